Source: an optimization exercise on an open RTL-to-GDS flow (aim: a short achievable clock period and few clock cycles). Production flows keep margins and buffers that such runs may drop.
Where RTL was checked, it was by simulation tests only, not by an equivalence proof against the original.
Order is by start time. A run may have started before the one above it ended, and the first run may already hold edits.
Not every run is shown, and edits may drop behaviour that the tests do not exercise.
The RTL of runs 1 and 2 was laid out without a check of its function.
Power is estimated from default activity; no workload was simulated.

===== design.v =====
`timescale 1ns / 1ps
module ALU #(parameter N=32)(busA, busB, opCode, result, zero, overflow);
	input signed [N-1:0] busA;
   input	signed [N-1:0] busB;
   input [3:0] opCode;
	output reg [N-1:0] result;
	output reg zero;
	output reg overflow;
	always@(*)
		begin
			case(opCode)				
				0: {overflow,result} = busB <<  busA[4:0];	 
				1: {overflow,result} = busB >>  busA[4:0];	 
				2: {overflow,result} = busB >>> busA[4:0];	 
				3: {overflow,result} = busA + busB;				 
				4: {overflow,result} = busA - busB;				 
				5: {overflow,result} = busA & busB;				 
				6: {overflow,result} = busA | busB;				 
				7: {overflow,result} = busA ^ busB;				 
				8: {overflow,result} = ~(busA | busB);			 
				9: {overflow,result} = (busA < busB);			 
				default: {overflow,result} = 0;
			endcase
			zero = (result==0)? 1'b1 : 1'b0;
		end
endmodule
`timescale 1ns / 1ps
module Main_Control(InstrOP, InstrFunc, RegDst, Branch, BranchType, Jump, MemToReg, MemWrite, ALUSrc,
							ALUShiftImm, RegWrite, LoadImm, ZeroEx, EOP, memReadWidth, aluControlCU);
	input [5:0] InstrOP;
	input [5:0] InstrFunc;
	output reg RegDst;
	output reg Branch;
	output reg BranchType;
	output reg Jump;
	output reg MemToReg;
	output reg [3:0] MemWrite;
	output reg ALUSrc;
	output reg ALUShiftImm;
	output reg RegWrite;
	output reg LoadImm;
	output reg ZeroEx;
	output reg EOP;
	output reg [1:0] memReadWidth;  
	output reg [3:0] aluControlCU;
	always @*
	begin
	case (InstrOP)
		'b100000:
		begin		 
			EOP				<= 0; 
			RegDst 			<= 0; 
			Branch 			<= 0;
			BranchType 		<= 0;
			Jump        	<= 0;
			MemToReg		<= 1;
			MemWrite		<= 0;
			ALUSrc			<= 1;
			ALUShiftImm		<= 0;
			RegWrite	 	<= 1;
			LoadImm			<= 0;
			ZeroEx			<= 0;
			aluControlCU	<= 3;
			memReadWidth	<= 2;
		end		
		'b100001:
		begin		 
			EOP				<= 0; 
			RegDst			<= 0;
			Branch			<= 0;
			BranchType		<= 0;
			Jump        	<= 0;
			MemToReg		<= 1;
			MemWrite		<= 0;
			ALUSrc			<= 1;
			ALUShiftImm		<= 0;
			RegWrite		<= 1;
			LoadImm			<= 0;
			ZeroEx			<= 0;
			aluControlCU	<= 3;
			memReadWidth	<= 1;
		end
		'b100011:
		begin		 
			EOP				<= 0; 
			RegDst			<= 0;
			Branch			<= 0;
			BranchType		<= 0;
			Jump        	<= 0;
			MemToReg		<= 1;
			MemWrite		<= 0;
			ALUSrc			<= 1;
			ALUShiftImm		<= 0;
			RegWrite		<= 1;
			LoadImm			<= 0;
			ZeroEx			<= 0;
			aluControlCU	<= 3;
			memReadWidth	<= 0;
		end
		'b100111:
		begin		 
			EOP				<= 0;
			RegDst			<= 0;
			Branch			<= 0;
			BranchType		<= 0;
			Jump        	<= 0;
			MemToReg		<= 1;
			MemWrite		<= 0;
			ALUSrc			<= 1;
			ALUShiftImm		<= 0;
			RegWrite		<= 1;
			LoadImm  		<= 0;
			ZeroEx			<= 0;
			aluControlCU	<= 3;
			memReadWidth	<= 0;
		end
		'b100100:
		begin	 
			EOP				<= 0;
			RegDst			<= 0;
			Branch			<= 0;
			BranchType		<= 0;
			Jump        	<= 0;
			MemToReg		<= 1;
			MemWrite		<= 0;
			ALUSrc			<= 1;
			ALUShiftImm		<= 0;
			RegWrite		<= 1;
			LoadImm			<= 0;
			ZeroEx			<= 0;
			aluControlCU	<= 3;
			memReadWidth	<= 2;
		end
		'b100101:
		begin	 
			EOP				<= 0;
			RegDst			<= 0;
			Branch			<= 0;
			BranchType		<= 0;
			Jump        	<= 0;
			MemToReg		<= 1;
			MemWrite		<= 0;
			ALUSrc			<= 1;
			ALUShiftImm		<= 0;
			RegWrite		<= 1;
			LoadImm			<= 0;
			ZeroEx			<= 0;
			aluControlCU	<= 3;
			memReadWidth	<= 1;
		end
		'b101000:
		begin	 
			EOP				<= 0;
			RegDst			<= 0;
			Branch			<= 0;
			BranchType		<= 0;
			Jump        	<= 0;
			MemToReg		<= 0;
			MemWrite		<= 4'd1;
			ALUSrc			<= 1;
			ALUShiftImm		<= 0;
			RegWrite		<= 0;
			LoadImm			<= 0;
			ZeroEx			<= 0;
			aluControlCU	<= 3;
			memReadWidth	<= 0;
		end
		'b101001:
		begin	 
			EOP				<= 0;
			RegDst			<= 0;
			Branch			<= 0;
			BranchType		<= 0;
			Jump        	<= 0;
			MemToReg		<= 0;
			MemWrite		<= 4'b0011;
			ALUSrc			<= 1;
			ALUShiftImm		<= 0;
			RegWrite		<= 0;
			LoadImm			<= 0;
			ZeroEx			<= 0;
			aluControlCU	<= 3;
			memReadWidth	<= 0;
		end
		'b101011:
		begin	 
			EOP				<= 0;
			RegDst			<= 0;
			Branch			<= 0;
			BranchType		<= 0;
			Jump        	<= 0;
			MemToReg		<= 0;
			MemWrite		<= 4'b1111;
			ALUSrc			<= 1;
			ALUShiftImm		<= 0;
			RegWrite		<= 0;
			LoadImm			<= 0;
			ZeroEx			<= 0;
			aluControlCU	<= 3;
			memReadWidth	<= 0;
		end
		'b001000:
		begin	 
			EOP				<= 0;
			RegDst			<= 0;
			Branch			<= 0;
			BranchType		<= 0;
			Jump        	<= 0;
			MemToReg		<= 0;
			MemWrite		<= 0;
			ALUSrc			<= 1;
			ALUShiftImm		<= 0;
			RegWrite		<= 1;
			LoadImm			<= 0;
			ZeroEx			<= 0;
			aluControlCU	<= 3;
			memReadWidth	<= 0;
		end
		'b001100:
		begin	 
			EOP				<= 0;
			RegDst			<= 0;
			Branch			<= 0;
			BranchType		<= 0;
			Jump        	<= 0;
			MemToReg		<= 0;
			MemWrite		<= 0;
			ALUSrc			<= 1;
			ALUShiftImm		<= 0;
			RegWrite		<= 1;
			LoadImm			<= 0;
			ZeroEx			<= 1;
			aluControlCU	<= 5;
			memReadWidth	<= 0;
		end
		'b001101:
		begin	 
			EOP				<= 0;
			RegDst			<= 0;
			Branch			<= 0;
			BranchType		<= 0;
			Jump        	<= 0;
			MemToReg		<= 0;
			MemWrite		<= 0;
			ALUSrc			<= 1;
			ALUShiftImm		<= 0;
			RegWrite		<= 1;
			LoadImm			<= 0;
			ZeroEx			<= 1;
			aluControlCU	<= 6;
			memReadWidth	<= 0;
		end
		'b001110:
		begin	 
			EOP				<= 0;
			RegDst			<= 0;
			Branch			<= 0;
			BranchType		<= 0;
			Jump        	<= 0;
			MemToReg		<= 0;
			MemWrite		<= 0;
			ALUSrc			<= 1;
			ALUShiftImm		<= 0;
			RegWrite		<= 1;
			LoadImm			<= 0;
			ZeroEx			<= 1;
			aluControlCU	<= 7;
			memReadWidth	<= 0;
		end
		'b001010:
		begin	 
			EOP				<= 0;
			RegDst			<= 0;
			Branch			<= 0;
			BranchType		<= 0;
			Jump        	<= 0;
			MemToReg		<= 0;
			MemWrite		<= 0;
			ALUSrc			<= 1;
			ALUShiftImm		<= 0;
			RegWrite		<= 1;
			LoadImm			<= 0;
			ZeroEx			<= 0;
			aluControlCU	<= 9;
			memReadWidth	<= 0;
		end	
	   'b001111:
		begin	 
			EOP				<= 0;
			RegDst			<= 0;
			Branch			<= 0;
			BranchType		<= 0;
			Jump        	<= 0;
			MemToReg		<= 0;
			MemWrite		<= 0;
			ALUSrc			<= 1;
			ALUShiftImm		<= 0;
			RegWrite		<= 1;
			LoadImm			<= 1;
			ZeroEx			<= 0;
			aluControlCU	<= 0;
			memReadWidth	<= 0;
		end	
		'b000100:
		begin  
			EOP				<= 0;
			RegDst			<= 0;
			Branch			<= 1;
			BranchType		<= 0;
			Jump        	<= 0;
			MemToReg		<= 0;
			MemWrite		<= 0;
			ALUSrc			<= 0;
			ALUShiftImm		<= 0;
			RegWrite		<= 0;
			LoadImm			<= 0;
			ZeroEx			<= 0;
			aluControlCU	<= 4;
			memReadWidth	<= 0;
		end
		'b000101:
		begin  
			EOP				<= 0;
			RegDst			<= 0;
			Branch			<= 1;
			BranchType		<= 1;
			Jump        	<= 0;
			MemToReg		<= 0;
			MemWrite		<= 0;
			ALUSrc			<= 0;
			ALUShiftImm		<= 0;
			RegWrite		<= 0;
			LoadImm			<= 0;
			ZeroEx			<= 0;
			aluControlCU	<= 4;
			memReadWidth	<= 0;
		end
		'b000010:
		begin  
			EOP				<= 0;
			RegDst			<= 0;
			Branch			<= 1;  
			BranchType		<= 1;  
			Jump        	<= 1;
			MemToReg		<= 0;
			MemWrite		<= 0;
			ALUSrc			<= 0;
			ALUShiftImm		<= 0;
			RegWrite		<= 0;
			LoadImm			<= 0;
			ZeroEx			<= 0;
			aluControlCU	<= 4;
			memReadWidth	<= 0;
		end
		'b111111:
		begin  
			EOP				<= 1;
			RegDst			<= 0;
			Branch			<= 0;
			BranchType		<= 0;
			Jump        	<= 0;
			MemToReg		<= 0;
			MemWrite		<= 0;
			ALUSrc			<= 1;
			ALUShiftImm		<= 0;
			RegWrite		<= 0;
			LoadImm			<= 0;
			ZeroEx			<= 1;
			aluControlCU	<= 6;
			memReadWidth	<= 0;
		end
		default:
		begin  
			EOP				<= 0;
			RegDst			<= 1;
			Branch			<= 0;
			BranchType		<= 0;
			Jump        	<= 0;
			MemToReg		<= 0;
			MemWrite		<= 0;
			ALUSrc			<= 0;
			ALUShiftImm 	<=((InstrFunc==0) ||(InstrFunc==2)||(InstrFunc==3));
			RegWrite		<= 1;
			LoadImm			<= 0;
			ZeroEx			<= 0;
			memReadWidth	<= 0;
			case(InstrFunc)
				6'b000000: aluControlCU <= 0;  
				6'b000010: aluControlCU <= 1;  
				6'b000011: aluControlCU <= 2;  
				6'b000110: aluControlCU <= 1;  
				6'b000111: aluControlCU <= 2;  
				6'b000100: aluControlCU <= 0;  
				6'b100000: aluControlCU <= 3;  
				6'b100010: aluControlCU <= 4;  
				6'b100100: aluControlCU <= 5;  
				6'b100101: aluControlCU <= 6;  
				6'b100110: aluControlCU <= 7;  
				6'b100111: aluControlCU <= 8;  
				6'b101010: aluControlCU <= 9;  
				default: aluControlCU	<= 'hF;
			endcase
		end		
	endcase
end
endmodule
`timescale 1ns / 1ps
module Main_Hazard(branchID, rsID, rtID, rsEX, rtEX, writeRegEX, writeRegMEM, writeRegWB, memToRegEX, memToRegMEM,
						regWriteEX, regWriteMEM, regWriteWB, stallFE, stallID,
						forwardAID, forwardBID, flushEX, forwardAEX, forwardBEX);
	input branchID;
	input [4:0] rsID;
	input [4:0]	rtID;
	input [4:0]	rsEX;
	input [4:0]	rtEX;
	input [4:0]	writeRegEX;
	input [4:0]	writeRegMEM;
	input [4:0]	writeRegWB;
	input memToRegEX;
	input memToRegMEM;
	input regWriteEX;
	input regWriteMEM;
	input regWriteWB;
	output stallFE;
	output stallID;
	output forwardAID;
	output forwardBID;
	output flushEX;
	output reg [1:0] forwardAEX;
	output reg [1:0] forwardBEX;
	wire lwstall;
	wire branchstall;
	assign lwstall = ((rsID == rtEX) || (rtID == rtEX)) && memToRegEX;
	assign stallFE = lwstall || branchstall;
	assign stallID = lwstall || branchstall;
	assign flushEX = lwstall || branchstall;
	assign forwardAID =  (rsID == writeRegMEM) && regWriteMEM && (writeRegMEM != 0);
   assign forwardBID =  (rtID == writeRegMEM) && regWriteMEM && (writeRegMEM != 0);
	assign branchstall = (branchID && regWriteEX && (writeRegEX == rsID || writeRegEX == rtID)) || (branchID && memToRegMEM && (writeRegMEM == rsID || writeRegMEM == rtID));
	always @* 
	begin
		if ((rsEX == writeRegMEM) && regWriteMEM && (writeRegMEM != 0))
			begin
				forwardAEX <= 'b10;
			end
		else if ((rsEX == writeRegWB) && regWriteWB && (writeRegWB != 0))
			begin
				forwardAEX <= 'b01;
			end
		else 
			begin
				forwardAEX <= 'b00;
			end
		if ((rtEX == writeRegMEM) && regWriteMEM && (writeRegMEM != 0))
			begin
				forwardBEX <= 'b10;
			end
		else if ((rtEX == writeRegWB) && regWriteWB && (writeRegWB != 0))
			begin
				forwardBEX <= 'b01;
			end
		else
			begin
				forwardBEX <= 'b00;
			end
	end
endmodule
`timescale 1ns / 1ps
module Register_File(clk, reset, wr_enable3, read_addr1, read_addr2, write_addr3, write_data3, read_data1, read_data2, 
							read_data_to_debug_0, read_data_to_debug_1, read_data_to_debug_2, read_data_to_debug_3, 
							read_data_to_debug_4, read_data_to_debug_5, read_data_to_debug_6, read_data_to_debug_7,
							read_data_to_debug_8, read_data_to_debug_9, read_data_to_debug_10, read_data_to_debug_11, 
							read_data_to_debug_12, read_data_to_debug_13, read_data_to_debug_14, read_data_to_debug_15,
							read_data_to_debug_16, read_data_to_debug_17, read_data_to_debug_18, read_data_to_debug_19, 
							read_data_to_debug_20, read_data_to_debug_21, read_data_to_debug_22, read_data_to_debug_23,
							read_data_to_debug_24, read_data_to_debug_25, read_data_to_debug_26, read_data_to_debug_27, 
							read_data_to_debug_28, read_data_to_debug_29, read_data_to_debug_30, read_data_to_debug_31);
	input clk;
	input reset;
	input wr_enable3;
	input [4:0] read_addr1;
	input [4:0] read_addr2;
	input [4:0] write_addr3;
	input [31:0] write_data3;
	output [31:0] read_data1;
	output [31:0] read_data2;
	output [31:0] read_data_to_debug_0;
	output [31:0] read_data_to_debug_1;
	output [31:0] read_data_to_debug_2;
	output [31:0] read_data_to_debug_3;
	output [31:0] read_data_to_debug_4;
	output [31:0] read_data_to_debug_5;
	output [31:0] read_data_to_debug_6;
	output [31:0] read_data_to_debug_7;
	output [31:0] read_data_to_debug_8;
	output [31:0] read_data_to_debug_9;
	output [31:0] read_data_to_debug_10;
	output [31:0] read_data_to_debug_11;
	output [31:0] read_data_to_debug_12;
	output [31:0] read_data_to_debug_13;
	output [31:0] read_data_to_debug_14;
	output [31:0] read_data_to_debug_15;
	output [31:0] read_data_to_debug_16;
	output [31:0] read_data_to_debug_17;
	output [31:0] read_data_to_debug_18;
	output [31:0] read_data_to_debug_19;
	output [31:0] read_data_to_debug_20;
	output [31:0] read_data_to_debug_21;
	output [31:0] read_data_to_debug_22;
	output [31:0] read_data_to_debug_23;
	output [31:0] read_data_to_debug_24;
	output [31:0] read_data_to_debug_25;
	output [31:0] read_data_to_debug_26;
	output [31:0] read_data_to_debug_27;
	output [31:0] read_data_to_debug_28;
	output [31:0] read_data_to_debug_29;
	output [31:0] read_data_to_debug_30;
	output [31:0] read_data_to_debug_31;
	reg [31:0] reg_file[31:0];
	integer i;
	always @(posedge clk)
		begin
			if (reset == 1)
				begin
					for (i = 0; i <= 31; i = i + 1)
						reg_file[i] <= 0;
				end
			else if (wr_enable3 == 1)
				begin
					reg_file[write_addr3] <= write_data3;
				end
		end
	assign read_data1 = (read_addr1 == 0) ? 0 : (wr_enable3 && (write_addr3 == read_addr1)) ? write_data3 : reg_file[read_addr1];
	assign read_data2 = (read_addr2 == 0) ? 0 : (wr_enable3 && (write_addr3 == read_addr2)) ? write_data3 : reg_file[read_addr2];
	assign read_data_to_debug_0 = reg_file[0];
	assign read_data_to_debug_1 = reg_file[1];
	assign read_data_to_debug_2 = reg_file[2];
	assign read_data_to_debug_3 = reg_file[3];
	assign read_data_to_debug_4 = reg_file[4];
	assign read_data_to_debug_5 = reg_file[5];
	assign read_data_to_debug_6 = reg_file[6];
	assign read_data_to_debug_7 = reg_file[7];
	assign read_data_to_debug_8 = reg_file[8];
	assign read_data_to_debug_9 = reg_file[9];
	assign read_data_to_debug_10 = reg_file[10];
	assign read_data_to_debug_11 = reg_file[11];
	assign read_data_to_debug_12 = reg_file[12];
	assign read_data_to_debug_13 = reg_file[13];
	assign read_data_to_debug_14 = reg_file[14];
	assign read_data_to_debug_15 = reg_file[15];
	assign read_data_to_debug_16 = reg_file[16];
	assign read_data_to_debug_17 = reg_file[17];
	assign read_data_to_debug_18 = reg_file[18];
	assign read_data_to_debug_19 = reg_file[19];
	assign read_data_to_debug_20 = reg_file[20];
	assign read_data_to_debug_21 = reg_file[21];
	assign read_data_to_debug_22 = reg_file[22];
	assign read_data_to_debug_23 = reg_file[23];
	assign read_data_to_debug_24 = reg_file[24];
	assign read_data_to_debug_25 = reg_file[25];
	assign read_data_to_debug_26 = reg_file[26];
	assign read_data_to_debug_27 = reg_file[27];
	assign read_data_to_debug_28 = reg_file[28];
	assign read_data_to_debug_29 = reg_file[29];
	assign read_data_to_debug_30 = reg_file[30];
	assign read_data_to_debug_31 = reg_file[31];
endmodule
`timescale 1ns / 1ps
module IF_ID(clk, reset, clear, stall_ID, programCounter_in, instruction_in, enableDebug, resetDebug, programCounter_out, instruction_out);
	input clk;
	input reset;
	input clear;
	input stall_ID;
	input	[7:0] programCounter_in;
	input	[31:0] instruction_in;
	input enableDebug;
	input resetDebug;
	output reg [7:0] programCounter_out;
	output reg [31:0] instruction_out;
	always @(posedge clk)
		begin
			if(reset || resetDebug)
				begin
					instruction_out <= 0;
					programCounter_out <= 0;
				end
			else if(~stall_ID && enableDebug)
				begin
					if(clear)
						begin
							instruction_out <= 0;
						end
					else
						begin
							instruction_out <= instruction_in;
						end
					programCounter_out <= programCounter_in;
				end
		end
endmodule
`timescale 1ns / 1ps
module ID_EX(clk, reset, syncClr, aluSrc_in, aluShiftImm_in, regDst_in, loadImm_in, memToReg_in, regWrite_in, eop_in, 
				memReadWidth_in, memWrite_in, aluControl_in, rs_in, rt_in, rd_in, sa_in, signImm_in, readData1_in, readData2_in, 
				enableDebug, resetDebug, aluSrc_out, aluShiftImm_out, memToReg_out, regDst_out, loadImm_out, regWrite_out, 
				eop_out, memReadWidth_out, memWrite_out, aluControl_out, rs_out, rt_out, rd_out, sa_out, signImm_out, 
				readData1_out, readData2_out);
	input clk;
	input reset;
	input syncClr;
	input aluSrc_in;
	input aluShiftImm_in;
	input regDst_in;
	input loadImm_in;
	input memToReg_in;
	input regWrite_in;
	input eop_in;
	input [1:0] memReadWidth_in;
	input [3:0] memWrite_in;
	input [3:0] aluControl_in;
	input [4:0] rs_in;
	input [4:0] rt_in;
	input [4:0] rd_in;
	input [4:0] sa_in;
	input [31:0] signImm_in;
	input [31:0] readData1_in;
	input [31:0] readData2_in;
	input enableDebug;
	input resetDebug;
	output reg aluSrc_out;
	output reg aluShiftImm_out;
	output reg memToReg_out;
	output reg regDst_out;
	output reg loadImm_out;
	output reg regWrite_out;
	output reg eop_out;
	output reg [1:0] memReadWidth_out;
	output reg [3:0] memWrite_out;
	output reg [3:0] aluControl_out;
	output reg [4:0] rs_out;
	output reg [4:0] rt_out;
	output reg [4:0] rd_out;
	output reg [4:0] sa_out;
	output reg [31:0] signImm_out;
	output reg [31:0] readData1_out;
	output reg [31:0] readData2_out;
	always @(posedge clk)
		begin
			if (reset || resetDebug || (syncClr && enableDebug))
				begin
					aluControl_out <= 0;
					signImm_out <= 0;
					readData1_out <= 0;
					readData2_out <= 0;
					aluSrc_out <= 0;
					aluShiftImm_out <= 0;
					memWrite_out <= 0;
					memToReg_out <= 0;
					memReadWidth_out <= 0;
					regWrite_out <= 0;
					rs_out <= 0;
					rt_out <= 0;
					rd_out <= 0;
					sa_out <= 0;
					regDst_out <= 0;
					loadImm_out <= 0;
					eop_out <= 0;
				end
			else if (enableDebug)
				begin
					aluControl_out <= aluControl_in;
					signImm_out <= signImm_in;
					readData1_out <= readData1_in;
					readData2_out <= readData2_in;
					aluSrc_out <= aluSrc_in;
					aluShiftImm_out <= aluShiftImm_in;
					memWrite_out <= memWrite_in;
					memToReg_out <=  memToReg_in;
					memReadWidth_out <= memReadWidth_in;
					regWrite_out <= regWrite_in;
					rs_out <= rs_in;
					rt_out <= rt_in;
					rd_out <= rd_in;
					sa_out <= sa_in;
					regDst_out <= regDst_in;
					loadImm_out <= loadImm_in;
					eop_out <= eop_in;
				end		
			end
endmodule
`timescale 1ns / 1ps
module EX_MEM(clk, reset, writeReg_in, writeData_in, aluOut_in, regWrite_in, memToReg_in,
					memWrite_in, memReadWidth_in, eop_in, writeReg_out, writeData_out, aluOut_out,
					regWrite_out, memToReg_out, memWrite_out, memReadWidth_out, eop_out,
					enableDebug, resetDebug);
		input clk;
		input reset;
		input	[4:0] writeReg_in;
		input	[31:0] writeData_in;
		input	[31:0] aluOut_in;
		input regWrite_in;
		input memToReg_in;
		input [3:0]memWrite_in;
		input [1:0] memReadWidth_in;
		input	eop_in;
		input enableDebug;
		input resetDebug;
		output reg [4:0] writeReg_out;
		output reg [31:0] writeData_out;
		output reg [31:0] aluOut_out;
		output reg regWrite_out;
		output reg memToReg_out;
		output reg [3:0]memWrite_out;
		output reg [1:0] memReadWidth_out;
		output reg eop_out;
always @(posedge clk)
	 begin
		if(reset || resetDebug)
		begin
			writeReg_out<=0;
			writeData_out<=0;
			aluOut_out<=0;
			regWrite_out<=0;
			memToReg_out<=0;
			memWrite_out<=0;
			memReadWidth_out<=0;
			eop_out<=0;
		end
		else if(enableDebug)
		begin
			writeReg_out<=writeReg_in;
			writeData_out<=writeData_in;
			aluOut_out<=aluOut_in;
			regWrite_out<=regWrite_in;
			memToReg_out<=memToReg_in;
			memWrite_out<=memWrite_in;
			memReadWidth_out<=memReadWidth_in;
			eop_out<=eop_in;
		end		
	 end
endmodule
`timescale 1ns / 1ps
module MEM_WB(clk, reset, enableDebug, resetDebug, regWrite_in, memToReg_in, eop_in, writeReg_in, aluOut_in, readData_in,
					regWrite_out, memToReg_out, eop_out, writeReg_out, aluOut_out, readData_out);
	input clk;
	input reset;
	input regWrite_in;
	input memToReg_in;
	input eop_in;
	input [4:0] writeReg_in;
	input [31:0] aluOut_in;
	input [31:0] readData_in;
	input enableDebug;
	input resetDebug;
	output reg regWrite_out;
	output reg memToReg_out;
	output reg eop_out;
	output reg [4:0] writeReg_out;
	output reg [31:0] aluOut_out;
	output reg [31:0] readData_out;
	always @(posedge clk)
	begin
		if(reset || resetDebug)
		begin
			writeReg_out <= 0;
			aluOut_out <= 0;
			readData_out <= 0;
			regWrite_out <= 0;
			memToReg_out <= 0;
			eop_out <= 0;
		end
		else if(enableDebug)
		begin
			writeReg_out <= writeReg_in;
			aluOut_out <= aluOut_in;
			readData_out <= readData_in;
			regWrite_out <= regWrite_in;
			memToReg_out <= memToReg_in;
			eop_out <= eop_in;
		end		
	 end
endmodule
`timescale 1ns / 1ps
module Program_Counter(clk,notEnable,reset,enableDebug,resetDebug,addr_in,addr_out);
	input clk;
	input notEnable;
	input reset;
	input enableDebug;
	input resetDebug;
	input	[7:0] addr_in;
	output reg [7:0] addr_out;
	always @(posedge clk)
		begin
			if(reset || resetDebug)
				begin
					addr_out <= 0;
				end
			else if(~notEnable && enableDebug)
				begin
					addr_out <= addr_in;
				end
		end
endmodule
`timescale 1ns / 1ps
module Sign_Extend(a,zeroEx,y);
	input [15:0] a;
	input zeroEx;
	output reg [31:0] y;
	always @(*) 
		begin
			if(zeroEx)
				begin
					y <= {16'h0000,a};
				end
			else if(a[15])
				begin
					y <= {16'hFFFF,a};
				end
			else 
				begin
					y <= {16'h0000,a};
				end
		end
endmodule
`timescale 1ns / 1ps
module Sumador(a, b, result);
	input [7:0] a;
	input [7:0] b;
	output [7:0] result;
	assign result = a + b;
endmodule
`timescale 1ns / 1ps
module MemoryLoadMask(dataIn, maskLength, dataOut);
	input      [31:0]	dataIn;
	input      [1:0]	maskLength;
	output reg [31:0]	dataOut;
	always @*
		begin
			case (maskLength)
				0: dataOut <= dataIn;
				1: dataOut <= dataIn&32'hFFFF;
				2: dataOut <= dataIn&32'hFF;
				default: dataOut <= dataIn;
			endcase
		end
endmodule
`timescale 1ns / 1ps
module Mux_2in_1out #(parameter DB = 32)(DatoA, DatoB, Sel, Salida);
	input [DB-1:0] DatoA;
	input [DB-1:0] DatoB;
	input Sel;
	output reg [DB-1:0] Salida;
	always @(*)
	begin
		if(Sel == 0)
			Salida <= DatoA;
		else
			Salida <= DatoB;
	end
endmodule
`timescale 1ns / 1ps
module Mux_3in_1out #(parameter DB = 32)(DatoA, DatoB, DatoC, Sel, Salida);
    input [DB-1:0] DatoA;
    input [DB-1:0] DatoB;
    input [DB-1:0] DatoC;
    input [1:0] Sel;	 
    output reg [DB-1:0] Salida;
	always @(*)
	begin
		if(Sel == 0)
			begin
				Salida = DatoA;
			end
		else if(Sel == 1)
			begin
				Salida = DatoB;
			end
		else if(Sel == 2)
			begin
				Salida = DatoC;
			end
		else
			begin
				Salida = DatoC;
			end
	end
endmodule
`timescale 1ns / 1ps
module mips_core(clk, reset, imem_addr, imem_data, dmem_addr, dmem_we, dmem_wdata, dmem_rdata, halted);
	input clk;
	input reset;
	output [7:0] imem_addr;
	input [31:0] imem_data;
	output [7:0] dmem_addr;
	output [3:0] dmem_we;
	output [31:0] dmem_wdata;
	input [31:0] dmem_rdata;
	output halted;
	wire [31:0]instruction;
	wire [31:0]instructionID;
	wire regWrite, regWriteEX, regWriteMEM, regWriteWB;
	wire memToReg, memToRegEX, memToRegMEM, memToRegWB;
	wire [3:0]memWrite;
	wire [3:0]memWriteEX;
	wire [3:0]memWriteMEM;
	wire [3:0]aluControl;
	wire [3:0]aluControlEX;
	wire aluSrc, aluSrcEX;
	wire aluShiftImm, aluShiftImmEX;
	wire regDst, regDstEX;
	wire loadImm, loadImmEX;
	wire branch, branchType, jump;
	wire endOfProgramFlag, endOfProgramFlagEX, endOfProgramFlagMEM, endOfProgramFlagWB;
	wire [1:0] memReadWidth;
	wire [1:0] memReadWidthEX;
	wire [1:0] memReadWidthMEM;
	wire [31:0]sigExtOut;
	wire [31:0]sigExtEX;
	wire zeroExtendFlag;
	wire [31:0]aluOut;
	wire [31:0]aluOutMEM;
	wire [31:0]aluOutWB;
	wire aluZero;
	wire aluOverflow;
	wire [31:0]readData1;
	wire [31:0]readData1EX;
	wire [31:0]readData2;
	wire [31:0]readData2EX;
	wire [31:0]readDataMemory;
	wire [31:0]readDataMemoryMasked;
	wire [31:0]memoryOutWB;
	wire [7:0] PC;
	wire [7:0] pcFE;
	wire [7:0] pcNext;
	wire [7:0] pcNextID;
	wire [4:0]rsEX;
	wire [4:0]rtEX;
	wire [4:0]rdEX;
	wire [4:0]shamtEX;
	wire [4:0]writeRegisterMEM;
	wire [4:0]writeRegisterWB;
	wire [7:0]pcBranchAddr;
	wire [31:0] writeDataEX;
	wire [31:0] writeDataMEM;
	wire stallFE, stallID, forwardAID, forwardBID, flushEX;
	wire [1:0] forwardAEX;
	wire [1:0] forwardBEX;
	wire [4:0]writeRegister;
	wire [31:0]aluOperand1;
	wire [31:0]aluOperand2;
	wire [31:0] resultWB;
	wire pcSrc;
	wire branchTaken;
	wire [31:0]srcAEX;
	wire [31:0]srcBEX;
	wire [31:0]branchSrcA;
	wire [31:0]branchSrcB;
	wire run = ~endOfProgramFlagWB;
	Main_Control unit_control(
		.InstrOP(instructionID[31:26]),
		.InstrFunc(instructionID[5:0]),
		.RegDst(regDst),
		.Branch(branch),
		.BranchType(branchType),
		.Jump(jump),
		.MemToReg(memToReg),
		.MemWrite(memWrite),
		.ALUSrc(aluSrc),
		.ALUShiftImm(aluShiftImm),
		.RegWrite(regWrite),
		.LoadImm(loadImm),
		.ZeroEx(zeroExtendFlag),
		.EOP(endOfProgramFlag),
		.memReadWidth(memReadWidth),
		.aluControlCU(aluControl)
	);
	Register_File reg_bank(
		.clk(clk),
		.wr_enable3(regWriteWB),
		.read_addr1(instructionID[25:21]),
		.read_addr2(instructionID[20:16]),
		.write_addr3(writeRegisterWB),
		.reset(reset),
		.write_data3(resultWB),
		.read_data1(readData1),
		.read_data2(readData2)
	);
	ALU alu(
		.busA(aluOperand1),
		.busB(aluOperand2),
		.opCode(aluControlEX),
		.result(aluOut),
		.zero(aluZero),
		.overflow(aluOverflow)
	);
	Sign_Extend signExt(
		.a(instructionID[15:0]),
		.zeroEx(zeroExtendFlag),
		.y(sigExtOut)
	);
	Sumador branchPCAdd(
		.a(pcNextID),
		.b(sigExtOut[7:0]),
		.result(pcBranchAddr)
	);
	Sumador PCAdd(
		.a(pcFE),
		.b(8'b1),
		.result(pcNext)
	);
	IF_ID if_id(
		.clk(clk),
		.reset(reset),
		.enableDebug(run),
		.resetDebug(1'b0),
		.stall_ID(stallID),
		.clear(pcSrc),
		.instruction_in(instruction),
		.programCounter_in(pcNext),
		.instruction_out(instructionID),
		.programCounter_out(pcNextID)
	);
	ID_EX id_ex(
		.clk(clk),
		.reset(reset),
		.enableDebug(run),
		.resetDebug(1'b0),
		.syncClr(flushEX),
		.rs_in(instructionID[25:21]),
		.rt_in(instructionID[20:16]),
		.rd_in(instructionID[15:11]),
		.sa_in(instructionID[10:6]),
		.aluControl_in(aluControl),
		.signImm_in(sigExtOut),
		.readData1_in(readData1),
		.readData2_in(readData2),
		.aluSrc_in(aluSrc),
		.aluShiftImm_in(aluShiftImm),
		.regDst_in(regDst),
		.loadImm_in(loadImm),
		.memWrite_in(memWrite),
		.memToReg_in(memToReg),
		.memReadWidth_in(memReadWidth),
		.regWrite_in(regWrite),
		.eop_in(endOfProgramFlag),
		.aluControl_out(aluControlEX),
		.signImm_out(sigExtEX),
		.readData1_out(readData1EX),
		.readData2_out(readData2EX),
		.aluSrc_out(aluSrcEX),
		.aluShiftImm_out(aluShiftImmEX),
		.memWrite_out(memWriteEX),
		.memToReg_out(memToRegEX),
		.memReadWidth_out(memReadWidthEX),
		.rs_out(rsEX),
		.rt_out(rtEX),
		.rd_out(rdEX),
		.sa_out(shamtEX),
		.regDst_out(regDstEX),
		.loadImm_out(loadImmEX),
		.regWrite_out(regWriteEX),
		.eop_out(endOfProgramFlagEX)
	);
	EX_MEM ex_mem(
		.clk(clk),
		.reset(reset),
		.enableDebug(run),
		.resetDebug(1'b0),
		.writeReg_in(writeRegister),
		.writeData_in(writeDataEX),
		.aluOut_in(aluOut),
		.regWrite_in(regWriteEX),
		.memToReg_in(memToRegEX),
		.memWrite_in(memWriteEX),
		.memReadWidth_in(memReadWidthEX),
		.eop_in(endOfProgramFlagEX),
		.writeReg_out(writeRegisterMEM),
		.writeData_out(writeDataMEM),
		.aluOut_out(aluOutMEM),
		.regWrite_out(regWriteMEM),
		.memToReg_out(memToRegMEM),
		.memWrite_out(memWriteMEM),
		.memReadWidth_out(memReadWidthMEM),
		.eop_out(endOfProgramFlagMEM)
	);
	MemoryLoadMask mask (
		.dataIn(readDataMemory),
		.maskLength(memReadWidthMEM),
		.dataOut(readDataMemoryMasked)
	);
	MEM_WB mem_wb(
		.clk(clk),
		.reset(reset),
		.enableDebug(run),
		.resetDebug(1'b0),
		.writeReg_in(writeRegisterMEM),
		.aluOut_in(aluOutMEM),
		.readData_in(readDataMemoryMasked),
		.regWrite_in(regWriteMEM),
		.memToReg_in(memToRegMEM),
		.eop_in(endOfProgramFlagMEM),
		.writeReg_out(writeRegisterWB),
		.aluOut_out(aluOutWB),
		.readData_out(memoryOutWB),
		.regWrite_out(regWriteWB),
		.memToReg_out(memToRegWB),
		.eop_out(endOfProgramFlagWB)
	);
	Program_Counter programCounter(
		.clk(clk),
		.reset(reset),
		.enableDebug(run),
		.resetDebug(1'b0),
		.notEnable(stallFE),
		.addr_in(PC),
		.addr_out(pcFE)
	);
	Main_Hazard hazards (
		.branchID(branch),
		.rsID(instructionID[25:21]),
		.rtID(instructionID[20:16]),
		.rsEX(rsEX),
		.rtEX(rtEX),
		.writeRegEX(writeRegister),
		.writeRegMEM(writeRegisterMEM),
		.writeRegWB(writeRegisterWB),
		.memToRegEX(memToRegEX),
		.memToRegMEM(memToRegMEM),
		.regWriteEX(regWriteEX),
		.regWriteMEM(regWriteMEM),
		.regWriteWB(regWriteWB),
		.stallFE(stallFE),
		.stallID(stallID),
		.forwardAID(forwardAID),
		.forwardBID(forwardBID),
		.flushEX(flushEX),
		.forwardAEX(forwardAEX),
		.forwardBEX(forwardBEX)
	);
	Mux_2in_1out #(5) registerWriteMux(
		.DatoA(rtEX),
		.DatoB(rdEX),
		.Sel(regDstEX),
		.Salida(writeRegister)
	);
	Mux_3in_1out regOrImmSelectorMux(
		.DatoA(srcAEX),
		.DatoB({27'd0, shamtEX}),
		.DatoC(32'd16),
		.Sel((loadImmEX) ? 2'd2 : {1'b0, aluShiftImmEX}),
		.Salida(aluOperand1)
	);
	Mux_2in_1out aluSourceSelectorMux(
		.DatoA(srcBEX),
		.DatoB(sigExtEX),
		.Sel(aluSrcEX),
		.Salida(aluOperand2)
	);
	Mux_2in_1out #(1) programCounterMux(
		.DatoA(branch & branchTaken),
		.DatoB(1'b1),
		.Sel(jump),
		.Salida(pcSrc)
	);
	Mux_2in_1out #(1) branchTakenMux(
		.DatoA(branchSrcA == branchSrcB),
		.DatoB(branchSrcA != branchSrcB),
		.Sel(branchType),
		.Salida(branchTaken)
	);
	Mux_2in_1out memToRegMux(
		.DatoA(aluOutWB),
		.DatoB(memoryOutWB),
		.Sel(memToRegWB),
		.Salida(resultWB)
	);
	Mux_3in_1out #(8) programCounterAddressMux(
		.DatoA(pcNext),
		.DatoB(pcBranchAddr),
		.DatoC(pcBranchAddr),
		.Sel((jump) ? 2'd2 : {1'b0, pcSrc}),
		.Salida(PC)
	);
	Mux_3in_1out srcASelectorMux(
		.DatoA(readData1EX),
		.DatoB(resultWB),
		.DatoC(aluOutMEM),
		.Sel(forwardAEX),
		.Salida(srcAEX)
	);
	Mux_3in_1out srcBSelectorMux(
		.DatoA(readData2EX),
		.DatoB(resultWB),
		.DatoC(aluOutMEM),
		.Sel(forwardBEX),
		.Salida(srcBEX)
	);
	Mux_2in_1out branchSrcASelectorMux(
		.DatoA(readData1),
		.DatoB(aluOutMEM),
		.Sel(forwardAID),
		.Salida(branchSrcA)
	);
	Mux_2in_1out branchSrcBSelectorMux(
		.DatoA(readData2),
		.DatoB(aluOutMEM),
		.Sel(forwardBID),
		.Salida(branchSrcB)
	);
	assign writeDataEX = srcBEX;
	assign imem_addr = pcFE;
	assign instruction = imem_data;
	assign dmem_addr = aluOutMEM[7:0];
	assign dmem_we = run ? memWriteMEM : 4'b0000;
	assign dmem_wdata = writeDataMEM;
	assign readDataMemory = dmem_rdata;
	assign halted = endOfProgramFlagWB;
endmodule

===== run.sh =====
#!/bin/bash
# synth_recipe.tcl (not shown) runs the flow's synth.tcl, then flattens the netlist and writes it again
# the make line also repeats each setting of config.mk as NAME=value (left out here)
make -C /OpenROAD-flow-scripts/flow DESIGN_CONFIG=/design/flow/config.mk WORK_HOME=/design/flow/orfs CLKGATE_MAP_FILE= SYNTH_SCRIPT=/design/flow/synth_recipe.tcl finish

===== config.mk =====
export PLATFORM = sky130hd
export DESIGN_NAME = mips_core
export DESIGN_NICKNAME = mips_core
export VERILOG_FILES = /design/flow/design.v
export SDC_FILE = /design/flow/constraint.sdc
export NUM_CORES = 4
export LEC_CHECK = 0
export CAP_MARGIN = 20
export CORE_MARGIN = 2
export CORE_UTILIZATION = 40
export SLEW_MARGIN = 20

===== constraint.sdc =====
create_clock -name core_clock -period 9.0 [get_ports {clk}]
set_input_delay 1.8000 -clock core_clock [delete_from_list [all_inputs] [get_ports {clk}]]
set_output_delay 1.8000 -clock core_clock [all_outputs]
set_load 0.01 [all_outputs]

==> results of run 1 <==
[kinds of logic after synthesis]
kind of cell	count (synthesis)	share of synthesized area
mux	899	0.2038
buf+inv	815	0.04490
simple gates	2462	0.1316
flops	1342	0.4786
fa+ha+maj	118	0.01933
compound gates	1284	0.1102
xor+xnor	103	0.01163
[worst paths after layout]
path / startpoint / end / slack (ns) / cells past startpoint
max: mem_wb.writeReg_out[4]$_SDFFE_PP0N_ / ex_mem.aluOut_out[29]$_SDFFE_PP0N_ / 1.09 / 21
min: if_id.instruction_out[13]$_SDFFE_PP0P_ / id_ex.rd_out[2]$_SDFFE_PP0N_ / 0.45 / 2
max reg2reg: mem_wb.writeReg_out[4]$_SDFFE_PP0N_ / ex_mem.aluOut_out[29]$_SDFFE_PP0N_ / 1.09 / 21
min reg2reg: if_id.instruction_out[13]$_SDFFE_PP0P_ / id_ex.rd_out[2]$_SDFFE_PP0N_ / 0.45 / 2
[cell type report]
cell class / instances / area (um^2) / area share
Multi-Input combinational cell: 4866 / 37670 / 0.4340
Sequential cell: 1342 / 37150 / 0.4280
Clock buffer: 193 / 4004 / 0.04613
Timing Repair Buffer: 373 / 3274 / 0.03773
Tap cell: 2526 / 3161 / 0.03642
Clock inverter: 83 / 1047 / 0.01207
Inverter: 128 / 481.7 / 0.005551
Antenna cell: 3 / 7.507 / 0.00008650
[cells in the mapped netlist, types with 66 or more instances]
cell,count
nor2_1,1574
inv_1,121
nand2_1,502
a21oi_1,271
mux2i_1,321
mux4_2,540
a22oi_1,149
o22ai_1,101
clkbuf_1,506
o211ai_1,68
ha_1,115
edfxtp_1,1024
dfxtp_1,318
o21ai_0,245
nor3_1,66
[metal layers]
layer	track usage	vias to the layer above
met5	0	-
met4	0.1946	10
met3	0.09567	1047
met2	0.4768	4464
met1	0.3938	31394
li1	-	25799
[worst register-to-register path, cell delays in order, from the launching register on]
cell and delay [ns]:
dfxtp_1 0.48, or3_1 0.46, o31ai_1 0.80, nor4_1 0.14, o311ai_0 0.78, o211ai_1 0.36
ha_1 0.41, a21oi_1 0.18, o21bai_1 0.14, a2111oi_0 0.74, nor3_1 0.21, o21ai_0 0.43
o211ai_1 0.19, a41oi_1 0.35, o31ai_1 0.19, a31o_2 0.31, a221o_1 0.39, a211o_1 0.31
a21oi_1 0.18, xnor2_1 0.09, a2111oi_0 0.47, a211oi_1 0.14
[cell usage in the layout, fill, tap and decap left out, drive strengths merged, types with 70 or more instances in the layout]
cell type / n
a21oi: 271
a22oi: 149
buf: 256
clkbuf: 193
clkdlybuf4s50: 117
dfxtp: 318
edfxtp: 1024
ha: 115
inv: 130
mux2i: 321
mux4: 540
nand2: 502
nor2: 1576
o211ai: 70
o21ai: 256
o22ai: 102
[report_power, final]
| part | leakage, nW | total [mW] | internal [mW] | switching, mW |
|---|---|---|---|---|
| Combinational | 14.4 | 6.61 | 2.22 | 4.39 |
| Clock | 2.44 | 6.35 | 3.55 | 2.80 |
| Sequential | 13.2 | 7.60 | 7.04 | 0.553 |
| Total | 30.1 | 20.6 | 12.8 | 7.74 |
[sequential cells by signal, summed over array words and instances, names as in the netlist, 5 cells and up, named ones only]
signal / cells
id_ex.readData1_out: 32
if_id.instruction_out: 32
ex_mem.writeReg_out: 5
id_ex.rt_out: 5
id_ex.signImm_out: 9
mem_wb.readData_out: 32
programCounter.addr_out: 8
id_ex.readData2_out: 32
reg_bank.reg_file: 1024
ex_mem.writeData_out: 32
id_ex.rs_out: 5
ex_mem.aluOut_out: 32
mem_wb.aluOut_out: 32
if_id.programCounter_out: 8
mem_wb.writeReg_out: 5
==> impl_metrics.env, run 1 <==
export IMPL_synth_edf_count=1024
export IMPL_setup_worst_path_end_class="register"
export IMPL_synth_flop_cell="edfxtp_1"
export IMPL_grt_start_max_net_pins=104
export IMPL_io_pins=119
export IMPL_path_class="register to register"
export IMPL_path_buf_inv=0
export IMPL_layout_cells_non_filler=9514
export IMPL_fp_dieH_um=444.3
export IMPL_track_usage=0.3146
export IMPL_dr_pass1_iters=7
export IMPL_cts_htree_levels=4
export IMPL_routabilityCongestion=1.000
export IMPL_min_period_over_period=0.8791
export IMPL_dr_total_vias=62714
export IMPL_syn_inst=7023
export IMPL_cts_buffers=149
export IMPL_powerDensity_nw_per_um2=236.9
export IMPL_yosysSeqAreaShare=0.4786
export IMPL_coreArea_um2=192600
export IMPL_cp_slowest_cell="o31ai_1"
export IMPL_drtIter0Drc=9614
export IMPL_wl_met2_um=139300
export IMPL_ant_nets=0
export IMPL_grt_pass1_vias=60191
export IMPL_cts_tree="done"
export IMPL_worstMarginPinSlew_ns=1.295
export IMPL_crit_chain="or3_1 > o31ai_1 > nor4_1 > o311ai_0 > o211ai_1 > ha_1 > a21oi_1 > o21bai_1 > a2111oi_0 > nor3_1 > o21ai_0 > o211ai_1 > a41oi_1 > o31ai_1 > a31o_2 > a221o_1 > a211o_1 > a21oi_1 > xnor2_1 > a2111oi_0 > a211oi_1"
export IMPL_cts_resized=0
export IMPL_gr_total_overflow=0
export IMPL_worst_hold_path_type="register to register"
export IMPL_fill_cells=17627
export IMPL_place_hpwl_um=206100
export IMPL_ys_top_cells_by_area="edfxtp_1, mux4_2, dfxtp_1, nor2_1, mux2i_1"
export IMPL_rsz0062_at_grt="no"
export IMPL_synth_seq_cells=1342
export IMPL_hold_viol=0
export IMPL_fmax_ghz=0.1264
export IMPL_wl_um=317000
export IMPL_cts_setup_buffers=0
export IMPL_rows=161
export IMPL_post_drt_wl_per_cell_um=33.32
export IMPL_status="complete, no violations"
export IMPL_dp_cells=9234
export IMPL_final_util=0.4507
export IMPL_synth_top_area_cell="edfxtp_1"
export IMPL_tns_ns=0
export IMPL_wirelength_met1_um=113600
export IMPL_fin_total_pwr_mw=20.56
export IMPL_setup_viol=0
export IMPL_crit_family="compound AO/OA/AOI/OAI gates"
export IMPL_die_width_um=444.3
export IMPL_wl_met3_um=39900
export IMPL_clk_pin_slew_worst_paths_ns=0.06
export IMPL_slew_limit_headroom=0.1294
export IMPL_start_util=0.4027
export IMPL_fin_area_um2=86790
export IMPL_grt_pass1_wl_um=446700
export IMPL_ir_worst_vdd_uv=202.0
export IMPL_critPathMaxFanout=14
export IMPL_synth_top_area_share=0.3965
export IMPL_drcViolationCount=0
export IMPL_place_area_um2=81700
export IMPL_startpoint_type="register"
export IMPL_clockBufferDepth=3
export IMPL_max_cap_violations=0
export IMPL_finalNetCount=7044
export IMPL_slew_violations=0
export IMPL_syn_avg_cell_area_um2=11.04
export IMPL_portBuffers=118
export IMPL_area_growth_pct=11.90
export IMPL_timing_final_crit_period_ns=7.912
export IMPL_clk_latency_ns=0.86
export IMPL_cts_sinks=1342
export IMPL_top_layer_used="met5"
export IMPL_timing_final_ws_setup_ns=1.088
export IMPL_cts_root_buffer="clkbuf_16"
export IMPL_antenna_found_initial=6
export IMPL_finClkSkew_ns=0.08194
export IMPL_synthArstFlopShare=0
export IMPL_yosys_warnings=16
export IMPL_syn_area_um2=77560
export IMPL_p_leak_nw=30.07
export IMPL_drive_above_1_share=0.1770
export IMPL_max_stage_delay_ns=0.80
export IMPL_yosysUniqueCellTypes=93
export IMPL_cp_data_arrival_time_ns=8.55
export IMPL_die_area_um2=197400
export IMPL_ctsHoldBuffers=0
export IMPL_viasPerCell=6.592
export IMPL_hold_worst_slack_ns=0.4548
export IMPL_required_ns=9.64
export IMPL_dpl_worst_slack_ns=1.466
==> inputs of run 2 (changes only) <==
==> design.v (replaced) <==
`timescale 1ns / 1ps
module mips_core(clk, reset, imem_addr, imem_data, dmem_addr, dmem_we, dmem_wdata, dmem_rdata, halted);
	input clk;
	input reset;
	output [7:0] imem_addr;
	input [31:0] imem_data;
	output [7:0] dmem_addr;
	output [3:0] dmem_we;
	output [31:0] dmem_wdata;
	input [31:0] dmem_rdata;
	output halted;
	localparam K_ADD = 4, K_SUB = 3, K_LOG = 2, K_SH = 1, K_SLT = 0;
	localparam F_WB = 1, F_REG = 0;
	reg        reset_q;
	reg  [7:0] fa_seq, fa_tgt;
	reg        fa_sel;
	reg        d_valid;
	reg [31:0] d_ir;
	reg  [7:0] d_pc1, d_tgt;
	reg        d_pred;
	reg  [4:0] e_rd;
	reg  [3:0] e_we;
	reg        e_load, e_br, e_eop;
	reg        e_bne, e_pred;
	reg  [7:0] e_alt;
	reg [31:0] e_a, e_b, e_t;
	reg  [6:0] e_fa, e_fb, e_ft;
	reg  [4:0] e_kind;
	reg        e_and, e_or, e_xor, e_nor, e_sll, e_sra;
	reg  [1:0] e_width;
	reg        mis_q;     
	reg        dead;      
	reg        h;         
	reg  [4:0] m_rd;
	reg  [3:0] m_we;
	reg        m_load;
	reg  [4:0] m_kind;
	reg [31:0] m_add, m_sub, m_log, m_sh;
	reg        m_slt;
	reg [31:0] m_wd;
	reg  [1:0] m_width;
	reg  [4:0] w_rd;
	reg [31:0] w_res;
	assign halted = h;
	wire [7:0] pcF = fa_sel ? fa_tgt : fa_seq;
	assign imem_addr = pcF;
	wire [31:0] fI = imem_data;
	wire [7:0] pc1F = pcF + 8'd1;
	wire [7:0] tgtF;
	wire predF;
	mc_fetch u_fetch(.pc1(pc1F), .ir(fI), .tgt(tgtF), .pred(predF));
	wire [5:0] op = d_ir[31:26];
	wire [4:0] rs = d_ir[25:21];
	wire [4:0] rt = d_ir[20:16];
	wire [4:0] rdf = d_ir[15:11];
	wire [4:0] sa = d_ir[10:6];
	wire [5:0] fn = d_ir[5:0];
	wire [15:0] imm = d_ir[15:0];
	wire isLoad  = (op[5:3] == 3'b100) & (op[1:0] != 2'b10);
	wire isStore = (op[5:2] == 4'b1010) & (op[1:0] != 2'b10);
	wire isADDI  = (op == 6'b001000);
	wire isSLTI  = (op == 6'b001010);
	wire isANDI  = (op == 6'b001100);
	wire isORI   = (op == 6'b001101);
	wire isXORI  = (op == 6'b001110);
	wire isLUI   = (op == 6'b001111);
	wire isBr    = (op[5:1] == 5'b00010);
	wire isJ     = (op == 6'b000010);
	wire isEOP   = (op == 6'b111111);
	wire isI     = isADDI | isSLTI | isANDI | isORI | isXORI | isLUI;
	wire isR     = ~(isLoad | isStore | isI | isBr | isJ | isEOP);
	wire fSLL  = (fn == 6'b000000);
	wire fSRL  = (fn == 6'b000010);
	wire fSRA  = (fn == 6'b000011);
	wire fSLLV = (fn == 6'b000100);
	wire fSRLV = (fn == 6'b000110);
	wire fSRAV = (fn == 6'b000111);
	wire fADD  = (fn == 6'b100000);
	wire fSUB  = (fn == 6'b100010);
	wire fAND  = (fn == 6'b100100);
	wire fOR   = (fn == 6'b100101);
	wire fXOR  = (fn == 6'b100110);
	wire fNOR  = (fn == 6'b100111);
	wire fSLT  = (fn == 6'b101010);
	wire shImm = isR & (fSLL | fSRL | fSRA);
	wire kAnd = (isR & fAND) | isANDI;
	wire kOr  = (isR & fOR) | isORI | isLUI;
	wire kXor = (isR & fXOR) | isXORI;
	wire kNor = isR & fNOR;
	wire kSll = isR & (fSLL | fSLLV);
	wire kSr  = isR & (fSRL | fSRLV | fSRA | fSRAV);
	wire [4:0] kind;
	assign kind[K_ADD] = (isR & fADD) | isADDI | isLoad | isStore;
	assign kind[K_SUB] = isR & fSUB;
	assign kind[K_LOG] = kAnd | kOr | kXor | kNor;
	assign kind[K_SH]  = kSll | kSr;
	assign kind[K_SLT] = (isR & fSLT) | isSLTI;
	wire useA = ((isR & ~shImm) | isLoad | isStore | (isI & ~isLUI) | isBr);
	wire useB = isR | isBr;
	wire useT = isStore;
	wire [4:0] dest = isR ? rdf : ((isLoad | isI) ? rt : 5'd0);
	wire [32*32-1:0] rf_flat;
	wire [31:0] rfA, rfB;
	mc_rfread u_rfread(.rf(rf_flat), .ra(rs), .rb(rt), .w_rd(w_rd), .w_res(w_res), .da(rfA), .db(rfB));
	wire [31:0] seImm = {{16{imm[15]}}, imm};
	wire [31:0] zeImm = {16'd0, imm};
	wire [31:0] immX = isLUI ? {imm, 16'd0} : ((isANDI | isORI | isXORI) ? zeImm : seImm);
	wire [31:0] aVal = shImm ? {27'd0, sa} : (isLUI ? 32'd0 : rfA);
	wire [31:0] bVal = useB ? rfB : immX;
	wire eLd = e_load & (e_rd != 5'd0);
	wire stall = d_valid & eLd & ((useA & (rs == e_rd)) | ((useB | useT) & (rt == e_rd)));
	wire eW = (e_rd != 5'd0);
	wire mW = (m_rd != 5'd0);
	wire fam = useA & eW & (rs == e_rd);
	wire faw = useA & mW & (rs == m_rd) & ~fam;
	wire fbm = useB & eW & (rt == e_rd);
	wire fbw = useB & mW & (rt == m_rd) & ~fbm;
	wire ftm = useT & eW & (rt == e_rd);
	wire ftw = useT & mW & (rt == m_rd) & ~ftm;
	wire [6:0] selA = {{5{fam}} & e_kind, faw, ~(fam | faw)};
	wire [6:0] selB = {{5{fbm}} & e_kind, fbw, ~(fbm | fbw)};
	wire [6:0] selT = {{5{ftm}} & e_kind, ftw, ~(ftm | ftw)};
	wire [31:0] xAdd, xSub, xLog, xSh, T;
	wire xSlt, eq;
	mc_ex u_ex(.fa(e_fa), .fb(e_fb), .ft(e_ft),
		.m_add(m_add), .m_sub(m_sub), .m_log(m_log), .m_sh(m_sh), .m_slt(m_slt),
		.w_res(w_res), .e_a(e_a), .e_b(e_b), .e_t(e_t),
		.op_and(e_and), .op_or(e_or), .op_xor(e_xor), .op_nor(e_nor),
		.op_sll(e_sll), .op_sra(e_sra),
		.add(xAdd), .sub(xSub), .slt(xSlt), .log(xLog), .sh(xSh), .t(T), .eq(eq));
	wire eValid = ~mis_q;
	wire mis = e_br & eValid & ((e_bne ^ eq) ^ e_pred);
	wire eopEX = e_eop & eValid;
	assign dmem_addr = m_add[7:0];
	assign dmem_we = m_we;
	assign dmem_wdata = m_wd;
	wire [31:0] mRes = ({32{m_kind[K_ADD]}} & m_add) | ({32{m_kind[K_SUB]}} & m_sub) |
	                   ({32{m_kind[K_LOG]}} & m_log) | ({32{m_kind[K_SH]}} & m_sh) |
	                   {31'd0, m_kind[K_SLT] & m_slt};
	wire [31:0] ldMask = {{16{m_width[1]}}, {8{m_width[0]}}, 8'hff};
	wire [31:0] resM = m_load ? (dmem_rdata & ldMask) : mRes;
	always @(posedge clk) reset_q <= reset;
	always @(posedge clk) begin
		if (reset) begin
			fa_seq <= 8'd0;
			fa_sel <= 1'b0;
			d_valid <= 1'b0;
			mis_q <= 1'b0;
			dead <= 1'b0;
			h <= 1'b0;
			e_rd <= 5'd0; e_we <= 4'd0; e_load <= 1'b0; e_br <= 1'b0; e_eop <= 1'b0;
			m_rd <= 5'd0; m_we <= 4'd0; m_load <= 1'b0;
			w_rd <= 5'd0;
		end else begin
			if (mis) begin
				fa_seq <= e_alt;
				fa_sel <= 1'b0;
				d_valid <= 1'b0;
			end else if (stall) begin
				fa_seq <= pcF;
				fa_sel <= 1'b0;
			end else begin
				fa_seq <= pc1F;
				fa_sel <= predF;
				d_valid <= 1'b1;
			end
			mis_q <= mis;
			dead <= dead | eopEX;
			if (stall | ~d_valid | dead | eopEX) begin
				e_rd <= 5'd0; e_we <= 4'd0; e_load <= 1'b0; e_br <= 1'b0; e_eop <= 1'b0;
			end else begin
				e_rd <= dest;
				e_we <= isStore ? {op[1] & op[0], op[1] & op[0], op[0], 1'b1} : 4'd0;
				e_load <= isLoad;
				e_br <= isBr & (rs != rt);
				e_eop <= isEOP;
			end
			m_rd <= eValid ? e_rd : 5'd0;
			m_we <= eValid ? e_we : 4'd0;
			m_load <= e_load & eValid;
			h <= h | eopEX;
			w_rd <= m_rd;
		end
	end
	always @(posedge clk) fa_tgt <= tgtF;
	always @(posedge clk) begin
		if (~stall) begin
			d_ir <= fI;
			d_pc1 <= pc1F;
			d_tgt <= tgtF;
			d_pred <= predF;
		end
		e_bne <= op[0];
		e_pred <= d_pred;
		e_alt <= d_pred ? d_pc1 : d_tgt;
		e_a <= aVal; e_b <= bVal; e_t <= rfB;
		e_fa <= selA; e_fb <= selB; e_ft <= selT;
		e_kind <= kind;
		e_and <= kAnd; e_or <= kOr; e_xor <= kXor; e_nor <= kNor;
		e_sll <= kSll; e_sra <= fSRA | fSRAV;
		e_width <= op[1:0];
		m_kind <= e_kind;
		m_add <= xAdd; m_sub <= xSub; m_log <= xLog; m_sh <= xSh; m_slt <= xSlt;
		m_wd <= T;
		m_width <= e_width;
		w_res <= resM;
	end
	assign rf_flat[31:0] = 32'd0;
	genvar gi;
	generate
		for (gi = 1; gi < 32; gi = gi + 1) begin : g_rf
			reg [31:0] q;
			always @(posedge clk) begin
				if (reset_q)
					q <= 32'd0;
				else if (w_rd == gi)
					q <= w_res;
			end
			assign rf_flat[gi*32 +: 32] = q;
		end
	endgenerate
endmodule
module mc_fetch(pc1, ir, tgt, pred);
	input [7:0] pc1;
	input [31:0] ir;
	output [7:0] tgt;
	output pred;
	wire [5:0] op = ir[31:26];
	assign tgt = pc1 + ir[7:0];
	assign pred = (op == 6'b000010) |
	              ((op[5:1] == 5'b00010) & (op[0] ^ (ir[25:21] == ir[20:16])));
endmodule
module mc_rfread(rf, ra, rb, w_rd, w_res, da, db);
	input [32*32-1:0] rf;
	input [4:0] ra, rb, w_rd;
	input [31:0] w_res;
	output [31:0] da, db;
	assign da = (ra == 5'd0) ? 32'd0 : (ra == w_rd) ? w_res : rf[ra*32 +: 32];
	assign db = (rb == 5'd0) ? 32'd0 : (rb == w_rd) ? w_res : rf[rb*32 +: 32];
endmodule
module mc_ex(fa, fb, ft, m_add, m_sub, m_log, m_sh, m_slt, w_res, e_a, e_b, e_t,
	op_and, op_or, op_xor, op_nor, op_sll, op_sra, add, sub, slt, log, sh, t, eq);
	input [6:0] fa, fb, ft;
	input [31:0] m_add, m_sub, m_log, m_sh, w_res, e_a, e_b, e_t;
	input m_slt;
	input op_and, op_or, op_xor, op_nor, op_sll, op_sra;
	output [31:0] add, sub, log, sh, t;
	output slt, eq;
	wire [31:0] A = ({32{fa[6]}} & m_add) | ({32{fa[5]}} & m_sub) | ({32{fa[4]}} & m_log) |
	                ({32{fa[3]}} & m_sh) | {31'd0, fa[2] & m_slt} | ({32{fa[1]}} & w_res) |
	                ({32{fa[0]}} & e_a);
	wire [31:0] B = ({32{fb[6]}} & m_add) | ({32{fb[5]}} & m_sub) | ({32{fb[4]}} & m_log) |
	                ({32{fb[3]}} & m_sh) | {31'd0, fb[2] & m_slt} | ({32{fb[1]}} & w_res) |
	                ({32{fb[0]}} & e_b);
	assign t      = ({32{ft[6]}} & m_add) | ({32{ft[5]}} & m_sub) | ({32{ft[4]}} & m_log) |
	                ({32{ft[3]}} & m_sh) | {31'd0, ft[2] & m_slt} | ({32{ft[1]}} & w_res) |
	                ({32{ft[0]}} & e_t);
	mc_add32 u_add(.a(A), .b(B), .cin(1'b0), .s(add));
	mc_add32 u_sub(.a(A), .b(~B), .cin(1'b1), .s(sub));
	assign slt = (A[31] ^ B[31]) ? A[31] : sub[31];
	assign log = ({32{op_and}} & (A & B)) | ({32{op_or}} & (A | B)) |
	             ({32{op_xor}} & (A ^ B)) | ({32{op_nor}} & ~(A | B));
	wire [4:0] s = A[4:0];
	wire [33:0] srx = $signed({op_sra & B[31], B[31], B}) >>> s;
	assign sh = op_sll ? (B << s) : srx[31:0];
	assign eq = (A == B);
endmodule
module mc_add32(a, b, cin, s);
	input [31:0] a, b;
	input cin;
	output [31:0] s;
	wire [31:0] p0 = a ^ b;
	wire [31:0] g0 = (a & b) | {31'd0, p0[0] & cin};
	wire [31:0] g1, p1, g2, p2, g3, p3, g4, p4, g5, p5;
	genvar i;
	generate
		for (i = 0; i < 32; i = i + 1) begin : g_ks
			if (i >= 1) begin : l1
				assign g1[i] = g0[i] | (p0[i] & g0[i-1]);
				assign p1[i] = p0[i] & p0[i-1];
			end else begin : l1n
				assign g1[i] = g0[i];
				assign p1[i] = p0[i];
			end
			if (i >= 2) begin : l2
				assign g2[i] = g1[i] | (p1[i] & g1[i-2]);
				assign p2[i] = p1[i] & p1[i-2];
			end else begin : l2n
				assign g2[i] = g1[i];
				assign p2[i] = p1[i];
			end
			if (i >= 4) begin : l3
				assign g3[i] = g2[i] | (p2[i] & g2[i-4]);
				assign p3[i] = p2[i] & p2[i-4];
			end else begin : l3n
				assign g3[i] = g2[i];
				assign p3[i] = p2[i];
			end
			if (i >= 8) begin : l4
				assign g4[i] = g3[i] | (p3[i] & g3[i-8]);
				assign p4[i] = p3[i] & p3[i-8];
			end else begin : l4n
				assign g4[i] = g3[i];
				assign p4[i] = p3[i];
			end
			if (i >= 16) begin : l5
				assign g5[i] = g4[i] | (p4[i] & g4[i-16]);
				assign p5[i] = p4[i] & p4[i-16];
			end else begin : l5n
				assign g5[i] = g4[i];
				assign p5[i] = p4[i];
			end
		end
	endgenerate
	wire [31:0] c = {g5[30:0], cin};
	assign s = p0 ^ c;
endmodule
--- a/config.mk
+++ b/config.mk
@@ -8,4 +8,8 @@
 export CAP_MARGIN = 20
 export CORE_MARGIN = 2
 export CORE_UTILIZATION = 40
+export SETUP_SLACK_MARGIN = 5
 export SLEW_MARGIN = 20
+export SYNTH_HIERARCHICAL = 1
+export SYNTH_MINIMUM_KEEP_SIZE = 0
+export TNS_END_PERCENT = 100
==> impl_metrics.env, run 2 <==
export IMPL_track_usage=0.3290
export IMPL_start_util=0.4016
export IMPL_p_leak_nw=29.76
export IMPL_syn_area_um2=76220
export IMPL_ys_top_cells_by_area="dfxtp_1, mux4_2, nand2_1, a21oi_1, a22oi_1"
export IMPL_reg2reg_depth=10
export IMPL_syn_inst=8650
export IMPL_crit_family="buffers and inverters"
export IMPL_synth_seq_cells=1427
export IMPL_yosys_warnings=7
export IMPL_yosysSeqAreaShare=0.3812
export IMPL_cts_tree="done"
export IMPL_max_cap_violations=0
export IMPL_cts_root_buffer="clkbuf_16"
export IMPL_setup_worst_path_end_class="register"
export IMPL_cts_buffers=161
export IMPL_setup_viol=0
export IMPL_grt_pass1_vias=66677
export IMPL_clockBufferDepth=3
export IMPL_io_pins=119
export IMPL_gr_total_overflow=0
export IMPL_crit_chain="buf_4 > buf_4 > buf_4 > nor2b_4 > buf_6 > a22oi_1 > a21oi_1 > a22o_1 > nand2_1 > o21ai_0"
export IMPL_cpMostUsedCell="buf_4"
export IMPL_drive_above_1_share=0.1375
export IMPL_final_common_cell="nand2_1"
export IMPL_synthArstFlopShare=0
export IMPL_area_growth_pct=12.06
export IMPL_place_hpwl_um=201900
export IMPL_path_class="register to register"
export IMPL_cp_depth=10
export IMPL_cp_data_arrival_time_ns=4.81
export IMPL_synth_xor_area_frac=0.01184
export IMPL_routabilityCongestion=1.019
export IMPL_clk_latency_ns=0.83
export IMPL_required_ns=9.72
export IMPL_rows=160
export IMPL_layout_cells_non_filler=11031
export IMPL_hold_viol=0
export IMPL_slew_violations=0
export IMPL_tns_ns=0
export IMPL_synth_top_area_cell="dfxtp_1"
export IMPL_slew_limit_headroom=0.1749
export IMPL_grt_pass1_wl_um=470600
export IMPL_wl_um=331100
export IMPL_coreArea_um2=189800
export IMPL_syn_avg_cell_area_um2=8.811
export IMPL_ir_worst_vdd_uv=163.4
export IMPL_place_area_um2=79210
export IMPL_synth_top_family_by_area="multiplexers"
export IMPL_portBuffers=118
export IMPL_post_drt_wl_per_cell_um=30.01
export IMPL_top_register="g_rf.q"
export IMPL_synth_common_cells="nand2_1, dfxtp_1, a21oi_1"
export IMPL_synth_most_common_cell="nand2_1"
export IMPL_antenna_found_initial=13
export IMPL_finClkSkew_ns=0.04336
export IMPL_cts_sinks=1427
export IMPL_ctsHoldBuffers=0
export IMPL_die_width_um=440.5
export IMPL_dr_pass1_iters=10
export IMPL_synth_top_area_share=0.3619
export IMPL_grt_start_max_net_pins=223
export IMPL_finalNetCount=8589
export IMPL_timing_final_ws_setup_ns=4.906
export IMPL_synth_mux_area_frac=0.1873
export IMPL_dr_total_vias=71053
export IMPL_yosysUniqueCellTypes=105
export IMPL_min_path_cells=0
export IMPL_cp_slowest_cell="nor2b_4"
export IMPL_synth_adder_area_share=0.02331
export IMPL_drtIter0Drc=10978
export IMPL_synth_compound_gate_area_share=0.1833
export IMPL_synth_edf_count=49
export IMPL_mostFrequentLayoutCells="nand2_1, dfxtp_1, a21oi_1, mux4_2, a22oi_1"
export IMPL_drcViolationCount=0
export IMPL_ant_nets=0
export IMPL_dp_cells=10718
export IMPL_synth_flop_cell="dfxtp_1"
export IMPL_fp_dieH_um=440.5
export IMPL_dpl_worst_slack_ns=4.456
export IMPL_fmax_ghz=0.2442
export IMPL_worstMarginPinSlew_ns=1.233
export IMPL_viasPerCell=6.441
export IMPL_final_util=0.4501
export IMPL_rsz0062_at_grt="yes"
export IMPL_path_buf_inv=4
export IMPL_powerDensity_nw_per_um2=195.9
export IMPL_clk_pin_slew_worst_paths_ns=0.07
export IMPL_largest_register_ffs=992
export IMPL_max_stage_delay_ns=0.58
export IMPL_min_period_over_period=0.4549
export IMPL_hold_worst_slack_ns=0.3297
export IMPL_fin_total_pwr_mw=16.73
export IMPL_die_area_um2=194100
export IMPL_fin_area_um2=85410
export IMPL_timing_final_crit_period_ns=4.094
export IMPL_yosys_area_share_simple=0.1624
export IMPL_startpoint_type="register"
export IMPL_status="complete, no violations"
export IMPL_worst_hold_path_type="register to register"
export IMPL_critPathMaxFanout=17
export IMPL_cts_htree_levels=4
==> run 2: changes by cell type in the layout (fill, tap and decap cells not counted), sizes merged, moves of 66 or more <==
cell | previous run | this run
nand2 | 502 | 2284
buf | 256 | 188
edfxtp | 1024 | 49
nor2 | 1576 | 202
mux4 | 540 | 452
o21ai | 256 | 124
nand3 | 52 | 143
dfxtp | 318 | 1378
a22oi | 149 | 431
o22ai | 102 | 33
conb | 0 | 66
a21oi | 271 | 1188
==> run 2: path summary, 6_finish.rpt <==
check                     start                 end  slack [ns]
max          d_ir[24]$_DFFE_PN_      e_a[0]$_DFF_P_        4.91
min          e_width[1]$_DFF_P_  m_width[1]$_DFF_P_        0.33
max reg2reg  d_ir[24]$_DFFE_PN_      e_a[0]$_DFF_P_        4.91
min reg2reg  e_width[1]$_DFF_P_  m_width[1]$_DFF_P_        0.33
==> run 2: modules after synthesis (local to each module, per instance) <==
module,area [um^2],flops+latches,cells inside,times used
mc_fetch,439.2,0,61,1
mc_ex,8238,0,1201,1
mips_core,47040,1427,5488,1
mc_rfread,16550,0,1324,1
mc_add32,1977,0,288,2
==> run 2: timing repair <==
item / CTS / global route
buffers inserted: 6 / 2
pin swaps: 4 / 6
cloned: 0 / 1
endpoints found under the setup margin: 46 / 89
resized for setup: 45 / 50
==> run 2: cell type report <==
cell class / instances / area (um^2)
antenna: 6 / 15.01
timing repair buffer: 309 / 2913
clock inverter: 74 / 1036
tap: 2511 / 3142
fill: 18173 / 104400
clock buffer: 219 / 4549
inverter: 107 / 414.1
multi-input combinational: 6378 / 44270
sequential: 1427 / 29080
==> run 2: report_power, final <==
part | switching, mW | total, mW | internal, mW
Combinational | 1.74 | 2.56 | 0.821
Clock | 2.98 | 7.04 | 4.07
Sequential | 0.480 | 7.13 | 6.65
==> run 2: logic make-up after synthesis <==
| family | Yosys count |
|---|---|
| xor+xnor | 103 |
| buf+inv | 909 |
| mux | 850 |
| flops | 1427 |
| other cells | 3 |
| simple gates | 2980 |
| compound gates | 2239 |
| fa+ha+maj | 139 |
==> run 2: metal layers <==
| layer | track usage | share of wire | wire [um] | vias up |
|---|---|---|---|---|
| met2 | 0.4938 | 0.43 | 142900 | 4869 |
| met5 | 0 | 0.00041 | 137 | - |
| li1 | - | - | - | 30494 |
| met3 | 0.08821 | 0.12 | 41270 | 1099 |
| met4 | 0.1852 | 0.066 | 21740 | 8 |
| met1 | 0.4274 | 0.38 | 125000 | 34583 |
==> inputs of run 3 (changes only) <==
--- a/design.v
+++ b/design.v
@@ -12,8 +12,7 @@
 	localparam K_ADD = 4, K_SUB = 3, K_LOG = 2, K_SH = 1, K_SLT = 0;
 	localparam F_WB = 1, F_REG = 0;
 	reg        reset_q;
-	reg  [7:0] fa_seq, fa_tgt;
-	reg        fa_sel;
+	reg  [7:0] pc;
 	reg        d_valid;
 	reg [31:0] d_ir;
 	reg  [7:0] d_pc1, d_tgt;
@@ -21,7 +20,7 @@
 	reg  [4:0] e_rd;
 	reg  [3:0] e_we;
 	reg        e_load, e_br, e_eop;
-	reg        e_bne, e_pred;
+	reg        e_misEq, e_misNe;   
 	reg  [7:0] e_alt;
 	reg [31:0] e_a, e_b, e_t;
 	reg  [6:0] e_fa, e_fb, e_ft;
@@ -42,8 +41,8 @@
 	reg  [4:0] w_rd;
 	reg [31:0] w_res;
 	assign halted = h;
-	wire [7:0] pcF = fa_sel ? fa_tgt : fa_seq;
-	assign imem_addr = pcF;
+	wire [7:0] pcF = pc;
+	assign imem_addr = pc;
 	wire [31:0] fI = imem_data;
 	wire [7:0] pc1F = pcF + 8'd1;
 	wire [7:0] tgtF;
@@ -108,7 +107,8 @@
 	wire [31:0] aVal = shImm ? {27'd0, sa} : (isLUI ? 32'd0 : rfA);
 	wire [31:0] bVal = useB ? rfB : immX;
 	wire eLd = e_load & (e_rd != 5'd0);
-	wire stall = d_valid & eLd & ((useA & (rs == e_rd)) | ((useB | useT) & (rt == e_rd)));
+	wire idValid = d_valid & ~mis_q;
+	wire stall = idValid & eLd & ((useA & (rs == e_rd)) | ((useB | useT) & (rt == e_rd)));
 	wire eW = (e_rd != 5'd0);
 	wire mW = (m_rd != 5'd0);
 	wire fam = useA & eW & (rs == e_rd);
@@ -129,7 +129,7 @@
 		.op_sll(e_sll), .op_sra(e_sra),
 		.add(xAdd), .sub(xSub), .slt(xSlt), .log(xLog), .sh(xSh), .t(T), .eq(eq));
 	wire eValid = ~mis_q;
-	wire mis = e_br & eValid & ((e_bne ^ eq) ^ e_pred);
+	wire mis = e_br & eValid & (eq ? e_misEq : e_misNe);
 	wire eopEX = e_eop & eValid;
 	assign dmem_addr = m_add[7:0];
 	assign dmem_we = m_we;
@@ -142,8 +142,7 @@
 	always @(posedge clk) reset_q <= reset;
 	always @(posedge clk) begin
 		if (reset) begin
-			fa_seq <= 8'd0;
-			fa_sel <= 1'b0;
+			pc <= 8'd0;
 			d_valid <= 1'b0;
 			mis_q <= 1'b0;
 			dead <= 1'b0;
@@ -152,21 +151,15 @@
 			m_rd <= 5'd0; m_we <= 4'd0; m_load <= 1'b0;
 			w_rd <= 5'd0;
 		end else begin
-			if (mis) begin
-				fa_seq <= e_alt;
-				fa_sel <= 1'b0;
-				d_valid <= 1'b0;
-			end else if (stall) begin
-				fa_seq <= pcF;
-				fa_sel <= 1'b0;
-			end else begin
-				fa_seq <= pc1F;
-				fa_sel <= predF;
+			if (mis)
+				pc <= e_alt;
+			else if (~stall)
+				pc <= predF ? tgtF : pc1F;
+			if (~stall)
 				d_valid <= 1'b1;
-			end
 			mis_q <= mis;
 			dead <= dead | eopEX;
-			if (stall | ~d_valid | dead | eopEX) begin
+			if (stall | ~idValid | dead | eopEX) begin
 				e_rd <= 5'd0; e_we <= 4'd0; e_load <= 1'b0; e_br <= 1'b0; e_eop <= 1'b0;
 			end else begin
 				e_rd <= dest;
@@ -182,7 +175,6 @@
 			w_rd <= m_rd;
 		end
 	end
-	always @(posedge clk) fa_tgt <= tgtF;
 	always @(posedge clk) begin
 		if (~stall) begin
 			d_ir <= fI;
@@ -190,8 +182,8 @@
 			d_tgt <= tgtF;
 			d_pred <= predF;
 		end
-		e_bne <= op[0];
-		e_pred <= d_pred;
+		e_misEq <= op[0] ^ ~d_pred;
+		e_misNe <= op[0] ^ d_pred;
 		e_alt <= d_pred ? d_pc1 : d_tgt;
 		e_a <= aVal; e_b <= bVal; e_t <= rfB;
 		e_fa <= selA; e_fb <= selB; e_ft <= selT;
@@ -246,72 +238,49 @@
 	input op_and, op_or, op_xor, op_nor, op_sll, op_sra;
 	output [31:0] add, sub, log, sh, t;
 	output slt, eq;
-	wire [31:0] A = ({32{fa[6]}} & m_add) | ({32{fa[5]}} & m_sub) | ({32{fa[4]}} & m_log) |
-	                ({32{fa[3]}} & m_sh) | {31'd0, fa[2] & m_slt} | ({32{fa[1]}} & w_res) |
-	                ({32{fa[0]}} & e_a);
-	wire [31:0] B = ({32{fb[6]}} & m_add) | ({32{fb[5]}} & m_sub) | ({32{fb[4]}} & m_log) |
-	                ({32{fb[3]}} & m_sh) | {31'd0, fb[2] & m_slt} | ({32{fb[1]}} & w_res) |
-	                ({32{fb[0]}} & e_b);
-	assign t      = ({32{ft[6]}} & m_add) | ({32{ft[5]}} & m_sub) | ({32{ft[4]}} & m_log) |
-	                ({32{ft[3]}} & m_sh) | {31'd0, ft[2] & m_slt} | ({32{ft[1]}} & w_res) |
-	                ({32{ft[0]}} & e_t);
+	wire [31:0] A, B, A2, B2;
+	mc_fwd u_fa(.sel(fa), .m_add(m_add), .m_sub(m_sub), .m_log(m_log), .m_sh(m_sh), .m_slt(m_slt), .w_res(w_res), .r(e_a), .y(A));
+	mc_fwd u_fb(.sel(fb), .m_add(m_add), .m_sub(m_sub), .m_log(m_log), .m_sh(m_sh), .m_slt(m_slt), .w_res(w_res), .r(e_b), .y(B));
+	mc_fwd u_fa2(.sel(fa), .m_add(m_add), .m_sub(m_sub), .m_log(m_log), .m_sh(m_sh), .m_slt(m_slt), .w_res(w_res), .r(e_a), .y(A2));
+	mc_fwd u_fb2(.sel(fb), .m_add(m_add), .m_sub(m_sub), .m_log(m_log), .m_sh(m_sh), .m_slt(m_slt), .w_res(w_res), .r(e_b), .y(B2));
+	mc_fwd u_ft(.sel(ft), .m_add(m_add), .m_sub(m_sub), .m_log(m_log), .m_sh(m_sh), .m_slt(m_slt), .w_res(w_res), .r(e_t), .y(t));
 	mc_add32 u_add(.a(A), .b(B), .cin(1'b0), .s(add));
 	mc_add32 u_sub(.a(A), .b(~B), .cin(1'b1), .s(sub));
-	assign slt = (A[31] ^ B[31]) ? A[31] : sub[31];
-	assign log = ({32{op_and}} & (A & B)) | ({32{op_or}} & (A | B)) |
-	             ({32{op_xor}} & (A ^ B)) | ({32{op_nor}} & ~(A | B));
-	wire [4:0] s = A[4:0];
-	wire [33:0] srx = $signed({op_sra & B[31], B[31], B}) >>> s;
-	assign sh = op_sll ? (B << s) : srx[31:0];
+	assign slt = (A2[31] ^ B2[31]) ? A2[31] : sub[31];
+	assign log = ({32{op_and}} & (A2 & B2)) | ({32{op_or}} & (A2 | B2)) |
+	             ({32{op_xor}} & (A2 ^ B2)) | ({32{op_nor}} & ~(A2 | B2));
+	wire [4:0] s = A2[4:0];
+	wire [63:0] srx = {{31{op_sra & B2[31]}}, B2[31], B2} >> s;
+	assign sh = op_sll ? (B2 << s) : srx[31:0];
 	assign eq = (A == B);
 endmodule
+module mc_fwd(sel, m_add, m_sub, m_log, m_sh, m_slt, w_res, r, y);
+	input [6:0] sel;
+	input [31:0] m_add, m_sub, m_log, m_sh, w_res, r;
+	input m_slt;
+	output [31:0] y;
+	assign y = ({32{sel[6]}} & m_add) | ({32{sel[5]}} & m_sub) | ({32{sel[4]}} & m_log) |
+	           ({32{sel[3]}} & m_sh) | {31'd0, sel[2] & m_slt} | ({32{sel[1]}} & w_res) |
+	           ({32{sel[0]}} & r);
+endmodule
 module mc_add32(a, b, cin, s);
 	input [31:0] a, b;
 	input cin;
 	output [31:0] s;
-	wire [31:0] p0 = a ^ b;
-	wire [31:0] g0 = (a & b) | {31'd0, p0[0] & cin};
-	wire [31:0] g1, p1, g2, p2, g3, p3, g4, p4, g5, p5;
-	genvar i;
-	generate
-		for (i = 0; i < 32; i = i + 1) begin : g_ks
-			if (i >= 1) begin : l1
-				assign g1[i] = g0[i] | (p0[i] & g0[i-1]);
-				assign p1[i] = p0[i] & p0[i-1];
-			end else begin : l1n
-				assign g1[i] = g0[i];
-				assign p1[i] = p0[i];
-			end
-			if (i >= 2) begin : l2
-				assign g2[i] = g1[i] | (p1[i] & g1[i-2]);
-				assign p2[i] = p1[i] & p1[i-2];
-			end else begin : l2n
-				assign g2[i] = g1[i];
-				assign p2[i] = p1[i];
-			end
-			if (i >= 4) begin : l3
-				assign g3[i] = g2[i] | (p2[i] & g2[i-4]);
-				assign p3[i] = p2[i] & p2[i-4];
-			end else begin : l3n
-				assign g3[i] = g2[i];
-				assign p3[i] = p2[i];
-			end
-			if (i >= 8) begin : l4
-				assign g4[i] = g3[i] | (p3[i] & g3[i-8]);
-				assign p4[i] = p3[i] & p3[i-8];
-			end else begin : l4n
-				assign g4[i] = g3[i];
-				assign p4[i] = p3[i];
-			end
-			if (i >= 16) begin : l5
-				assign g5[i] = g4[i] | (p4[i] & g4[i-16]);
-				assign p5[i] = p4[i] & p4[i-16];
-			end else begin : l5n
-				assign g5[i] = g4[i];
-				assign p5[i] = p4[i];
-			end
-		end
-	endgenerate
-	wire [31:0] c = {g5[30:0], cin};
-	assign s = p0 ^ c;
+	wire [31:0] p = a ^ b;
+	wire [31:0] g = a & b;
+	wire [31:0] t = a | b;
+	wire [31:0] h0 = {g[31:1], g[0] | cin};
+	wire [31:0] x0 = {t[30:0], 1'b0};
+	wire [31:0] h1 = h0 | (x0 & {h0[30:0], 1'b0});
+	wire [31:0] x1 = x0 & {x0[30:0], 1'b0};
+	wire [31:0] h2 = h1 | (x1 & {h1[29:0], 2'b0});
+	wire [31:0] x2 = x1 & {x1[29:0], 2'b0};
+	wire [31:0] h3 = h2 | (x2 & {h2[27:0], 4'b0});
+	wire [31:0] x3 = x2 & {x2[27:0], 4'b0};
+	wire [31:0] h4 = h3 | (x3 & {h3[23:0], 8'b0});
+	wire [31:0] x4 = x3 & {x3[23:0], 8'b0};
+	wire [31:0] h5 = h4 | (x4 & {h4[15:0], 16'b0});
+	wire [31:0] c = {t[30:0] & h5[30:0], cin};
+	assign s = p ^ c;
 endmodule
==> impl_metrics.env, run 3 <==
export IMPL_syn_area_um2=81830
export IMPL_p_clk_frac=0.411
export IMPL_ant_nets=0
export IMPL_rsz0062_at_grt="yes"
export IMPL_slew_limit_headroom=0.1172
export IMPL_yosysSeqAreaShare=0.3531
export IMPL_cpMostUsedCell="buf_4"
export IMPL_cts_tree="done"
export IMPL_largest_register_ffs=992
export IMPL_yosys_warnings=7
export IMPL_timing_final_ws_setup_ns=4.851
export IMPL_ir_worst_vdd_uv=147.9
export IMPL_cts_htree_levels=4
export IMPL_fmax_ghz=0.2410
export IMPL_clk_latency_ns=0.86
export IMPL_synth_top_area_share=0.3352
export IMPL_antenna_found_initial=26
export IMPL_tns_ns=0
export IMPL_coreArea_um2=204000
export IMPL_setup_worst_path_end_class="register"
export IMPL_place_area_um2=84700
export IMPL_min_period_over_period=0.4610
export IMPL_worstMarginPinSlew_ns=1.324
export IMPL_yosysUniqueCellTypes=106
export IMPL_gr_total_overflow=0
export IMPL_finalNetCount=9215
export IMPL_viasPerCell=6.453
export IMPL_drcViolationCount=0
export IMPL_synth_flop_cell="dfxtp_1"
export IMPL_area_growth_pct=10.79
export IMPL_powerDensity_nw_per_um2=184.9
export IMPL_synth_common_cells="nand2_1, dfxtp_1, a21oi_1"
export IMPL_synthArstFlopShare=0
export IMPL_portBuffers=118
export IMPL_internal_power_mw=11.39
export IMPL_p_leak_nw=31.51
export IMPL_final_util=0.4445
export IMPL_ctsHoldBuffers=0
export IMPL_synth_seq_cells=1419
export IMPL_cts_sinks=1419
export IMPL_switching_share=0.3205
export IMPL_io_pins=119
export IMPL_fill_cells=19524
export IMPL_fin_area_um2=90660
export IMPL_start_util=0.4012
export IMPL_path_class="register to register"
export IMPL_clk_pin_slew_worst_paths_ns=0.06
export IMPL_place_hpwl_um=218900
export IMPL_drtIter0Drc=10667
export IMPL_cts_root_buffer="clkbuf_16"
export IMPL_dpl_worst_slack_ns=3.880
export IMPL_final_common_cell="nand2_1"
export IMPL_grt_pass1_wl_um=507600
export IMPL_fin_total_pwr_mw=16.76
export IMPL_timing_final_crit_period_ns=4.149
export IMPL_drive_above_1_share=0.1557
export IMPL_grt_pass1_vias=71882
export IMPL_dr_total_vias=75569
export IMPL_synth_top_area_cell="dfxtp_1"
export IMPL_synth_most_common_cell="nand2_1"
export IMPL_hold_viol=0
export IMPL_die_area_um2=208200
export IMPL_dr_pass1_iters=7
export IMPL_fp_dieH_um=456.3
export IMPL_worst_hold_path_type="register to register"
export IMPL_cp_slowest_cell="a221oi_1"
export IMPL_synth_edf_count=49
export IMPL_slew_violations=0
export IMPL_grt_start_max_net_pins=220
export IMPL_startpoint_type="register"
export IMPL_wl_um=357200
export IMPL_top_register="g_rf.q"
export IMPL_path_buf_inv=2
export IMPL_syn_avg_cell_area_um2=8.933
export IMPL_rows=166
export IMPL_crit_chain="buf_4 > nand3b_1 > buf_4 > o221ai_1 > a221oi_1 > a21oi_1 > a22o_1 > and2_1"
export IMPL_max_stage_delay_ns=0.96
export IMPL_critPathMaxFanout=31
export IMPL_routabilityCongestion=0.9964
export IMPL_cp_data_arrival_time_ns=4.86
export IMPL_p_comb_frac=0.160
export IMPL_layout_cells_non_filler=11710
export IMPL_hold_worst_slack_ns=0.2975
export IMPL_power_switching_mw=5.372
export IMPL_setup_viol=0
export IMPL_pwr_share_seq=0.429
export IMPL_ys_top_cells_by_area="dfxtp_1, mux4_2, nand2_1, a21oi_1, a22oi_1"
export IMPL_post_drt_wl_per_cell_um=30.50
export IMPL_finClkSkew_ns=0.07151
export IMPL_status="complete, no violations"
export IMPL_die_width_um=456.3
export IMPL_max_cap_violations=0
export IMPL_mostFrequentLayoutCells="nand2_1, dfxtp_1, a21oi_1, mux4_2, a22oi_1"
export IMPL_syn_inst=9161
export IMPL_track_usage=0.3284
export IMPL_dp_cells=11396
export IMPL_required_ns=9.71
export IMPL_clockBufferDepth=3
export IMPL_crit_family="compound AO/OA/AOI/OAI gates"
export IMPL_cts_buffers=162
-- run 3: power groups by stage --
stage          registers (mW)  logic (mW)  clock network [mW]
5_1_grt                  7.20        2.77                7.18
4_1_cts                  7.15        2.57                6.94
3_5_place_dp             7.28        2.54                   0
3_3_place_gp             7.29        2.53                   0
6_report                 7.19        2.68                6.90
2_1_floorplan            7.03        1.64                   0
-- run 3: metal layers --
layer / GRT usage / share of wire / up-vias
li1: - / - / 32276
met1: 0.4020 / 0.36 / 36651
met2: 0.5029 / 0.44 / 5125
met3: 0.08550 / 0.12 / 1497
met4: 0.2320 / 0.084 / 20
met5: 0 / 0.00048 / -
-- run 3: cell type report --
type,count,area [um^2],area share
flip-flops and latches,1419,28980,0.3196
multi-input cells,6718,48750,0.5378
inverters,257,967.2,0.01067
well taps,2688,3363,0.03710
clock inverters,66,858.3,0.009468
clock buffers,227,4648,0.05127
repair buffers,326,3068,0.03384
diodes,9,22.52,0.0002484
-- run 3: kinds of logic (layout without fill, tap and decap cells) --
kind of cell    Yosys count  in the layout  share of synthesized area
simple gates           3041           3043                     0.1531
compound gates         2365           2366                     0.1957
flops                  1419           1419                     0.3531
buf+inv                1092            876                    0.06049
mux                     835            835                     0.1814
fa+ha+maj               265            265                    0.04098
xor+xnor                141            141                    0.01509
other cells               3             77                  0.0001376
-- run 3: final timing paths --
| check | start | end | slack, ns | cells after the start |
|---|---|---|---|---|
| hold / removal | e_width[0]$_DFF_P_ | m_width[0]$_DFF_P_ | 0.30 | 0 |
| hold reg to reg | e_width[0]$_DFF_P_ | m_width[0]$_DFF_P_ | 0.30 | 0 |
| setup / recovery | d_ir[24]$_DFFE_PN_ | e_a[26]$_SDFF_PP0_ | 4.85 | 8 |
| setup reg to reg | d_ir[24]$_DFFE_PN_ | e_a[26]$_SDFF_PP0_ | 4.85 | 8 |
-- run 3: Yosys stat by module, one instance, submodules excluded --
module	flip-flops and latches	times used	cell area, um^2
mc_add32	0	2	2688
mc_fwd	0	5	1220
mc_ex	0	1	6556
mc_fetch	0	1	439.2
mips_core	1419	1	46810
mc_rfread	0	1	16550
-- run 3: what timing repair did --
action	in CTS	in global routing
cloned	3	1
setup endpoints to repair	95	99
resized for setup	36	39
pin swaps	6	0
setup buffers	7	0
Testbench counts for the RTL of run 3, summed over its fixed seeds: cycles 73,312.
==> inputs of run 4 (changes only) <==
==> flow/run.sh (new file) <==
#!/bin/bash
set -euo pipefail
bash standard.sh SETUP_SLACK_MARGIN=6.3 finish > make_finish.log 2>&1
==> standard.sh (new file) <==
#!/bin/bash
# synth_recipe.tcl (not shown) runs the flow's synth.tcl, then flattens the netlist and writes it again
# the make line also repeats each setting of config.mk as NAME=value (left out here)
make -C /OpenROAD-flow-scripts/flow DESIGN_CONFIG=/design/flow/config.mk WORK_HOME=/design/flow/orfs CLKGATE_MAP_FILE= SYNTH_SCRIPT=/design/flow/synth_recipe.tcl "${@:-finish}"
removed: run.sh
==> impl_metrics.env, run 4 <==
export IMPL_setup_viol=0
export IMPL_synth_top_area_cell="dfxtp_1"
export IMPL_post_drt_wl_per_cell_um=32.30
export IMPL_critPathMaxFanout=12
export IMPL_ys_top_cells_by_area="dfxtp_1, mux4_2, nand2_1, a21oi_1, a22oi_1"
export IMPL_required_ns=9.72
export IMPL_routabilityCongestion=0.9904
export IMPL_synth_edf_count=49
export IMPL_rsz0062_at_grt="yes"
export IMPL_area_growth_pct=23.46
export IMPL_startpoint_type="register"
export IMPL_finClkSkew_ns=0.06585
export IMPL_synth_flop_cell="dfxtp_1"
export IMPL_min_path_cells=0
export IMPL_rr_startpoint="e_fa[3]$_DFF_P_"
export IMPL_dr_total_vias=80398
export IMPL_cts_sinks=1419
export IMPL_grt_pass1_wl_um=545300
export IMPL_yosysUniqueCellTypes=106
export IMPL_cts_root_buffer="clkbuf_16"
export IMPL_dp_cells=11398
export IMPL_timing_final_ws_setup_ns=5.475
export IMPL_clk_latency_ns=0.85
export IMPL_mostFrequentLayoutCells="nand2_1, dfxtp_1, a21oi_1, mux4_2, buf_4"
export IMPL_p_leak_nw=36.31
export IMPL_cp_data_arrival_time_ns=4.24
export IMPL_status="complete, no violations"
export IMPL_path_class="register to register"
export IMPL_ff2ff_setup_slack_ns=5.47
export IMPL_top_register="g_rf.q"
export IMPL_grt_pass1_vias=75167
export IMPL_synth_common_cells="nand2_1, dfxtp_1, a21oi_1"
export IMPL_reg2reg_depth=13
export IMPL_fp_dieH_um=456.3
export IMPL_synth_top_area_share=0.3352
export IMPL_tns_ns=0
export IMPL_yosysSeqAreaShare=0.3531
export IMPL_largest_register_ffs=992
export IMPL_synth_most_common_cell="nand2_1"
export IMPL_dr_pass1_iters=12
export IMPL_ant_nets=0
export IMPL_cts_buffers=161
export IMPL_synth_seq_cells=1419
export IMPL_cts_tree="done"
export IMPL_clk_pin_slew_worst_paths_ns=0.06
export IMPL_drcViolationCount=0
export IMPL_syn_inst=9161
export IMPL_die_area_um2=208200
export IMPL_syn_area_um2=81830
export IMPL_grt_start_max_net_pins=238
export IMPL_finalNetCount=9694
export IMPL_max_cap_violations=0
export IMPL_track_usage=0.3568
export IMPL_r2r_end="pc[5]$_SDFFE_PP0P_"
export IMPL_place_hpwl_um=219800
export IMPL_wl_um=393900
export IMPL_viasPerCell=6.594
export IMPL_drive_above_1_share=0.2628
export IMPL_fill_cells=18547
export IMPL_yosys_warnings=7
export IMPL_portBuffers=118
export IMPL_antenna_found_initial=19
export IMPL_slew_violations=0
export IMPL_cts_htree_levels=4
export IMPL_gr_total_overflow=0
export IMPL_timing_final_crit_period_ns=3.525
export IMPL_powerDensity_nw_per_um2=174.6
export IMPL_drtIter0Drc=11743
export IMPL_clockBufferDepth=3
export IMPL_syn_avg_cell_area_um2=8.933
export IMPL_worstHoldStart="e_width[1]$_DFF_P_"
export IMPL_rows=166
export IMPL_slew_limit_headroom=0.2506
export IMPL_synthArstFlopShare=0
export IMPL_coreArea_um2=204000
export IMPL_hold_viol=0
export IMPL_layout_cells_non_filler=12193
export IMPL_die_width_um=456.3
export IMPL_fmax_ghz=0.2837
export IMPL_ir_worst_vdd_uv=194.6
export IMPL_setup_worst_path_end_class="register"
export IMPL_final_common_cell="nand2_1"
export IMPL_worst_hold_path_type="register to register"
export IMPL_io_pins=119
export IMPL_worstMarginPinSlew_ns=1.124
export IMPL_worstHoldEndpoint="m_width[1]$_DFF_P_"
export IMPL_start_util=0.4012
export IMPL_dpl_worst_slack_ns=3.858
export IMPL_fin_total_pwr_mw=17.64
export IMPL_min_period_over_period=0.3917
==> run 4: worst max path at each step <==
| stage | start | endpoint | slack, ns | cells past startpoint |
|---|---|---|---|---|
| after floorplan | imem_data[29] | pc[5]$_SDFFE_PP0P_ | 5.74 | 10 |
| after global routing | e_fa[3]$_DFF_P_ | pc[5]$_SDFFE_PP0P_ | 5.45 | 13 |
| after detailed placement | e_fa[3]$_DFF_P_ | pc[5]$_SDFFE_PP0P_ | 3.86 | 13 |
| final | e_fa[3]$_DFF_P_ | pc[5]$_SDFFE_PP0P_ | 5.47 | 13 |
| after global placement | e_fa[3]$_DFF_P_ | pc[5]$_SDFFE_PP0P_ | 3.77 | 13 |
| after CTS | e_fb[3]$_DFF_P_ | pc[5]$_SDFFE_PP0P_ | 5.67 | 12 |
==> run 4: where the power goes <==
group / internal, mW / switching, mW / total (mW)
registers: 6.60 / 0.628 / 7.23
clock network: 3.98 / 2.96 / 6.95
logic: 1.33 / 2.14 / 3.47
==> run 4: worst max-delay path: stages, from the launching register on <==
cell      delay (ns)
dfxtp_4         0.41
buf_12          0.17
buf_16          0.17
a22oi_2         0.21
nand3_2         0.15
xor2_2          0.19
nor4_4          0.33
nand4_1         0.19
nor2_4          0.42
mux2_4          0.35
nand3b_1        0.15
nand2_1         0.11
a21oi_4         0.21
mux2_4          0.32
==> run 4: final cells by class <==
type | instances | area, um^2 | area share
tap | 2688 | 3363 | 0.03329
sequential | 1419 | 29110 | 0.2881
inverter | 257 | 1001 | 0.009908
multi-input combinational | 6718 | 52310 | 0.5177
clock buffer | 229 | 4627 | 0.04580
timing repair inverter | 3 | 22.52 | 0.0002229
clock inverter | 61 | 855.8 | 0.008471
antenna | 15 | 37.54 | 0.0003715
timing repair buffer | 803 | 9709 | 0.09611
==> run 4: stage by stage <==
| step | hold WS, ns | instance area [um^2] | utilization |
|---|---|---|---|
| 2_1_floorplan | 0.3096 | 82450 | - |
| 3_5_place_dp | 0.3143 | 84970 | 0.4166 |
| 3_3_place_gp | 0.3119 | 84970 | 0.4166 |
| 4_1_cts | 0.3282 | 97410 | 0.4776 |
| 6_report | 0.3286 | 101000 | 0.4953 |
| 5_1_grt | 0.3384 | 101000 | 0.4952 |
==> run 4: routing by layer <==
| layer | wire, um | vias to the layer above | GRT usage |
|---|---|---|---|
| met5 | 109 | - | 0 |
| met4 | 36240 | 16 | 0.2712 |
| met3 | 53150 | 1769 | 0.1099 |
| met2 | 168900 | 6387 | 0.5358 |
| met1 | 135400 | 38942 | 0.4275 |
| li1 | - | 33284 | - |
==> run 4: kinds of logic (layout without fill, tap and decap cells) <==
| family | Yosys count | after routing | share of synthesized area |
|---|---|---|---|
| buf+inv | 1092 | 1353 | 0.06049 |
| mux | 835 | 835 | 0.1814 |
| compound gates | 2365 | 2365 | 0.1957 |
| xor+xnor | 141 | 141 | 0.01509 |
| other cells | 3 | 83 | 0.0001376 |
| flops | 1419 | 1419 | 0.3531 |
| simple gates | 3041 | 3044 | 0.1531 |
| fa+ha+maj | 265 | 265 | 0.04098 |
==> run 4: modules after synthesis (local to each module, per instance) <==
module,flip-flops and latches,cells
mips_core,1419,5481
mc_rfread,0,1324
mc_ex,0,841
mc_add32,0,362
mc_fwd,0,146
mc_fetch,0,61
==> run 4: what timing repair did <==
item | in CTS | in global routing
hold endpoints to repair | 0 | 0
gates resized for setup | 1029 | 338
endpoints found under the setup margin | 1083 | 617
setup buffers | 220 | 185
pin swaps | 139 | 154
hold buffers | 0 | 0
gates cloned | 63 | 22
==> inputs of run 5 (changes only) <==
--- a/design.v
+++ b/design.v
@@ -15,7 +15,7 @@
 	reg  [7:0] pc;
 	reg        d_valid;
 	reg [31:0] d_ir;
-	reg  [7:0] d_pc1, d_tgt;
+	reg  [7:0] d_pc1, d_tgt, d_alt;
 	reg        d_pred;
 	reg  [4:0] e_rd;
 	reg  [3:0] e_we;
@@ -23,11 +23,11 @@
 	reg        e_misEq, e_misNe;   
 	reg  [7:0] e_alt;
 	reg [31:0] e_a, e_b, e_t;
-	reg  [6:0] e_fa, e_fb, e_ft;
 	reg  [4:0] e_kind;
 	reg        e_and, e_or, e_xor, e_nor, e_sll, e_sra;
 	reg  [1:0] e_width;
 	reg        mis_q;     
+	reg        er_q;      
 	reg        dead;      
 	reg        h;         
 	reg  [4:0] m_rd;
@@ -107,7 +107,8 @@
 	wire [31:0] aVal = shImm ? {27'd0, sa} : (isLUI ? 32'd0 : rfA);
 	wire [31:0] bVal = useB ? rfB : immX;
 	wire eLd = e_load & (e_rd != 5'd0);
-	wire idValid = d_valid & ~mis_q;
+	wire eValid = ~mis_q;
+	wire idValid = d_valid & ~mis_q & ~er_q;
 	wire stall = idValid & eLd & ((useA & (rs == e_rd)) | ((useB | useT) & (rt == e_rd)));
 	wire eW = (e_rd != 5'd0);
 	wire mW = (m_rd != 5'd0);
@@ -121,16 +122,22 @@
 	wire [6:0] selB = {{5{fbm}} & e_kind, fbw, ~(fbm | fbw)};
 	wire [6:0] selT = {{5{ftm}} & e_kind, ftw, ~(ftm | ftw)};
 	wire [31:0] xAdd, xSub, xLog, xSh, T;
-	wire xSlt, eq;
-	mc_ex u_ex(.fa(e_fa), .fb(e_fb), .ft(e_ft),
+	wire xSlt, mis, er;
+	wire [7:0] pcNext;
+	mc_ex u_ex(.clk(clk), .fa_d(selA), .fb_d(selB), .ft_d(selT),
 		.m_add(m_add), .m_sub(m_sub), .m_log(m_log), .m_sh(m_sh), .m_slt(m_slt),
 		.w_res(w_res), .e_a(e_a), .e_b(e_b), .e_t(e_t),
 		.op_and(e_and), .op_or(e_or), .op_xor(e_xor), .op_nor(e_nor),
 		.op_sll(e_sll), .op_sra(e_sra),
-		.add(xAdd), .sub(xSub), .slt(xSlt), .log(xLog), .sh(xSh), .t(T), .eq(eq));
-	wire eValid = ~mis_q;
-	wire mis = e_br & eValid & (eq ? e_misEq : e_misNe);
+		.add(xAdd), .sub(xSub), .slt(xSlt), .log(xLog), .sh(xSh), .t(T),
+		.br(e_br & eValid), .mis_eq(e_misEq), .mis_ne(e_misNe), .er_z(erZ), .er_nz(erNZ),
+		.e_alt(e_alt), .d_alt(d_alt), .pc_seq(pcSeq), .mis(mis), .er(er), .pc_next(pcNext));
 	wire eopEX = e_eop & eValid;
+	wire erOK = idValid & isBr & (rs != rt) & eValid & e_kind[K_ADD] & ~e_load & eW &
+	            (((rs == e_rd) & (rt == 5'd0)) | ((rt == e_rd) & (rs == 5'd0)));
+	wire erZ = erOK & ~(op[0] ^ d_pred);
+	wire erNZ = erOK & (op[0] ^ d_pred);
+	wire [7:0] pcSeq = stall ? pc : (predF ? tgtF : pc1F);
 	assign dmem_addr = m_add[7:0];
 	assign dmem_we = m_we;
 	assign dmem_wdata = m_wd;
@@ -145,19 +152,18 @@
 			pc <= 8'd0;
 			d_valid <= 1'b0;
 			mis_q <= 1'b0;
+			er_q <= 1'b0;
 			dead <= 1'b0;
 			h <= 1'b0;
 			e_rd <= 5'd0; e_we <= 4'd0; e_load <= 1'b0; e_br <= 1'b0; e_eop <= 1'b0;
 			m_rd <= 5'd0; m_we <= 4'd0; m_load <= 1'b0;
 			w_rd <= 5'd0;
 		end else begin
-			if (mis)
-				pc <= e_alt;
-			else if (~stall)
-				pc <= predF ? tgtF : pc1F;
+			pc <= pcNext;
 			if (~stall)
 				d_valid <= 1'b1;
 			mis_q <= mis;
+			er_q <= er & ~mis;
 			dead <= dead | eopEX;
 			if (stall | ~idValid | dead | eopEX) begin
 				e_rd <= 5'd0; e_we <= 4'd0; e_load <= 1'b0; e_br <= 1'b0; e_eop <= 1'b0;
@@ -165,7 +171,7 @@
 				e_rd <= dest;
 				e_we <= isStore ? {op[1] & op[0], op[1] & op[0], op[0], 1'b1} : 4'd0;
 				e_load <= isLoad;
-				e_br <= isBr & (rs != rt);
+				e_br <= isBr & (rs != rt) & ~erOK;
 				e_eop <= isEOP;
 			end
 			m_rd <= eValid ? e_rd : 5'd0;
@@ -180,13 +186,13 @@
 			d_ir <= fI;
 			d_pc1 <= pc1F;
 			d_tgt <= tgtF;
+			d_alt <= predF ? pc1F : tgtF;
 			d_pred <= predF;
 		end
 		e_misEq <= op[0] ^ ~d_pred;
 		e_misNe <= op[0] ^ d_pred;
 		e_alt <= d_pred ? d_pc1 : d_tgt;
 		e_a <= aVal; e_b <= bVal; e_t <= rfB;
-		e_fa <= selA; e_fb <= selB; e_ft <= selT;
 		e_kind <= kind;
 		e_and <= kAnd; e_or <= kOr; e_xor <= kXor; e_nor <= kNor;
 		e_sll <= kSll; e_sra <= fSRA | fSRAV;
@@ -230,29 +236,53 @@
 	assign da = (ra == 5'd0) ? 32'd0 : (ra == w_rd) ? w_res : rf[ra*32 +: 32];
 	assign db = (rb == 5'd0) ? 32'd0 : (rb == w_rd) ? w_res : rf[rb*32 +: 32];
 endmodule
-module mc_ex(fa, fb, ft, m_add, m_sub, m_log, m_sh, m_slt, w_res, e_a, e_b, e_t,
-	op_and, op_or, op_xor, op_nor, op_sll, op_sra, add, sub, slt, log, sh, t, eq);
-	input [6:0] fa, fb, ft;
+module mc_ex(clk, fa_d, fb_d, ft_d, m_add, m_sub, m_log, m_sh, m_slt, w_res, e_a, e_b, e_t,
+	op_and, op_or, op_xor, op_nor, op_sll, op_sra, add, sub, slt, log, sh, t,
+	br, mis_eq, mis_ne, er_z, er_nz, e_alt, d_alt, pc_seq, mis, er, pc_next);
+	input clk;
+	input [6:0] fa_d, fb_d, ft_d;    
 	input [31:0] m_add, m_sub, m_log, m_sh, w_res, e_a, e_b, e_t;
 	input m_slt;
 	input op_and, op_or, op_xor, op_nor, op_sll, op_sra;
 	output [31:0] add, sub, log, sh, t;
-	output slt, eq;
+	output slt;
+	input br, mis_eq, mis_ne, er_z, er_nz;
+	input [7:0] e_alt, d_alt, pc_seq;
+	output mis, er;
+	output [7:0] pc_next;
 	wire [31:0] A, B, A2, B2;
-	mc_fwd u_fa(.sel(fa), .m_add(m_add), .m_sub(m_sub), .m_log(m_log), .m_sh(m_sh), .m_slt(m_slt), .w_res(w_res), .r(e_a), .y(A));
-	mc_fwd u_fb(.sel(fb), .m_add(m_add), .m_sub(m_sub), .m_log(m_log), .m_sh(m_sh), .m_slt(m_slt), .w_res(w_res), .r(e_b), .y(B));
-	mc_fwd u_fa2(.sel(fa), .m_add(m_add), .m_sub(m_sub), .m_log(m_log), .m_sh(m_sh), .m_slt(m_slt), .w_res(w_res), .r(e_a), .y(A2));
-	mc_fwd u_fb2(.sel(fb), .m_add(m_add), .m_sub(m_sub), .m_log(m_log), .m_sh(m_sh), .m_slt(m_slt), .w_res(w_res), .r(e_b), .y(B2));
-	mc_fwd u_ft(.sel(ft), .m_add(m_add), .m_sub(m_sub), .m_log(m_log), .m_sh(m_sh), .m_slt(m_slt), .w_res(w_res), .r(e_t), .y(t));
+	mc_fwdr u_fa(.clk(clk), .sel_d(fa_d), .m_add(m_add), .m_sub(m_sub), .m_log(m_log), .m_sh(m_sh), .m_slt(m_slt), .w_res(w_res), .r(e_a), .y(A));
+	mc_fwdr u_fb(.clk(clk), .sel_d(fb_d), .m_add(m_add), .m_sub(m_sub), .m_log(m_log), .m_sh(m_sh), .m_slt(m_slt), .w_res(w_res), .r(e_b), .y(B));
+	mc_fwdr u_fa2(.clk(clk), .sel_d(fa_d), .m_add(m_add), .m_sub(m_sub), .m_log(m_log), .m_sh(m_sh), .m_slt(m_slt), .w_res(w_res), .r(e_a), .y(A2));
+	mc_fwdr u_fb2(.clk(clk), .sel_d(fb_d), .m_add(m_add), .m_sub(m_sub), .m_log(m_log), .m_sh(m_sh), .m_slt(m_slt), .w_res(w_res), .r(e_b), .y(B2));
+	wire [31:0] A3;
+	mc_fwdr u_fa3(.clk(clk), .sel_d(fa_d), .m_add(m_add), .m_sub(m_sub), .m_log(m_log), .m_sh(m_sh), .m_slt(m_slt), .w_res(w_res), .r(e_a), .y(A3));
+	mc_fwdr u_ft(.clk(clk), .sel_d(ft_d), .m_add(m_add), .m_sub(m_sub), .m_log(m_log), .m_sh(m_sh), .m_slt(m_slt), .w_res(w_res), .r(e_t), .y(t));
 	mc_add32 u_add(.a(A), .b(B), .cin(1'b0), .s(add));
 	mc_add32 u_sub(.a(A), .b(~B), .cin(1'b1), .s(sub));
 	assign slt = (A2[31] ^ B2[31]) ? A2[31] : sub[31];
 	assign log = ({32{op_and}} & (A2 & B2)) | ({32{op_or}} & (A2 | B2)) |
 	             ({32{op_xor}} & (A2 ^ B2)) | ({32{op_nor}} & ~(A2 | B2));
-	wire [4:0] s = A2[4:0];
+	wire [4:0] s = A3[4:0];
 	wire [63:0] srx = {{31{op_sra & B2[31]}}, B2[31], B2} >> s;
 	assign sh = op_sll ? (B2 << s) : srx[31:0];
-	assign eq = (A == B);
+	wire eq = (A == B);
+	assign mis = br & (eq ? mis_eq : mis_ne);
+	wire sum_zero = ((A ^ B) == {A[30:0] | B[30:0], 1'b0});
+	assign er = sum_zero ? er_z : er_nz;
+	assign pc_next = mis ? e_alt : (er ? d_alt : pc_seq);
+endmodule
+module mc_fwdr(clk, sel_d, m_add, m_sub, m_log, m_sh, m_slt, w_res, r, y);
+	input clk;
+	input [6:0] sel_d;
+	input [31:0] m_add, m_sub, m_log, m_sh, w_res, r;
+	input m_slt;
+	output [31:0] y;
+	reg [6:0] sel;
+	always @(posedge clk) sel <= sel_d;
+	assign y = ({32{sel[6]}} & m_add) | ({32{sel[5]}} & m_sub) | ({32{sel[4]}} & m_log) |
+	           ({32{sel[3]}} & m_sh) | {31'd0, sel[2] & m_slt} | ({32{sel[1]}} & w_res) |
+	           ({32{sel[0]}} & r);
 endmodule
 module mc_fwd(sel, m_add, m_sub, m_log, m_sh, m_slt, w_res, r, y);
 	input [6:0] sel;
==> impl_metrics.env, run 5 <==
export IMPL_status="complete, no violations"
export IMPL_syn_area_um2=82390
export IMPL_dr_pass1_iters=10
export IMPL_cp_data_arrival_time_ns=4.23
export IMPL_max_stage_delay_ns=0.59
export IMPL_grt_start_max_net_pins=186
export IMPL_slew_limit_headroom=0.1835
export IMPL_fin_total_pwr_mw=18.92
export IMPL_fill_cells=17910
export IMPL_cts_root_buffer="clkbuf_16"
export IMPL_hold_viol=0
export IMPL_crit_chain="buf_12 > buf_16 > a22oi_1 > nand3_2 > inv_2 > inv_1 > ha_2 > or4_4 > nor3_4 > nand3_4 > a21oi_4 > buf_12 > nor3_1 > nor3_1 > xor2_1"
export IMPL_top_register="g_rf.q"
export IMPL_final_common_cell="nand2_1"
export IMPL_tns_ns=0
export IMPL_crit_family="simple AND/OR/NAND/NOR gates"
export IMPL_clk_pin_slew_worst_paths_ns=0.07
export IMPL_grt_pass1_wl_um=570400
export IMPL_drtIter0Drc=12834
export IMPL_io_pins=119
export IMPL_area_growth_pct=29.14
export IMPL_post_drt_wl_per_cell_um=33.44
export IMPL_yosys_warnings=8
export IMPL_track_usage=0.3749
export IMPL_worstMarginPinSlew_ns=1.225
export IMPL_cts_sinks=1449
export IMPL_finClkSkew_ns=0.07099
export IMPL_required_ns=9.74
export IMPL_ir_worst_vdd_uv=170.2
export IMPL_path_buf_inv=5
export IMPL_clk_latency_ns=0.85
export IMPL_cts_tree="done"
export IMPL_finalNetCount=9985
export IMPL_clockBufferDepth=3
export IMPL_multiInputGateArea_um2=54120
export IMPL_timing_final_crit_period_ns=3.492
export IMPL_drive_above_1_share=0.3004
export IMPL_start_util=0.4027
export IMPL_antenna_found_initial=32
export IMPL_setup_worst_path_end_class="register"
export IMPL_portBuffers=118
export IMPL_worst_hold_path_type="register to register"
export IMPL_routabilityCongestion=0.9970
export IMPL_gr_total_overflow=0
export IMPL_seq_area_um2=29810
export IMPL_largest_register_ffs=992
export IMPL_syn_inst=9227
export IMPL_ctsHoldBuffers=0
export IMPL_rsz0062_at_grt="yes"
export IMPL_rows=166
export IMPL_fp_dieH_um=457.8
export IMPL_grt_pass1_vias=77164
export IMPL_powerDensity_nw_per_um2=177.8
export IMPL_p_leak_nw=38.49
export IMPL_path_class="register to register"
export IMPL_coreArea_um2=204600
export IMPL_wl_um=416900
export IMPL_place_hpwl_um=231800
export IMPL_die_width_um=457.8
export IMPL_cts_buffers=165
export IMPL_setup_viol=0
export IMPL_drcViolationCount=0
export IMPL_ant_nets=0
export IMPL_die_area_um2=209600
export IMPL_min_period_over_period=0.3880
export IMPL_viasPerCell=6.639
export IMPL_critPathMaxFanout=10
export IMPL_cp_slowest_cell="or4_4"
export IMPL_max_cap_violations=0
export IMPL_mostFrequentLayoutCells="nand2_1, dfxtp_1, a21oi_1, mux4_2, buf_4"
export IMPL_syn_avg_cell_area_um2=8.929
export IMPL_final_util=0.5201
export IMPL_cts_htree_levels=4
export IMPL_slew_violations=0
export IMPL_fmax_ghz=0.2864
export IMPL_startpoint_type="register"
export IMPL_dr_total_vias=82781
-- run 5: routing by layer --
metal,global-route usage,wire (um),up-vias
met5,0.004363,354,-
met4,0.2855,40420,32
met3,0.1389,59450,2142
met2,0.5518,174900,6897
met1,0.4429,141800,39793
li1,-,-,33917
-- run 5: path summary, 6_finish.rpt --
path	startpoint	to	slack (ns)	cells after the start
setup / recovery	u_ex.u_fb.sel[1]$_DFF_P_	m_sub[25]$_DFF_P_	5.51	15
hold / removal	e_width[0]$_DFF_P_	m_width[0]$_DFF_P_	0.34	0
setup reg to reg	u_ex.u_fb.sel[1]$_DFF_P_	m_sub[25]$_DFF_P_	5.51	15
hold reg to reg	e_width[0]$_DFF_P_	m_width[0]$_DFF_P_	0.34	0
-- run 5: where the power goes --
part           internal [mW]  switching, mW  total, mW
logic                   1.72           2.51       4.23
clock network           4.27           3.04       7.30
registers               6.75          0.641       7.39
total                   12.7           6.19       18.9
-- run 5: per-stage QoR --
step / instance area [um^2] / hold slack (ns) / setup WS (ns) / instances
after floorplan: 83200 / 0.3096 / 5.581 / 9292
after global placement: 85830 / 0.3196 / 3.917 / 11472
after detailed placement: 85830 / 0.3252 / 4.244 / 11472
after CTS: 100600 / 0.3448 / 5.593 / 12166
after global routing: 106300 / 0.3499 / 5.469 / 12444
final: 106400 / 0.3399 / 5.508 / 12468
-- run 5: area by class of cell --
cell class | instances | share of cell area
clock buffers | 233 | 0.04532
flip-flops and latches | 1449 | 0.2802
well taps | 2688 | 0.03161
clock inverters | 64 | 0.009020
diodes | 25 | 0.0005880
multi-input cells | 6712 | 0.5087
repair buffers | 996 | 0.1132
repair inverters | 1 | 0.00008232
inverters | 300 | 0.01121
-- run 5: repair_timing --
item,in CTS,in global routing
gates resized for setup,1351,644
endpoints found under the setup margin,753,398
cloned,65,33
pin swaps,231,271
setup buffers,332,244
Testbench counts for the RTL of run 5, summed over its fixed seeds: cycles 71,745.
==> inputs of run 6 (changes only) <==
--- a/design.v
+++ b/design.v
@@ -130,8 +130,9 @@
 		.op_and(e_and), .op_or(e_or), .op_xor(e_xor), .op_nor(e_nor),
 		.op_sll(e_sll), .op_sra(e_sra),
 		.add(xAdd), .sub(xSub), .slt(xSlt), .log(xLog), .sh(xSh), .t(T),
-		.br(e_br & eValid), .mis_eq(e_misEq), .mis_ne(e_misNe), .er_z(erZ), .er_nz(erNZ),
-		.e_alt(e_alt), .d_alt(d_alt), .pc_seq(pcSeq), .mis(mis), .er(er), .pc_next(pcNext));
+		.br(e_br & eValid & ~reset), .mis_eq(e_misEq), .mis_ne(e_misNe),
+		.er_z(erZ & ~reset), .er_nz(erNZ & ~reset),
+		.e_alt(e_alt), .d_alt(d_alt), .pc_seq(reset ? 8'd0 : pcSeq), .mis(mis), .er(er), .pc_next(pcNext));
 	wire eopEX = e_eop & eValid;
 	wire erOK = idValid & isBr & (rs != rt) & eValid & e_kind[K_ADD] & ~e_load & eW &
 	            (((rs == e_rd) & (rt == 5'd0)) | ((rt == e_rd) & (rs == 5'd0)));
@@ -147,9 +148,9 @@
 	wire [31:0] ldMask = {{16{m_width[1]}}, {8{m_width[0]}}, 8'hff};
 	wire [31:0] resM = m_load ? (dmem_rdata & ldMask) : mRes;
 	always @(posedge clk) reset_q <= reset;
+	always @(posedge clk) pc <= pcNext;
 	always @(posedge clk) begin
 		if (reset) begin
-			pc <= 8'd0;
 			d_valid <= 1'b0;
 			mis_q <= 1'b0;
 			er_q <= 1'b0;
@@ -159,7 +160,6 @@
 			m_rd <= 5'd0; m_we <= 4'd0; m_load <= 1'b0;
 			w_rd <= 5'd0;
 		end else begin
-			pc <= pcNext;
 			if (~stall)
 				d_valid <= 1'b1;
 			mis_q <= mis;
==> impl_metrics.env, run 6 <==
export IMPL_rr_startpoint="u_ex.u_fb.sel[4]$_DFF_P_"
export IMPL_critPathMaxFanout=9
export IMPL_dr_pass1_iters=10
export IMPL_fmax_ghz=0.2768
export IMPL_syn_area_um2=82450
export IMPL_crit_chain="buf_12 > buf_4 > a22oi_1 > nand3_2 > inv_2 > ha_4 > nor4_4 > nand4_1 > buf_4 > nor4_4 > buf_12 > o21ai_4 > buf_12 > o211ai_1 > o221ai_2"
export IMPL_top_register="g_rf.q"
export IMPL_wl_met3_um=61460
export IMPL_ant_nets=0
export IMPL_fin_total_pwr_mw=18.58
export IMPL_clk_latency_ns=0.87
export IMPL_cts_buffers=164
export IMPL_antenna_found_initial=25
export IMPL_io_pins=119
export IMPL_wl_um=418800
export IMPL_yosys_warnings=8
export IMPL_drtIter0Drc=13539
export IMPL_grt_pass1_wl_um=568200
export IMPL_largest_register_ffs=992
export IMPL_mostFrequentLayoutCells="nand2_1, dfxtp_1, a21oi_1, mux4_2, a22oi_1"
export IMPL_finClkSkew_ns=0.06284
export IMPL_start_util=0.4026
export IMPL_clk_pin_slew_worst_paths_ns=0.06
export IMPL_hold_viol=0
export IMPL_place_area_um2=85570
export IMPL_cts_htree_levels=4
export IMPL_clockBufferDepth=3
export IMPL_die_area_um2=209800
export IMPL_reg2reg_depth=15
export IMPL_cpMostUsedCell="buf_12"
export IMPL_ctsHoldBuffers=0
export IMPL_worstMarginPinSlew_ns=1.362
export IMPL_syn_avg_cell_area_um2=8.927
export IMPL_dr_total_vias=82678
export IMPL_wirelength_met1_um=141400
export IMPL_portBuffers=118
export IMPL_cp_data_arrival_time_ns=4.32
export IMPL_rows=166
export IMPL_fp_dieH_um=458.0
export IMPL_rsz0062_at_grt="yes"
export IMPL_track_usage=0.3741
export IMPL_die_width_um=458.0
export IMPL_ff2ff_setup_slack_ns=5.39
export IMPL_layout_cells_non_filler=12446
export IMPL_coreArea_um2=204800
export IMPL_grt_pass1_vias=77154
export IMPL_min_path_cells=0
export IMPL_slew_violations=0
export IMPL_powerDensity_nw_per_um2=175.9
export IMPL_post_drt_wl_per_cell_um=33.65
export IMPL_gr_total_overflow=0
export IMPL_worstHoldEndpoint="m_width[0]$_DFF_P_"
export IMPL_area_growth_pct=28.14
export IMPL_ir_worst_vdd_uv=215.8
export IMPL_cp_slowest_cell="nor4_4"
export IMPL_grt_start_max_net_pins=210
export IMPL_worst_hold_path_type="register to register"
export IMPL_cts_tree="done"
export IMPL_max_stage_delay_ns=0.48
export IMPL_cts_root_buffer="clkbuf_16"
export IMPL_dpl_worst_slack_ns=4.007
export IMPL_min_period_over_period=0.4014
export IMPL_status="complete, no violations"
export IMPL_final_common_cell="nand2_1"
export IMPL_wl_met2_um=175300
export IMPL_worstHoldStart="e_width[0]$_DFF_P_"
export IMPL_setup_worst_path_end_class="register"
export IMPL_timing_final_ws_setup_ns=5.387
export IMPL_slew_limit_headroom=0.09172
export IMPL_dp_cells=11477
export IMPL_timing_final_crit_period_ns=3.613
export IMPL_p_leak_nw=38.29
export IMPL_drive_above_1_share=0.2858
export IMPL_tns_ns=0
export IMPL_viasPerCell=6.643
export IMPL_finalNetCount=9951
export IMPL_syn_inst=9236
export IMPL_routabilityCongestion=1.005
export IMPL_setup_viol=0
export IMPL_cts_sinks=1449
export IMPL_path_class="register to register"
export IMPL_place_hpwl_um=225900
export IMPL_max_cap_violations=0
export IMPL_startpoint_type="register"
export IMPL_drcViolationCount=0
export IMPL_r2r_end="pc[2]$_DFF_P_"
export IMPL_fin_area_um2=105600
export IMPL_top_layer_used="met5"
export IMPL_required_ns=9.71
==> run 6: worst max-delay path, delay by kind of cell, from the launching register on <==
kind            cells  cell delay (ns)
simple gates        4             1.28
flops               1             0.41
fa+ha+maj           1             0.23
buf+inv             6             1.05
compound gates      4             0.47
==> run 6: layout make-up <==
| cell class | instances | area (um^2) |
|---|---|---|
| Antenna cell | 32 | 80.08 |
| Clock buffer | 235 | 4795 |
| Clock inverter | 66 | 922.1 |
| Fill cell | 18085 | 99140 |
| Inverter | 297 | 1145 |
| Multi-Input combinational cell | 6725 | 53340 |
| Sequential cell | 1449 | 29790 |
| Tap cell | 2688 | 3363 |
| Timing Repair Buffer | 954 | 12210 |
==> run 6: worst max-delay path by stage <==
stage	startpoint	endpoint	slack (ns)	cells after the start
after CTS	u_ex.u_fa.sel[5]$_DFF_P_	pc[1]$_DFF_P_	5.58	13
final	u_ex.u_fb.sel[4]$_DFF_P_	pc[2]$_DFF_P_	5.39	15
after global routing	u_ex.u_fb.sel[4]$_DFF_P_	pc[2]$_DFF_P_	5.40	15
after floorplan	imem_data[0]	pc[6]$_DFF_P_	5.56	12
after detailed placement	u_ex.u_fa.sel[5]$_DFF_P_	pc[3]$_DFF_P_	4.01	11
after global placement	w_res[1]$_DFF_P_	m_sh[9]$_DFF_P_	3.83	9
==> run 6: through the flow <==
stage               hold slack [ns]    util
global route                 0.3383  0.5156
detailed placement           0.3121  0.4179
global placement             0.3115  0.4175
floorplan                    0.3096       -
CTS                          0.3261  0.4917
finish                       0.3281  0.5159
==> run 6: metal layers <==
layer  up-vias  GRT usage
met4        14     0.2891
met3      2005     0.1354
li1      33922          -
met1     39833     0.4414
met5         -          0
met2      6904     0.5521
==> run 6: power by group <==
group / switching [mW] / internal [mW] / total, mW
combinational: 2.37 / 1.61 / 3.98
sequential: 0.628 / 6.75 / 7.38
clock: 3.05 / 4.16 / 7.21
==> run 6: repair_timing <==
action | CTS | global route
gates cloned | 88 | 24
endpoints found under the setup margin | 727 | 470
hold endpoints to repair | 0 | 0
pin swaps | 220 | 292
buffers inserted | 320 | 203
resized for setup | 1289 | 595
Testbench counts for the RTL of run 6, summed over its fixed seeds: cycles 71,745.
==> inputs of run 7 (changes only) <==
--- a/design.v
+++ b/design.v
@@ -251,13 +251,19 @@
 	output mis, er;
 	output [7:0] pc_next;
 	wire [31:0] A, B, A2, B2;
-	mc_fwdr u_fa(.clk(clk), .sel_d(fa_d), .m_add(m_add), .m_sub(m_sub), .m_log(m_log), .m_sh(m_sh), .m_slt(m_slt), .w_res(w_res), .r(e_a), .y(A));
-	mc_fwdr u_fb(.clk(clk), .sel_d(fb_d), .m_add(m_add), .m_sub(m_sub), .m_log(m_log), .m_sh(m_sh), .m_slt(m_slt), .w_res(w_res), .r(e_b), .y(B));
-	mc_fwdr u_fa2(.clk(clk), .sel_d(fa_d), .m_add(m_add), .m_sub(m_sub), .m_log(m_log), .m_sh(m_sh), .m_slt(m_slt), .w_res(w_res), .r(e_a), .y(A2));
-	mc_fwdr u_fb2(.clk(clk), .sel_d(fb_d), .m_add(m_add), .m_sub(m_sub), .m_log(m_log), .m_sh(m_sh), .m_slt(m_slt), .w_res(w_res), .r(e_b), .y(B2));
+	mc_fwdr16 #(.LO(1)) u_fa_lo(.clk(clk), .sel_d(fa_d), .m_add(m_add[15:0]), .m_sub(m_sub[15:0]), .m_log(m_log[15:0]), .m_sh(m_sh[15:0]), .m_slt(m_slt), .w_res(w_res[15:0]), .r(e_a[15:0]), .y(A[15:0]));
+	mc_fwdr16 #(.LO(0)) u_fa_hi(.clk(clk), .sel_d(fa_d), .m_add(m_add[31:16]), .m_sub(m_sub[31:16]), .m_log(m_log[31:16]), .m_sh(m_sh[31:16]), .m_slt(1'b0), .w_res(w_res[31:16]), .r(e_a[31:16]), .y(A[31:16]));
+	mc_fwdr16 #(.LO(1)) u_fb_lo(.clk(clk), .sel_d(fb_d), .m_add(m_add[15:0]), .m_sub(m_sub[15:0]), .m_log(m_log[15:0]), .m_sh(m_sh[15:0]), .m_slt(m_slt), .w_res(w_res[15:0]), .r(e_b[15:0]), .y(B[15:0]));
+	mc_fwdr16 #(.LO(0)) u_fb_hi(.clk(clk), .sel_d(fb_d), .m_add(m_add[31:16]), .m_sub(m_sub[31:16]), .m_log(m_log[31:16]), .m_sh(m_sh[31:16]), .m_slt(1'b0), .w_res(w_res[31:16]), .r(e_b[31:16]), .y(B[31:16]));
+	mc_fwdr16 #(.LO(1)) u_fa2_lo(.clk(clk), .sel_d(fa_d), .m_add(m_add[15:0]), .m_sub(m_sub[15:0]), .m_log(m_log[15:0]), .m_sh(m_sh[15:0]), .m_slt(m_slt), .w_res(w_res[15:0]), .r(e_a[15:0]), .y(A2[15:0]));
+	mc_fwdr16 #(.LO(0)) u_fa2_hi(.clk(clk), .sel_d(fa_d), .m_add(m_add[31:16]), .m_sub(m_sub[31:16]), .m_log(m_log[31:16]), .m_sh(m_sh[31:16]), .m_slt(1'b0), .w_res(w_res[31:16]), .r(e_a[31:16]), .y(A2[31:16]));
+	mc_fwdr16 #(.LO(1)) u_fb2_lo(.clk(clk), .sel_d(fb_d), .m_add(m_add[15:0]), .m_sub(m_sub[15:0]), .m_log(m_log[15:0]), .m_sh(m_sh[15:0]), .m_slt(m_slt), .w_res(w_res[15:0]), .r(e_b[15:0]), .y(B2[15:0]));
+	mc_fwdr16 #(.LO(0)) u_fb2_hi(.clk(clk), .sel_d(fb_d), .m_add(m_add[31:16]), .m_sub(m_sub[31:16]), .m_log(m_log[31:16]), .m_sh(m_sh[31:16]), .m_slt(1'b0), .w_res(w_res[31:16]), .r(e_b[31:16]), .y(B2[31:16]));
 	wire [31:0] A3;
-	mc_fwdr u_fa3(.clk(clk), .sel_d(fa_d), .m_add(m_add), .m_sub(m_sub), .m_log(m_log), .m_sh(m_sh), .m_slt(m_slt), .w_res(w_res), .r(e_a), .y(A3));
-	mc_fwdr u_ft(.clk(clk), .sel_d(ft_d), .m_add(m_add), .m_sub(m_sub), .m_log(m_log), .m_sh(m_sh), .m_slt(m_slt), .w_res(w_res), .r(e_t), .y(t));
+	mc_fwdr16 #(.LO(1)) u_fa3_lo(.clk(clk), .sel_d(fa_d), .m_add(m_add[15:0]), .m_sub(m_sub[15:0]), .m_log(m_log[15:0]), .m_sh(m_sh[15:0]), .m_slt(m_slt), .w_res(w_res[15:0]), .r(e_a[15:0]), .y(A3[15:0]));
+	assign A3[31:16] = 16'd0;
+	mc_fwdr16 #(.LO(1)) u_ft_lo(.clk(clk), .sel_d(ft_d), .m_add(m_add[15:0]), .m_sub(m_sub[15:0]), .m_log(m_log[15:0]), .m_sh(m_sh[15:0]), .m_slt(m_slt), .w_res(w_res[15:0]), .r(e_t[15:0]), .y(t[15:0]));
+	mc_fwdr16 #(.LO(0)) u_ft_hi(.clk(clk), .sel_d(ft_d), .m_add(m_add[31:16]), .m_sub(m_sub[31:16]), .m_log(m_log[31:16]), .m_sh(m_sh[31:16]), .m_slt(1'b0), .w_res(w_res[31:16]), .r(e_t[31:16]), .y(t[31:16]));
 	mc_add32 u_add(.a(A), .b(B), .cin(1'b0), .s(add));
 	mc_add32 u_sub(.a(A), .b(~B), .cin(1'b1), .s(sub));
 	assign slt = (A2[31] ^ B2[31]) ? A2[31] : sub[31];
@@ -272,6 +278,19 @@
 	assign er = sum_zero ? er_z : er_nz;
 	assign pc_next = mis ? e_alt : (er ? d_alt : pc_seq);
 endmodule
+module mc_fwdr16 #(parameter LO = 1) (clk, sel_d, m_add, m_sub, m_log, m_sh, m_slt, w_res, r, y);
+	input clk;
+	input [6:0] sel_d;
+	input [15:0] m_add, m_sub, m_log, m_sh, w_res, r;
+	input m_slt;
+	output [15:0] y;
+	reg [6:0] sel;
+	always @(posedge clk) sel <= sel_d;
+	wire slt = (LO != 0) & sel[2] & m_slt;
+	assign y = ({16{sel[6]}} & m_add) | ({16{sel[5]}} & m_sub) | ({16{sel[4]}} & m_log) |
+	           ({16{sel[3]}} & m_sh) | {15'd0, slt} | ({16{sel[1]}} & w_res) |
+	           ({16{sel[0]}} & r);
+endmodule
 module mc_fwdr(clk, sel_d, m_add, m_sub, m_log, m_sh, m_slt, w_res, r, y);
 	input clk;
 	input [6:0] sel_d;
==> impl_metrics.env, run 7 <==
export IMPL_cts_buffers=165
export IMPL_ctsHoldBuffers=0
export IMPL_ff2ff_setup_slack_ns=5.64
export IMPL_finClkSkew_ns=0.04882
export IMPL_top_usage_layer="met2"
export IMPL_required_ns=9.69
export IMPL_grt_pass1_wl_um=552400
export IMPL_multiInputGateArea_um2=53070
export IMPL_p_leak_nw=38.14
export IMPL_path_class="register to register"
export IMPL_fmax_ghz=0.2977
export IMPL_setup_viol=0
export IMPL_top_register="g_rf.q"
export IMPL_slew_limit_headroom=0.1736
export IMPL_r2r_end="pc[6]$_DFF_P_"
export IMPL_finalNetCount=9952
export IMPL_syn_inst=9285
export IMPL_yosys_warnings=9
export IMPL_coreArea_um2=207300
export IMPL_worstHoldEndpoint="m_width[1]$_DFF_P_"
export IMPL_worstMarginPinSlew_ns=1.240
export IMPL_portBuffers=118
export IMPL_rows=167
export IMPL_min_period_over_period=0.3732
export IMPL_critPathMaxFanout=15
export IMPL_cp_slowest_cell="nor4_4"
export IMPL_gr_total_overflow=0
export IMPL_final_common_cell="nand2_1"
export IMPL_largest_register_ffs=992
export IMPL_mostFrequentLayoutCells="nand2_1, dfxtp_1, a21oi_1, mux4_2, a22oi_1"
export IMPL_worstHoldStart="e_width[1]$_DFF_P_"
export IMPL_ir_worst_vdd_uv=166.5
export IMPL_max_stage_delay_ns=0.60
export IMPL_seq_area_um2=30540
export IMPL_grt_pass1_vias=76661
export IMPL_grt_start_max_net_pins=227
export IMPL_powerDensity_nw_per_um2=177.7
export IMPL_routabilityCongestion=0.9908
export IMPL_drive_above_1_share=0.2837
export IMPL_crit_chain="a22oi_2 > nand3_2 > inv_2 > ha_2 > xnor2_4 > nor4_4 > nand2_2 > o41a_1 > buf_6 > o211ai_1 > o221ai_2"
export IMPL_viasPerCell=6.554
export IMPL_ant_nets=0
export IMPL_startpoint_type="register"
export IMPL_cts_htree_levels=4
export IMPL_drcViolationCount=0
export IMPL_cp_data_arrival_time_ns=4.05
export IMPL_drtIter0Drc=13069
export IMPL_clk_latency_ns=0.85
export IMPL_clk_pin_slew_worst_paths_ns=0.06
export IMPL_syn_avg_cell_area_um2=8.998
export IMPL_grtUsageMet3=0.1206
export IMPL_worst_hold_path_type="register to register"
export IMPL_clockBufferDepth=3
export IMPL_tns_ns=0
export IMPL_cts_sinks=1479
export IMPL_final_util=0.5084
export IMPL_die_area_um2=212500
export IMPL_syn_area_um2=83550
export IMPL_start_util=0.4031
export IMPL_met2_usage=0.5231
export IMPL_slew_violations=0
export IMPL_met1_usage=0.4362
export IMPL_track_usage=0.3570
export IMPL_rr_startpoint="u_ex.u_fb_lo.sel[0]$_DFF_P_"
export IMPL_antenna_found_initial=24
export IMPL_cts_root_buffer="clkbuf_16"
export IMPL_place_hpwl_um=219600
export IMPL_fill_cells=18310
export IMPL_timing_final_crit_period_ns=3.359
export IMPL_area_growth_pct=26.14
export IMPL_cts_tree="done"
export IMPL_dr_pass1_iters=9
export IMPL_io_pins=119
export IMPL_dr_total_vias=82076
export IMPL_min_path_cells=0
export IMPL_fp_dieH_um=461.0
export IMPL_hold_viol=0
export IMPL_die_width_um=461.0
export IMPL_status="complete, no violations"
export IMPL_wl_um=406000
export IMPL_post_drt_wl_per_cell_um=32.42
export IMPL_reg2reg_depth=11
export IMPL_max_cap_violations=0
export IMPL_rsz0062_at_grt="yes"
export IMPL_setup_worst_path_end_class="register"
==> run 7: what timing repair did <==
item,CTS,global route
buffers inserted,330,209
cloned,73,36
resized for setup,1391,469
pin swaps,227,239
setup endpoints to repair,470,288
==> run 7: worst max-delay path by stage <==
stage                                start              end  slack [ns]  depth (start not counted)
2_1_floorplan                 imem_data[0]    pc[6]$_DFF_P_        5.56                         12
3_3_place_gp              w_res[2]$_DFF_P_  er_q$_SDFF_PP0_        3.76                         10
3_5_place_dp   u_ex.u_fa_hi.sel[6]$_DFF_P_    pc[1]$_DFF_P_        4.27                         10
4_1_cts                  w_res[28]$_DFF_P_    pc[6]$_DFF_P_        5.70                         13
5_1_grt        u_ex.u_fa_lo.sel[6]$_DFF_P_    pc[6]$_DFF_P_        5.57                         13
6_report       u_ex.u_fb_lo.sel[0]$_DFF_P_    pc[6]$_DFF_P_        5.64                         11
==> run 7: worst max-delay path: cells and delay by family, from the launching register on <==
family | cells | cell delay, ns
adders and majority gates | 1 | 0.32
buffers and inverters | 2 | 0.29
DFF | 1 | 0.42
AOI/OAI and AO/OA | 4 | 1.02
and+or+nand+nor | 3 | 0.93
xor gates and xnor gates | 1 | 0.21
==> run 7: report_power, final <==
group	internal [mW]	switching [mW]
registers	6.90	0.597
logic	1.72	2.46
clock network	3.99	3.07
==> run 7: metal layers <==
| metal | vias up | routed length [um] |
|---|---|---|
| li1 | 33829 | - |
| met1 | 39509 | 141100 |
| met2 | 6859 | 167200 |
| met3 | 1859 | 61530 |
| met4 | 20 | 36050 |
| met5 | - | 102 |
==> run 7: layout make-up <==
cell class | instances | area share
flip-flops and latches | 1479 | 0.2898
repair buffers | 936 | 0.1105
clock inverters | 62 | 0.007551
diodes | 12 | 0.0002849
multi-input cells | 6719 | 0.5036
inverters | 291 | 0.01047
clock buffers | 236 | 0.04468
well taps | 2788 | 0.03310
==> run 7: stage by stage <==
step           total power [mW]  hold WS, ns  std cells  setup WS (ns)  cell area (um^2)
2_1_floorplan             9.031       0.3096       9350          5.557             84070
3_3_place_gp              10.18       0.3152      11565          3.760             85940
3_5_place_dp              10.19       0.3121      11565          4.269             85950
4_1_cts                   18.09       0.3257      12266          5.700            100700
5_1_grt                   19.05       0.3287      12514          5.571            105400
6_report                  18.73       0.3272      12523          5.641            105400
Testbench counts for the RTL of run 7, summed over its fixed seeds: cycles 71,745.

re-timing with driven ports:
The flow's constraints put no driver on any port. The routed layouts listed below were extracted and timed again, unchanged, in two steps. Step 1, drivers: a clkbuf_16 drives clk and a buf_2 each remaining input, both assumed. Step 2 adds t to the input delays and takes it off the output delays; t is the mean of the earliest and latest rising clock arrival at the registers after step 1. Input paths then give back, and output paths get back, about the clock's delay inside the block. Slacks: no drivers / after step 1 / after step 2; pairs: no drivers / after step 1.
run	shift t [ns]	slack for setup (ns)	hold WS [ns]	cell pins on the clock port's net
run 1	0.901	1.088 / 1.088 / 1.088	0.455 / 0.455 / 0.455	1
run 2	0.897	4.906 / 4.878 / 4.906	0.330 / 0.330 / 0.330	1
run 3	0.920	4.851 / 4.851 / 4.594	0.298 / 0.298 / 0.298	1
run 4	0.906	5.475 / 5.475 / 4.981	0.329 / 0.329 / 0.329	1
run 5	0.909	5.508 / 5.508 / 4.984	0.340 / 0.340 / 0.340	1
run 6	0.932	5.387 / 5.387 / 4.953	0.328 / 0.328 / 0.328	1
run 7	0.924	5.641 / 5.641 / 5.077	0.327 / 0.327 / 0.327	1
After both steps every run listed still meets setup and hold. The setup slack of run 7, which loses most, moves by 0.000 ns with the drivers and by -0.564 ns with both steps.
